This is an optimization exercise on Yosys and OpenROAD, whose aim is small area, not a production implementation.
The RTL was checked by simulation tests, not by an equivalence proof against the original design.
Runs are listed by start time; runs that overlapped did not see each other's results, and the first one shown may already differ from the original design.
Not every run is shown, and edits may drop behaviour that the tests do not exercise.
Power and IR drop assume default switching activity.

===== flow/run.sh =====
#!/bin/bash
# synth_recipe.tcl (not shown) runs the flow's synth.tcl, then flattens the netlist and writes it again
# the make line also repeats each setting of config.mk as NAME=value (left out here)
make -C /OpenROAD-flow-scripts/flow DESIGN_CONFIG=/design/flow/config.mk WORK_HOME=/design/flow/orfs CLKGATE_MAP_FILE= SYNTH_SCRIPT=/design/flow/synth_recipe.tcl finish

===== flow/config.mk =====
export PLATFORM = sky130hd
export DESIGN_NAME = mlse_eq_top
export DESIGN_NICKNAME = mlse_eq_top
export VERILOG_FILES = /design/flow/design.v
export SDC_FILE = /design/flow/constraint.sdc
export NUM_CORES = 4
export LEC_CHECK = 0
export CAP_MARGIN = 20
export CORE_MARGIN = 2
export CORE_UTILIZATION = 40
export SLEW_MARGIN = 20

===== flow/constraint.sdc =====
create_clock -name core_clock -period 3.3 [get_ports {i_clk}]
set_input_delay 0.6600 -clock core_clock [delete_from_list [all_inputs] [get_ports {i_clk}]]
set_output_delay 0.6600 -clock core_clock [all_outputs]
set_load 0.01 [all_outputs]

===== flow/design.v =====
typedef struct packed {
  logic dpre;
  logic dpst;
  logic dcomp;
  logic dxp;
  logic dxn;
} ari_unit_t;
typedef struct packed {
  logic p1a;
  logic p1b;
  logic p2;
  logic p3o;
  logic p3a;
  logic p3b;
  logic p4p;
  logic p4m;
} flag_unit_t;
`timescale 1ns/1ps
`default_nettype none
module reset_sync #(
    parameter int ActiveLow = 0,
    parameter int SyncRegWidth = 2
) (
    i_rst,
    i_clk,
    o_rst
);
  input wire i_rst;
  input wire i_clk;
  output wire o_rst;
  reg [SyncRegWidth-1:0] sync_reg;
  assign o_rst = sync_reg[0];
  generate
    if (ActiveLow) begin : g_active_hilo
      always @(posedge i_clk or negedge i_rst) begin
        if (~i_rst) sync_reg <= {SyncRegWidth{1'b0}};
        else sync_reg <= {1'b1, sync_reg[SyncRegWidth-1:1]};
      end
    end
    else begin
      always @(posedge i_clk or posedge i_rst) begin
        if (i_rst) sync_reg <= {SyncRegWidth{1'b1}};
        else sync_reg <= {1'b0, sync_reg[SyncRegWidth-1:1]};
      end
    end
  endgenerate
endmodule
`default_nettype wire
`timescale 1ns/1ps
`default_nettype none
module dsp_be_mlse_alu_unit (
    input var logic [2:0][5:0] i_dat_unit_d0m1m2,
    input var logic [7:0] i_cfg_eq_hm1_unit,
    input var logic [7:0] i_cfg_eq_hp1_unit,
    input var logic [7:0] i_cfg_eq_hx_unit,
    output ari_unit_t o_ari_unit
);
  logic signed [5:0] sdat_d0_fxp6p0;
  logic signed [5:0] sdat_dm1_fxp6p0;
  logic signed [5:0] sdat_dm2_fxp6p0;
  logic signed [7:0] scfg_hm1_fxp6p2;
  logic signed [7:0] scfg_hp1_fxp6p2;
  logic signed [7:0] scfg_hx_fxp6p2;
  logic signed [7:0] sdat_d0_fxp6p2;
  logic signed [7:0] sdat_dm1_fxp6p2;
  logic signed [7:0] sdat_dm2_fxp6p2;
  logic signed [7:0] scfg_hm1plus_fxp6p2;
  logic signed [7:0] scfg_hp1plus_fxp6p2;
  logic signed [7:0] scfg_hxplus_fxp6p2;
  logic signed [7:0] scfg_hm1minus_fxp6p2;
  logic signed [7:0] scfg_hp1minus_fxp6p2;
  logic signed [7:0] scfg_hxminus_fxp6p2;
  ari_unit_t ari;
  logic [5:0] dat_d0;
  logic [5:0] dat_dm1;
  logic [5:0] dat_dm2;
  assign {dat_d0, dat_dm1, dat_dm2} = i_dat_unit_d0m1m2;
  assign sdat_d0_fxp6p0 = $signed(dat_d0);
  assign sdat_dm1_fxp6p0 = $signed(dat_dm1);
  assign sdat_dm2_fxp6p0 = $signed(dat_dm2);
  assign scfg_hm1_fxp6p2 = $signed(i_cfg_eq_hm1_unit);
  assign scfg_hp1_fxp6p2 = $signed(i_cfg_eq_hp1_unit);
  assign scfg_hx_fxp6p2 = $signed(i_cfg_eq_hx_unit);
  assign sdat_d0_fxp6p2 = $signed({sdat_d0_fxp6p0, 2'b00});
  assign sdat_dm1_fxp6p2 = $signed({sdat_dm1_fxp6p0, 2'b00});
  assign sdat_dm2_fxp6p2 = $signed({sdat_dm2_fxp6p0, 2'b00});
  assign scfg_hm1plus_fxp6p2 = scfg_hm1_fxp6p2;
  assign scfg_hp1plus_fxp6p2 = scfg_hp1_fxp6p2;
  assign scfg_hxplus_fxp6p2 = scfg_hx_fxp6p2;
  assign scfg_hm1minus_fxp6p2 = -scfg_hm1_fxp6p2;
  assign scfg_hp1minus_fxp6p2 = -scfg_hp1_fxp6p2;
  assign scfg_hxminus_fxp6p2 = -scfg_hx_fxp6p2;
  assign ari.dcomp = sdat_dm1_fxp6p2 > 0 ? 1'b1 : 1'b0;
  assign ari.dxp = sdat_dm1_fxp6p2 > scfg_hxplus_fxp6p2 ? 1'b1 : 1'b0;
  assign ari.dxn = sdat_dm1_fxp6p2 > scfg_hxminus_fxp6p2 ? 1'b1 : 1'b0;
  always_comb begin
    if (sdat_dm1_fxp6p2 > scfg_hp1plus_fxp6p2) begin
      ari.dpst = 1'b1;
    end
    else if (sdat_dm1_fxp6p2 < scfg_hp1minus_fxp6p2) begin
      ari.dpst = 1'b0;
    end
    else begin
      if (sdat_dm2_fxp6p2 > sdat_dm1_fxp6p2) begin
        ari.dpst = 1'b0;
      end
      else begin
        ari.dpst = 1'b1;
      end
    end
  end
  always_comb begin
    if (sdat_dm1_fxp6p2 > scfg_hm1plus_fxp6p2) begin
      ari.dpre = 1'b1;
    end
    else if (sdat_dm1_fxp6p2 < scfg_hm1minus_fxp6p2) begin
      ari.dpre = 1'b0;
    end
    else begin
      if (sdat_dm1_fxp6p2 > sdat_d0_fxp6p2) begin
        ari.dpre = 1'b1;
      end
      else begin
        ari.dpre = 1'b0;
      end
    end
  end
  assign o_ari_unit = ari;
endmodule
`default_nettype wire
`timescale 1ns/1ps
`default_nettype none
module dsp_be_mlse_alu #(
    parameter int PRLL_RANK = 64,
    parameter int PRE_PIPELINE_DEPTH = 3,
    parameter int PST_PIPELINE_DEPTH = 1
) (
    input var logic i_clk,
    input var logic [PRLL_RANK-1:0] i_rst,
    input var logic [PRLL_RANK-1:0] i_en,
    input var logic i_cfg_eq_in_inv,
    input var logic [PRLL_RANK-1:0][5:0] i_dat_be,
    input var logic [8*PRLL_RANK-1:0] i_cfg_eq_hm1,   
    input var logic [8*PRLL_RANK-1:0] i_cfg_eq_hp1,   
    input var logic [8*PRLL_RANK-1:0] i_cfg_eq_hx,    
    output logic [PRLL_RANK-1:0][4:0] o_ari
);
  logic [PRLL_RANK-1:0] rst_sync;
  logic [PRLL_RANK-1:0][5:0] dat_be;
  logic [PRLL_RANK-1:0][7:0] cfg_eq_hm1_unit;
  logic [PRLL_RANK-1:0][7:0] cfg_eq_hp1_unit;
  logic [PRLL_RANK-1:0][7:0] cfg_eq_hx_unit;
  logic [PRE_PIPELINE_DEPTH+1-1:0][PRLL_RANK-1:0][5:0] dat_pipe_pre;
  logic [PRE_PIPELINE_DEPTH+1-1:0][PRLL_RANK-1:0][5:0] dat_pipe_pre_dly;
  logic [PRLL_RANK-1:0][5:0] dat;
  logic [PRLL_RANK-1:0][5:0] dat_dly;
  logic [PRLL_RANK-1:0][2:0][5:0] dat_d0m1m2;
  logic [PRLL_RANK-1:0][4:0] ari;
  logic [PST_PIPELINE_DEPTH+1-1:0][PRLL_RANK-1:0][4:0] ari_pipe_pst;
  generate
    for (genvar k = 0; k < PRLL_RANK; k = k + 1) begin : g_rst_sync
      reset_sync #(
          .ActiveLow(0),
          .SyncRegWidth(2)
      ) reset_sync_alu (
          .i_rst(i_rst[k]),     
          .i_clk(i_clk),
          .o_rst(rst_sync[k])
      );
    end
  endgenerate
  generate
    for (genvar k = 0; k < PRLL_RANK; k = k + 1) begin : g_unpack_dat_be
      assign dat_be[k] = i_cfg_eq_in_inv ? ~i_dat_be[k] : i_dat_be[k];
    end
  endgenerate
  generate
    for (genvar k = 0; k < PRLL_RANK; k = k + 1) begin : g_unpack_cfg_eq
      assign cfg_eq_hm1_unit[k] = i_cfg_eq_hm1[8*k+:8];
      assign cfg_eq_hp1_unit[k] = i_cfg_eq_hp1[8*k+:8];
      assign cfg_eq_hx_unit[k]  = i_cfg_eq_hx[8*k+:8];
    end
  endgenerate
  assign dat_pipe_pre[0] = dat_be;
  generate
    for (genvar k = 0; k < PRLL_RANK; k = k + 1) begin : g_dat_pipe_pre_in_en
      always_ff @(posedge i_clk or posedge rst_sync[k]) begin
        if (rst_sync[k]) begin
          dat_pipe_pre_dly[0][k] <= '0;
        end
        else if (i_en[k]) begin
          dat_pipe_pre_dly[0][k] <= dat_be[k];
        end
      end
    end   
  endgenerate
  generate
    for (genvar k = 0; k < PRLL_RANK; k = k + 1) begin : g_dat_pipe_pre_en
      for (genvar i = 1; i < PRE_PIPELINE_DEPTH + 1; i = i + 1) begin : g_dat_pipe_pre
        always_ff @(posedge i_clk or posedge rst_sync[k]) begin
          if (rst_sync[k]) begin
            dat_pipe_pre[i][k] <= '0;
            dat_pipe_pre_dly[i][k] <= '0;
          end
          else if (i_en[k]) begin
            dat_pipe_pre[i][k] <= dat_pipe_pre[i-1][k];
            if (k == PRLL_RANK - 1 || k == PRLL_RANK - 2) begin
              dat_pipe_pre_dly[i][k] <= dat_pipe_pre_dly[i-1][k];
            end
            else begin
              dat_pipe_pre_dly[i][k] <= '0;
            end
          end
        end
      end   
    end   
  endgenerate
  assign dat = dat_pipe_pre[PRE_PIPELINE_DEPTH];
  assign dat_dly = dat_pipe_pre_dly[PRE_PIPELINE_DEPTH];
  generate
    for (genvar k = 0; k < PRLL_RANK; k = k + 1) begin : g_ari_unit
      if (k == 0) begin : g_assym_k_0
        assign dat_d0m1m2[k] = {dat[k], dat_dly[PRLL_RANK-1], dat_dly[PRLL_RANK-2]};
      end
      else if (k == 1) begin : g_assym_k_1
        assign dat_d0m1m2[k] = {dat[k], dat[k-1], dat_dly[PRLL_RANK-1]};
      end
      else begin : g_assym_k_2_63
        assign dat_d0m1m2[k] = {dat[k], dat[k-1], dat[k-2]};
      end
      dsp_be_mlse_alu_unit dsp_be_mlse_alu_unit (
          .i_dat_unit_d0m1m2(dat_d0m1m2[k]),
          .i_cfg_eq_hm1_unit(cfg_eq_hm1_unit[k]),
          .i_cfg_eq_hp1_unit(cfg_eq_hp1_unit[k]),
          .i_cfg_eq_hx_unit(cfg_eq_hx_unit[k]),
          .o_ari_unit(ari[k])
      );
    end   
  endgenerate
  assign ari_pipe_pst[0] = ari;
  generate
    for (genvar k = 0; k < PRLL_RANK; k = k + 1) begin : g_ari_pipe_pst_en
      for (genvar i = 1; i < PST_PIPELINE_DEPTH + 1; i = i + 1) begin : g_ari_pipe_pst
        always_ff @(posedge i_clk or posedge rst_sync[k]) begin
          if (rst_sync[k]) begin
            ari_pipe_pst[i][k] <= '0;
          end
          else if (i_en[k]) begin
            ari_pipe_pst[i][k] <= ari_pipe_pst[i-1][k];
          end
        end
      end   
    end   
  endgenerate
  assign o_ari = ari_pipe_pst[PST_PIPELINE_DEPTH];
endmodule
`default_nettype wire
`timescale 1ns/1ps
`default_nettype none
module dsp_be_patt_filt_unit (
    input var logic [2:0][4:0] i_ari_unit_d0m1m2,
    input var logic i_cfg_eq_p1a_en,
    input var logic i_cfg_eq_p1b_en,
    input var logic i_cfg_eq_p2_en,
    input var logic i_cfg_eq_p3o_en,
    input var logic i_cfg_eq_p3a_en,
    input var logic i_cfg_eq_p3b_en,
    input var logic i_cfg_eq_p4p_en,
    input var logic i_cfg_eq_p4m_en,
    output flag_unit_t o_flag_unit_d0
);
  ari_unit_t  ari_unit_d0;
  ari_unit_t  ari_unit_dm1;
  ari_unit_t  ari_unit_dm2;
  flag_unit_t flag_unit_d0;
  assign {ari_unit_d0, ari_unit_dm1, ari_unit_dm2} = i_ari_unit_d0m1m2;
  always_comb begin
    if ((ari_unit_dm2.dpre == ari_unit_dm1.dpre) &&
        (ari_unit_dm1.dpre == ari_unit_d0.dpre) &&
        (ari_unit_dm1.dpre != ari_unit_dm1.dpst)) begin
      flag_unit_d0.p1a = 1'b1;
    end
    else begin
      flag_unit_d0.p1a = 1'b0;
    end
  end
  always_comb begin
    if ((ari_unit_dm2.dpst == ari_unit_dm1.dpst) &&
            (ari_unit_dm1.dpst == ari_unit_d0.dpst) &&
            (ari_unit_dm1.dpre != ari_unit_dm1.dpst)) begin
      flag_unit_d0.p1b = 1'b1;
    end
    else begin
      flag_unit_d0.p1b = 1'b0;
    end
  end
  always_comb begin
    if ((ari_unit_dm2.dpre != ari_unit_dm2.dpst) && (ari_unit_d0.dpre != ari_unit_d0.dpst)) begin
      flag_unit_d0.p2 = 1'b1;
    end
    else begin
      flag_unit_d0.p2 = 1'b0;
    end
  end
  always_comb begin
    if (ari_unit_dm1.dpre != ari_unit_dm1.dpst) begin
      flag_unit_d0.p3o = 1'b1;
    end
    else begin
      flag_unit_d0.p3o = 1'b0;
    end
  end
  always_comb begin
    if ((ari_unit_dm1.dpre  != ari_unit_dm1.dpst    )   &&
          (ari_unit_dm2.dpre  == ari_unit_dm2.dpst    )   &&
          (ari_unit_d0.dpre    == ari_unit_d0.dpst  )   &&
          (ari_unit_dm1.dcomp == ari_unit_dm1.dpst    )   &&
          (ari_unit_d0.dxn == 1'b1     )   &&
          (ari_unit_d0.dxp == 1'b0     )   ) begin
      flag_unit_d0.p3a = 1'b1;
    end
    else begin
      flag_unit_d0.p3a = 1'b0;
    end
  end
  always_comb begin
    if (    (ari_unit_dm2.dpre  == ari_unit_dm2.dpst    )   &&
              (ari_unit_dm1.dpre  == ari_unit_dm1.dpst    )   &&
              (ari_unit_d0.dpre    == ari_unit_d0.dpst  )   &&
              (ari_unit_dm2.dpre  == ari_unit_d0.dpre  )   &&
              (ari_unit_dm1.dpre  == ari_unit_d0.dpre  )   &&
              (ari_unit_dm1.dpre  == 1'b1     )   &&
              (ari_unit_dm1.dxp   == 1'b0     )   )
          begin
      flag_unit_d0.p4m = 1'b1;
    end
    else begin
      flag_unit_d0.p4m = 1'b0;
    end
  end
  always_comb begin
    if (    (ari_unit_dm1.dpre  != ari_unit_dm1.dpst    )   &&
              (ari_unit_dm2.dpre  == ari_unit_dm2.dpst    )   &&
              (ari_unit_d0.dpre    == ari_unit_d0.dpst  )   &&
              (ari_unit_dm1.dcomp == ari_unit_dm1.dpre    )   &&
              (ari_unit_dm2.dxn   == 1'b1     )   &&
              (ari_unit_dm2.dxp   == 1'b0     )   )
          begin
      flag_unit_d0.p3b = 1'b1;
    end
    else begin
      flag_unit_d0.p3b = 1'b0;
    end
  end
  always_comb begin
    if (    (ari_unit_dm2.dpre  == ari_unit_dm2.dpst    )   &&
              (ari_unit_dm1.dpre  == ari_unit_dm1.dpst    )   &&
              (ari_unit_d0.dpre    == ari_unit_d0.dpst  )   &&
              (ari_unit_dm2.dpre  == ari_unit_d0.dpre  )   &&
              (ari_unit_dm1.dpre  == ari_unit_d0.dpre  )   &&
              (ari_unit_dm1.dpre  == 1'b0     )   &&
              (ari_unit_dm1.dxn   == 1'b1     )   )
          begin
      flag_unit_d0.p4p = 1'b1;
    end
    else begin
      flag_unit_d0.p4p = 1'b0;
    end
  end
  assign o_flag_unit_d0.p1a = flag_unit_d0.p1a & i_cfg_eq_p1a_en;
  assign o_flag_unit_d0.p1b = flag_unit_d0.p1b & i_cfg_eq_p1b_en;
  assign o_flag_unit_d0.p2  = flag_unit_d0.p2 & i_cfg_eq_p2_en;
  assign o_flag_unit_d0.p3o = flag_unit_d0.p3o & i_cfg_eq_p3o_en;
  assign o_flag_unit_d0.p3a = flag_unit_d0.p3a & i_cfg_eq_p3a_en;
  assign o_flag_unit_d0.p3b = flag_unit_d0.p3b & i_cfg_eq_p3b_en;
  assign o_flag_unit_d0.p4p = flag_unit_d0.p4p & i_cfg_eq_p4p_en;
  assign o_flag_unit_d0.p4m = flag_unit_d0.p4m & i_cfg_eq_p4m_en;
endmodule
`default_nettype wire
`timescale 1ns/1ps
`default_nettype none
module dsp_be_patt_filt #(
    parameter int PRLL_RANK = 64,
    parameter int PRE_PIPELINE_DEPTH = 3,
    parameter int PST_PIPELINE_DEPTH = 2
) (
    input var logic i_clk,
    input var logic [PRLL_RANK-1:0] i_rst,
    input var logic [PRLL_RANK-1:0] i_en,
    input var logic i_cfg_eq_p1a_en,
    input var logic i_cfg_eq_p1b_en,
    input var logic i_cfg_eq_p2_en,
    input var logic i_cfg_eq_p3o_en,
    input var logic i_cfg_eq_p3a_en,
    input var logic i_cfg_eq_p3b_en,
    input var logic i_cfg_eq_p4p_en,
    input var logic i_cfg_eq_p4m_en,
    input var logic [PRLL_RANK-1:0][4:0] i_ari,
    output logic [PRLL_RANK-1:0][4:0] o_ari,
    output logic [PRLL_RANK-1:0][7:0] o_flag
);
  logic [PRLL_RANK-1:0] rst_sync;
  logic [PRE_PIPELINE_DEPTH+1-1:0][PRLL_RANK-1:0][4:0] ari_pipe_pre;
  logic [PRE_PIPELINE_DEPTH+1-1:0][PRLL_RANK-1:0][4:0] ari_pipe_pre_dly;
  logic [PRLL_RANK-1:0][4:0] ari;
  logic [PRLL_RANK-1:0][4:0] ari_dly;
  logic [PRLL_RANK-1:0][2:0][4:0] ari_d0m1m2;
  logic [PRLL_RANK-1:0][7:0] flag_d0;
  logic [PST_PIPELINE_DEPTH+1-1:0][PRLL_RANK-1:0][7:0] flag_pipe_pst;
  logic [PST_PIPELINE_DEPTH+1-1:0][PRLL_RANK-1:0][4:0] ari_pipe_pst;
  generate
    for (genvar k = 0; k < PRLL_RANK; k = k + 1) begin : g_rst_sync
      reset_sync #(
          .ActiveLow(0),
          .SyncRegWidth(2)
      ) reset_sync_alu (
          .i_rst(i_rst[k]),     
          .i_clk(i_clk),
          .o_rst(rst_sync[k])
      );
    end
  endgenerate
  assign ari_pipe_pre[0] = i_ari;
  generate
    for (genvar k = 0; k < PRLL_RANK; k = k + 1) begin : g_ari_pipe_pre_in_en
      always_ff @(posedge i_clk or posedge rst_sync[k]) begin
        if (rst_sync[k]) begin
          ari_pipe_pre_dly[0][k] <= '0;
        end
        else if (i_en[k]) begin
          ari_pipe_pre_dly[0][k] <= i_ari[k];
        end
      end
    end   
  endgenerate
  generate
    for (genvar k = 0; k < PRLL_RANK; k = k + 1) begin : g_ari_pipe_pre_en
      for (genvar i = 1; i < PRE_PIPELINE_DEPTH + 1; i = i + 1) begin : g_ari_pipe_pre
        always_ff @(posedge i_clk or posedge rst_sync[k]) begin
          if (rst_sync[k]) begin
            ari_pipe_pre[i][k] <= '0;
            ari_pipe_pre_dly[i][k] <= '0;
          end
          else if (i_en[k]) begin
            ari_pipe_pre[i][k] <= ari_pipe_pre[i-1][k];
            if (k == PRLL_RANK - 1 || k == PRLL_RANK - 2) begin
              ari_pipe_pre_dly[i][k] <= ari_pipe_pre_dly[i-1][k];
            end
            else begin
              ari_pipe_pre_dly[i][k] <= '0;
            end
          end
        end
      end   
    end   
  endgenerate
  assign ari = ari_pipe_pre[PRE_PIPELINE_DEPTH];
  assign ari_dly = ari_pipe_pre_dly[PRE_PIPELINE_DEPTH];
  generate
    for (genvar k = 0; k < PRLL_RANK; k = k + 1) begin : g_patt_filt_unit
      if (k == 0) begin : g_assym_k_0
        assign ari_d0m1m2[k] = {ari[0], ari_dly[PRLL_RANK-1], ari_dly[PRLL_RANK-2]};
      end
      else if (k == 1) begin : g_assym_k_1
        assign ari_d0m1m2[k] = {ari[1], ari[0], ari_dly[PRLL_RANK-1]};
      end
      else begin : g_assym_k_2_63
        assign ari_d0m1m2[k] = {ari[k], ari[k-1], ari[k-2]};
      end
      dsp_be_patt_filt_unit dsp_be_patt_filt_unit (
          .i_ari_unit_d0m1m2(ari_d0m1m2[k]),
          .i_cfg_eq_p1a_en(i_cfg_eq_p1a_en),
          .i_cfg_eq_p1b_en(i_cfg_eq_p1b_en),
          .i_cfg_eq_p2_en (i_cfg_eq_p2_en),
          .i_cfg_eq_p3o_en(i_cfg_eq_p3o_en),
          .i_cfg_eq_p3a_en(i_cfg_eq_p3a_en),
          .i_cfg_eq_p3b_en(i_cfg_eq_p3b_en),
          .i_cfg_eq_p4p_en(i_cfg_eq_p4p_en),
          .i_cfg_eq_p4m_en(i_cfg_eq_p4m_en),
          .o_flag_unit_d0(flag_d0[k])
      );
    end
  endgenerate
  assign ari_pipe_pst[0] = ari;
  generate
    for (genvar k = 0; k < PRLL_RANK; k = k + 1) begin : g_ari_pipe_pst_en
      for (genvar i = 1; i < PST_PIPELINE_DEPTH + 1; i = i + 1) begin : g_ari_pipe_pst
        always_ff @(posedge i_clk or posedge rst_sync[k]) begin
          if (rst_sync[k]) begin
            ari_pipe_pst[i][k] <= '0;
          end
          else if (i_en[k]) begin
            ari_pipe_pst[i][k] <= ari_pipe_pst[i-1][k];
          end
        end
      end   
    end   
  endgenerate
  assign o_ari = ari_pipe_pst[PST_PIPELINE_DEPTH];
  assign flag_pipe_pst[0] = flag_d0;
  generate
    for (genvar k = 0; k < PRLL_RANK; k = k + 1) begin : g_flag_pipe_pst_en
      for (genvar i = 1; i < PST_PIPELINE_DEPTH + 1; i = i + 1) begin : g_flag_pipe_pst
        always_ff @(posedge i_clk or posedge rst_sync[k]) begin
          if (rst_sync[k]) begin
            flag_pipe_pst[i][k] <= '0;
          end
          else if (i_en[k]) begin
            flag_pipe_pst[i][k] <= flag_pipe_pst[i-1][k];
          end
        end
      end   
    end   
  endgenerate
  assign o_flag = flag_pipe_pst[PST_PIPELINE_DEPTH];
endmodule
`default_nettype wire
`timescale 1ns/1ps
`default_nettype none
module dsp_be_mlse_dec_unit (
    input var logic [2:0][7:0] i_flag_unit_d0m1m2,
    input var ari_unit_t i_ari_unit_dm2,
    output logic o_drx_unit_d0
);
  flag_unit_t flag_unit_d0;
  flag_unit_t flag_unit_dm1;
  flag_unit_t flag_unit_dm2;
  ari_unit_t  ari_unit_dm2;
  assign {flag_unit_d0, flag_unit_dm1, flag_unit_dm2} = i_flag_unit_d0m1m2;
  assign ari_unit_dm2 = i_ari_unit_dm2;
  always_comb begin
    if (flag_unit_d0.p3b == 1'b1) o_drx_unit_d0 = ~ari_unit_dm2.dpre;
    else if (flag_unit_d0.p2 == 1'b1) o_drx_unit_d0 = ari_unit_dm2.dpst;
    else if (flag_unit_dm1.p1a == 1'b1) o_drx_unit_d0 = ari_unit_dm2.dpst;
    else if (flag_unit_dm1.p1b == 1'b1) o_drx_unit_d0 = ari_unit_dm2.dpre;
    else if (flag_unit_dm1.p3o == 1'b1) o_drx_unit_d0 = ari_unit_dm2.dcomp;
    else if (flag_unit_dm1.p2 == 1'b1) o_drx_unit_d0 = ~ari_unit_dm2.dpre;
    else if (flag_unit_dm1.p4m == 1'b1) o_drx_unit_d0 = 1'b0;
    else if (flag_unit_dm1.p4p == 1'b1) o_drx_unit_d0 = 1'b1;
    else if (flag_unit_dm2.p3a == 1'b1) o_drx_unit_d0 = ~ari_unit_dm2.dpst;
    else if (flag_unit_dm2.p2 == 1'b1) o_drx_unit_d0 = ari_unit_dm2.dpre;
    else o_drx_unit_d0 = ari_unit_dm2.dpst;
  end
endmodule
`default_nettype wire
`timescale 1ns/1ps
`default_nettype none
module dsp_be_mlse_dec #(
    parameter int PRLL_RANK = 64,
    parameter int PRE_PIPELINE_DEPTH = 3,
    parameter int PST_PIPELINE_DEPTH = 1
) (
    input var logic i_clk,
    input var logic [PRLL_RANK-1:0] i_rst,
    input var logic [PRLL_RANK-1:0] i_en,
    input var logic i_cfg_eq_out_inv,
    input var logic i_cfg_eq_out_endian,
    input var logic [PRLL_RANK-1:0][4:0] i_ari,
    input var logic [PRLL_RANK-1:0][7:0] i_flag,
    output logic [PRLL_RANK-1:0] o_drx
);
  logic [PRLL_RANK-1:0] rst_sync;
  logic [PRE_PIPELINE_DEPTH+1-1:0][PRLL_RANK-1:0][4:0] ari_pipe_pre;
  logic [PRE_PIPELINE_DEPTH+1-1:0][PRLL_RANK-1:0][4:0] ari_pipe_pre_dly;
  logic [PRLL_RANK-1:0][4:0] ari;
  logic [PRLL_RANK-1:0][4:0] ari_dly;
  logic [PRE_PIPELINE_DEPTH+1-1:0][PRLL_RANK-1:0][7:0] flag_pipe_pre;
  logic [PRE_PIPELINE_DEPTH+1-1:0][PRLL_RANK-1:0][7:0] flag_pipe_pre_dly;
  logic [PRLL_RANK-1:0][7:0] flag;
  logic [PRLL_RANK-1:0][7:0] flag_dly;
  logic [PRLL_RANK-1:0][2:0][7:0] flag_d0m1m2;
  logic [PRLL_RANK-1:0][4:0] ari_dm2;
  logic [PRLL_RANK-1:0] drx_d0;
  logic [PST_PIPELINE_DEPTH+1-1:0][PRLL_RANK-1:0] drx_pipe_pst;
  logic [PRLL_RANK-1:0] drx_pipe_last;
  logic [PRLL_RANK-1:0] drx_chicken;
  generate
    for (genvar k = 0; k < PRLL_RANK; k = k + 1) begin : g_rst_sync
      reset_sync #(
          .ActiveLow(0),
          .SyncRegWidth(2)
      ) reset_sync_alu (
          .i_rst(i_rst[k]),     
          .i_clk(i_clk),
          .o_rst(rst_sync[k])
      );
    end
  endgenerate
  assign ari_pipe_pre[0] = i_ari;
  generate
    for (genvar k = 0; k < PRLL_RANK; k = k + 1) begin : g_ari_pipe_pre_in_en
      always_ff @(posedge i_clk or posedge rst_sync[k]) begin
        if (rst_sync[k]) begin
          ari_pipe_pre_dly[0][k] <= '0;
        end
        else if (i_en[k]) begin
          ari_pipe_pre_dly[0][k] <= i_ari[k];
        end
      end
    end   
  endgenerate
  generate
    for (genvar k = 0; k < PRLL_RANK; k = k + 1) begin : g_ari_pipe_pre_en
      for (genvar i = 1; i < PRE_PIPELINE_DEPTH + 1; i = i + 1) begin : g_ari_pipe_pre
        always_ff @(posedge i_clk or posedge rst_sync[k]) begin
          if (rst_sync[k]) begin
            ari_pipe_pre[i][k] <= '0;
            ari_pipe_pre_dly[i][k] <= '0;
          end
          else if (i_en[k]) begin
            ari_pipe_pre[i][k] <= ari_pipe_pre[i-1][k];
            if (k == PRLL_RANK - 1 || k == PRLL_RANK - 2) begin
              ari_pipe_pre_dly[i][k] <= ari_pipe_pre_dly[i-1][k];
            end
            else begin
              ari_pipe_pre_dly[i][k] <= '0;
            end
          end
        end
      end   
    end   
  endgenerate
  assign ari = ari_pipe_pre[PRE_PIPELINE_DEPTH];
  assign ari_dly = ari_pipe_pre_dly[PRE_PIPELINE_DEPTH];
  assign flag_pipe_pre[0] = i_flag;
  generate
    for (genvar k = 0; k < PRLL_RANK; k = k + 1) begin : g_flag_pipe_pre_in_en
      always_ff @(posedge i_clk or posedge rst_sync[k]) begin
        if (rst_sync[k]) begin
          flag_pipe_pre_dly[0][k] <= '0;
        end
        else if (i_en[k]) begin
          flag_pipe_pre_dly[0][k] <= i_flag[k];
        end
      end
    end   
  endgenerate
  generate
    for (genvar k = 0; k < PRLL_RANK; k = k + 1) begin : g_flag_pipe_pre_en
      for (genvar i = 1; i < PRE_PIPELINE_DEPTH + 1; i = i + 1) begin : g_flag_pipe_pre
        always_ff @(posedge i_clk or posedge rst_sync[k]) begin
          if (rst_sync[k]) begin
            flag_pipe_pre[i][k] <= '0;
            flag_pipe_pre_dly[i][k] <= '0;
          end
          else if (i_en[k]) begin
            flag_pipe_pre[i][k] <= flag_pipe_pre[i-1][k];
            if (k == PRLL_RANK - 1 || k == PRLL_RANK - 2) begin
              flag_pipe_pre_dly[i][k] <= flag_pipe_pre_dly[i-1][k];
            end
            else begin
              flag_pipe_pre_dly[i][k] <= '0;
            end
          end
        end
      end   
    end   
  endgenerate
  assign flag = flag_pipe_pre[PRE_PIPELINE_DEPTH];
  assign flag_dly = flag_pipe_pre_dly[PRE_PIPELINE_DEPTH];
  generate
    for (genvar k = 0; k < PRLL_RANK; k = k + 1) begin : g_dec_unit
      if (k == 0) begin : g_assym_k_0
        assign flag_d0m1m2[k] = {flag[k], flag_dly[PRLL_RANK-1], flag_dly[PRLL_RANK-2]};
        assign ari_dm2[k] = ari_dly[PRLL_RANK-2];
      end
      else if (k == 1) begin : g_assym_k_1
        assign flag_d0m1m2[k] = {flag[k], flag[k-1], flag_dly[PRLL_RANK-1]};
        assign ari_dm2[k] = ari_dly[PRLL_RANK-1];
      end
      else begin : g_assym_k_2_63
        assign flag_d0m1m2[k] = {flag[k], flag[k-1], flag[k-2]};
        assign ari_dm2[k] = ari[k-2];
      end
      dsp_be_mlse_dec_unit dsp_be_mlse_dec_unit (
          .i_flag_unit_d0m1m2(flag_d0m1m2[k]),
          .i_ari_unit_dm2(ari_dm2[k]),
          .o_drx_unit_d0(drx_d0[k])
      );
    end
  endgenerate
  assign drx_pipe_pst[0] = drx_d0;
  generate
    for (genvar k = 0; k < PRLL_RANK; k = k + 1) begin : g_drx_pipe_pst_en
      for (genvar i = 1; i < PST_PIPELINE_DEPTH + 1; i = i + 1) begin : g_drx_pipe_pst
        always_ff @(posedge i_clk or posedge rst_sync[k]) begin
          if (rst_sync[k]) begin
            drx_pipe_pst[i][k] <= '0;
          end
          else if (i_en[k]) begin
            drx_pipe_pst[i][k] <= drx_pipe_pst[i-1][k];
          end
        end
      end   
    end   
  endgenerate
  assign drx_pipe_last = drx_pipe_pst[PST_PIPELINE_DEPTH];
  assign drx_chicken   = i_cfg_eq_out_inv ? ~drx_pipe_last : drx_pipe_last;
  logic [PRLL_RANK-1:0] drx_chicken_rev;
  generate
    for (genvar k = 0; k < PRLL_RANK; k = k + 1) begin : g_drx_rev
      assign drx_chicken_rev[k] = drx_chicken[PRLL_RANK-1-k];
    end
  endgenerate
  always_comb begin
    if (i_cfg_eq_out_endian) begin
      o_drx = drx_chicken_rev;   
    end
    else begin
      o_drx = drx_chicken;   
    end
  end
endmodule
`default_nettype wire
`timescale 1ns/1ps
`default_nettype none
module dsp_be_eq #(
    parameter int PRLL_RANK = 64,
    parameter int ALU_PRE_PP_DEPTH = 3,
    parameter int ALU_PST_PP_DEPTH = 1,
    parameter int FILT_PRE_PP_DEPTH = 3,
    parameter int FILT_PST_PP_DEPTH = 2,
    parameter int DEC_PRE_PP_DEPTH = 3,
    parameter int DEC_PST_PP_DEPTH = 1
) (
    input var logic i_clk,
    input var logic [PRLL_RANK-1:0] i_rst_alu,
    input var logic [PRLL_RANK-1:0] i_rst_filt,
    input var logic [PRLL_RANK-1:0] i_rst_dec,
    input var logic [PRLL_RANK-1:0] i_en_alu,
    input var logic [PRLL_RANK-1:0] i_en_filt,
    input var logic [PRLL_RANK-1:0] i_en_dec,
    input var logic i_cfg_eq_in_inv,
    input var logic i_cfg_eq_out_inv,
    input var logic i_cfg_eq_out_endian,
    input var logic i_cfg_eq_p1a_en,
    input var logic i_cfg_eq_p1b_en,
    input var logic i_cfg_eq_p2_en,
    input var logic i_cfg_eq_p3o_en,
    input var logic i_cfg_eq_p3a_en,
    input var logic i_cfg_eq_p3b_en,
    input var logic i_cfg_eq_p4p_en,
    input var logic i_cfg_eq_p4m_en,
    input var logic [8*PRLL_RANK-1:0] i_cfg_eq_hm1,   
    input var logic [8*PRLL_RANK-1:0] i_cfg_eq_hp1,   
    input var logic [8*PRLL_RANK-1:0] i_cfg_eq_hx,    
    input var logic [PRLL_RANK-1:0][5:0] i_dat_be,   
    output var logic [PRLL_RANK-1:0] o_drx
);
  logic [PRLL_RANK-1:0][4:0] ari;
  logic [PRLL_RANK-1:0][4:0] ari_fwd;
  logic [PRLL_RANK-1:0][7:0] flag;
  dsp_be_mlse_alu #(
      .PRLL_RANK(PRLL_RANK),
      .PRE_PIPELINE_DEPTH(ALU_PRE_PP_DEPTH),
      .PST_PIPELINE_DEPTH(ALU_PST_PP_DEPTH)
  ) dsp_be_mlse_alu (
      .i_clk(i_clk),
      .i_rst(i_rst_alu),
      .i_en (i_en_alu),
      .i_cfg_eq_in_inv(i_cfg_eq_in_inv),
      .i_cfg_eq_hm1(i_cfg_eq_hm1),
      .i_cfg_eq_hp1(i_cfg_eq_hp1),
      .i_cfg_eq_hx(i_cfg_eq_hx),
      .i_dat_be(i_dat_be),
      .o_ari(ari)
  );
  dsp_be_patt_filt #(
      .PRLL_RANK(PRLL_RANK),
      .PRE_PIPELINE_DEPTH(FILT_PRE_PP_DEPTH),
      .PST_PIPELINE_DEPTH(FILT_PST_PP_DEPTH)
  ) dsp_be_patt_filt (
      .i_clk(i_clk),
      .i_rst(i_rst_filt),
      .i_en (i_en_filt),
      .i_cfg_eq_p1a_en(i_cfg_eq_p1a_en),
      .i_cfg_eq_p1b_en(i_cfg_eq_p1b_en),
      .i_cfg_eq_p2_en (i_cfg_eq_p2_en),
      .i_cfg_eq_p3o_en(i_cfg_eq_p3o_en),
      .i_cfg_eq_p3a_en(i_cfg_eq_p3a_en),
      .i_cfg_eq_p3b_en(i_cfg_eq_p3b_en),
      .i_cfg_eq_p4p_en(i_cfg_eq_p4p_en),
      .i_cfg_eq_p4m_en(i_cfg_eq_p4m_en),
      .i_ari (ari),
      .o_ari (ari_fwd),
      .o_flag(flag)
  );
  dsp_be_mlse_dec #(
      .PRLL_RANK(PRLL_RANK),
      .PRE_PIPELINE_DEPTH(DEC_PRE_PP_DEPTH),
      .PST_PIPELINE_DEPTH(DEC_PST_PP_DEPTH)
  ) dsp_be_mlse_dec (
      .i_clk(i_clk),
      .i_rst(i_rst_dec),
      .i_en (i_en_dec),
      .i_cfg_eq_out_inv(i_cfg_eq_out_inv),
      .i_cfg_eq_out_endian(i_cfg_eq_out_endian),
      .i_ari (ari_fwd),
      .i_flag(flag),
      .o_drx (o_drx)
  );
endmodule
`default_nettype wire
`timescale 1ns/1ps
`default_nettype none
module mlse_eq_top (
    input wire i_clk,
    input wire i_rst,
    input wire i_en,
    input wire i_cfg_eq_in_inv,
    input wire i_cfg_eq_out_inv,
    input wire i_cfg_eq_out_endian,
    input wire i_cfg_eq_p1a_en,
    input wire i_cfg_eq_p1b_en,
    input wire i_cfg_eq_p2_en,
    input wire i_cfg_eq_p3o_en,
    input wire i_cfg_eq_p3a_en,
    input wire i_cfg_eq_p3b_en,
    input wire i_cfg_eq_p4p_en,
    input wire i_cfg_eq_p4m_en,
    input wire [511:0] i_cfg_eq_hm1,   
    input wire [511:0] i_cfg_eq_hp1,   
    input wire [511:0] i_cfg_eq_hx,    
    input wire [383:0] i_dat_be,   
    output wire [63:0] o_drx
);
  localparam int N = 64;
  localparam int DEPTH = 13;
  logic [N-1:0][5:0] x;
  for (genvar k = 0; k < N; k++) begin : g_x
    assign x[k] = i_cfg_eq_in_inv ? ~i_dat_be[6*k+:6] : i_dat_be[6*k+:6];
  end
  logic [5:0] x63_q;      
  logic       c63_q;      
  logic [4:0] a63_q;      
  logic [3:0] a62_q;      
  logic [6:0] f63_q;      
  logic [1:0] f62_q;      
  logic [N-1:0] c;        
  logic [N-1:0] dpre, dpst, dcomp, dxp, dxn;
  for (genvar k = 0; k < N; k++) begin : g_alu
    logic signed [5:0] vm1, v0;
    logic signed [7:0] s, hm, hp, hx;
    logic cm1;
    assign v0 = x[k];
    if (k == 0) begin : g_k0
      assign vm1 = x63_q;
      assign cm1 = c63_q;
    end else begin : g_kn
      assign vm1 = x[k-1];
      assign cm1 = c[k-1];
    end
    assign c[k] = vm1 > v0;
    assign s  = {vm1, 2'b00};
    assign hm = i_cfg_eq_hm1[8*k+:8];
    assign hp = i_cfg_eq_hp1[8*k+:8];
    assign hx = i_cfg_eq_hx[8*k+:8];
    assign dcomp[k] = s > 0;
    assign dxp[k] = s > hx;
    assign dxn[k] = s > -hx;
    assign dpst[k] = (s > hp) ? 1'b1 : (s < -hp) ? 1'b0 : !cm1;
    assign dpre[k] = (s > hm) ? 1'b1 : (s < -hm) ? 1'b0 : c[k];
  end
  logic [N-1:0] m;
  assign m = dpre ^ dpst;
  logic [N-1:0] p1a, p1b, p2, p3o, p3a, p3b, p4p, p4m;
  for (genvar k = 0; k < N; k++) begin : g_flag
    logic pre0, pre1, pre2, pst0, pst1, pst2, m0, m1, m2;
    logic comp1, xp0, xn0, xp1, xn1, xw2;
    assign pre0 = dpre[k];
    assign pst0 = dpst[k];
    assign m0 = m[k];
    assign xp0 = dxp[k];
    assign xn0 = dxn[k];
    if (k == 0) begin : g_k0
      assign {pre1, pst1, comp1, xp1, xn1} = a63_q;
      assign pre2 = a62_q[3];
      assign pst2 = a62_q[2];
      assign xw2 = a62_q[0];
    end else if (k == 1) begin : g_k1
      assign pre1 = dpre[0];
      assign pst1 = dpst[0];
      assign comp1 = dcomp[0];
      assign xp1 = dxp[0];
      assign xn1 = dxn[0];
      assign pre2 = a63_q[4];
      assign pst2 = a63_q[3];
      assign xw2 = a63_q[0] & ~a63_q[1];
    end else begin : g_kn
      assign pre1 = dpre[k-1];
      assign pst1 = dpst[k-1];
      assign comp1 = dcomp[k-1];
      assign xp1 = dxp[k-1];
      assign xn1 = dxn[k-1];
      assign pre2 = dpre[k-2];
      assign pst2 = dpst[k-2];
      assign xw2 = dxn[k-2] & ~dxp[k-2];
    end
    assign m1 = pre1 ^ pst1;
    assign m2 = pre2 ^ pst2;
    assign p1a[k] = i_cfg_eq_p1a_en & (pre2 == pre1) & (pre1 == pre0) & m1;
    assign p1b[k] = i_cfg_eq_p1b_en & (pst2 == pst1) & (pst1 == pst0) & m1;
    assign p2[k]  = i_cfg_eq_p2_en & m2 & m0;
    assign p3o[k] = i_cfg_eq_p3o_en & m1;
    assign p3a[k] = i_cfg_eq_p3a_en & m1 & !m2 & !m0 & (comp1 == pst1) & xn0 & !xp0;
    assign p3b[k] = i_cfg_eq_p3b_en & m1 & !m2 & !m0 & (comp1 == pre1) & xw2;
    assign p4m[k] = i_cfg_eq_p4m_en & !m2 & !m1 & !m0 & (pre2 == pre0) & (pre1 == pre0) & pre1 & !xp1;
    assign p4p[k] = i_cfg_eq_p4p_en & !m2 & !m1 & !m0 & (pre2 == pre0) & (pre1 == pre0) & !pre1 & xn1;
  end
  logic [N-1:0] dec;
  for (genvar k = 0; k < N; k++) begin : g_dec
    logic f1_p1a, f1_p1b, f1_p3o, f1_p2, f1_p4m, f1_p4p, f2_p3a, f2_p2;
    logic a_pre, a_pst, a_comp;
    if (k == 0) begin : g_k0
      assign {f1_p1a, f1_p1b, f1_p2, f1_p3o, f2_p3a, f1_p4p, f1_p4m} = {f63_q[6:3], f62_q[1], f63_q[1:0]};
      assign f2_p2 = f62_q[0];
      assign {a_pre, a_pst, a_comp} = a62_q[3:1];
    end else if (k == 1) begin : g_k1
      assign f1_p1a = p1a[0];
      assign f1_p1b = p1b[0];
      assign f1_p2  = p2[0];
      assign f1_p3o = p3o[0];
      assign f1_p4p = p4p[0];
      assign f1_p4m = p4m[0];
      assign f2_p3a = f63_q[2];
      assign f2_p2  = f63_q[4];
      assign {a_pre, a_pst, a_comp} = a63_q[4:2];
    end else begin : g_kn
      assign f1_p1a = p1a[k-1];
      assign f1_p1b = p1b[k-1];
      assign f1_p2  = p2[k-1];
      assign f1_p3o = p3o[k-1];
      assign f1_p4p = p4p[k-1];
      assign f1_p4m = p4m[k-1];
      assign f2_p3a = p3a[k-2];
      assign f2_p2  = p2[k-2];
      assign a_pre  = dpre[k-2];
      assign a_pst  = dpst[k-2];
      assign a_comp = dcomp[k-2];
    end
    assign dec[k] = p3b[k] ? !a_pre :
                    p2[k]  ? a_pst :
                    f1_p1a ? a_pst :
                    f1_p1b ? a_pre :
                    f1_p3o ? a_comp :
                    f1_p2  ? !a_pre :
                    f1_p4m ? 1'b0 :
                    f1_p4p ? 1'b1 :
                    f2_p3a ? !a_pst :
                    f2_p2  ? a_pre : a_pst;
  end
  logic [DEPTH-1:0][N-1:0] dq;
  always_ff @(posedge i_clk) begin
    if (i_en) begin
      x63_q <= x[63];
      c63_q <= c[63];
      a63_q <= {dpre[63], dpst[63], dcomp[63], dxp[63], dxn[63]};
      a62_q <= {dpre[62], dpst[62], dcomp[62], dxn[62] & ~dxp[62]};
      f63_q <= {p1a[63], p1b[63], p2[63], p3o[63], p3a[63], p4p[63], p4m[63]};
      f62_q <= {p3a[62], p2[62]};
      dq <= {dq[DEPTH-2:0], dec};
    end
  end
  logic [N-1:0] drx, drx_rev;
  assign drx = dq[DEPTH-1] ^ {N{i_cfg_eq_out_inv}};
  for (genvar k = 0; k < N; k++) begin : g_rev
    assign drx_rev[k] = drx[N-1-k];
  end
  assign o_drx = i_cfg_eq_out_endian ? drx_rev : drx;
  logic unused_rst;
  assign unused_rst = i_rst;
endmodule
`default_nettype wire

==> metrics.md, run 1 <==
| Metric | Value |
|---|---|
| Die X | `571 um` |
| Syn Nets | `20000` |
| Final nets | `26400` |
| Unrepaired setup endpoints after global routing | `yes` |
| Crit path largest cell delay | `0.54 ns` |
| Final Total Pwr | `0.0796 W` |
| Post-synth top area cell | `ha_1` |
| H-tree levels | `3` |
| Synth warnings | `1` |
| Core ar. | `320000 sq um` |
| Most frequent cell after synthesis | `ha_1` |
| CTS Root Cell | `clkbuf_16` |
| Vias in the first global route | `139000` |
| DPL Wire Length | `579000 um` |
| Synth cell types | `111` |
| Overflow left after global routing | `0` |
| Layout cells sized above 1 | `29.5%` |
| First-pass GRT wire length | `937000 um` |
| Max Buffers Root-to-Sink | `3` |
| Hold Vio Cnt, Final | `0` |
| Crit-path cells | `buf_16 -> buf_6 -> buf_12 -> xnor2_1 -> inv_1 -> buf_4 -> ha_1 -> a2111o_1 -> a41oi_2 -> a21oi_2 -> a221o_1 -> buf_6 -> nor3_4 -> nand3_2 -> o31ai_2 -> a32oi_1 -> or4_1 -> a31oi_1 -> o31ai_1` |
| Hold Slack | `0.378 ns` |
| Worst path required time | `3.74 ns` |
| Tot GR Track Use | `39.4%` |
| Worst path slowest cell | `or4_1` |
| GPL Wtd Cong | `1.06` |
| Count of input and output buffers | `1996` |
| Top Family by Delay on Critical Path | `compound AO/OA/AOI/OAI gates` |
| Post-Syn Instances | `15400` |
| Fin Setup TNS | `-51.25 ns` |
| DRC errors left | `0` |
| Final setup margin | `-0.952 ns` |
| Minimum clock period after layout | `4.25 ns` |
| Simple-gate area share of the yosys netlist | `17.8%` |
| CTS tree | `done` |
| Final setup viols | `73` |
| Max Clk Rate | `235 MHz` |
| Synth Area per Inst | `8.35 sq um` |
| CTS Buf Count | `93` |
| Top cell type's share of synthesized area | `26.2%` |
| Post-synthesis xor/xnor area fraction | `8.85%` |
| Die height | `571 um` |
| CTS Hold Buffers Added | `0` |
| Fillers | `27600` |
| Worst Path Buf+Inv | `6` |
| P&R area growth vs syn | `61.4%` |
| Async S/R FF share, synth | `0%` |
| P_leak | `96.9 nW` |
| Largest net degree at the start of global routing | `83` |
| Post-synth top cells | `ha_1 (2688), inv_1 (1774), xnor2_1 (980)` |
| Area of the mapped netlist | `128000 sq um` |
| Final WL | `677000 um` |
| Slew Viols, Final | `0` |
| Pre-CTS WS | `-2.44 ns` |
| Post-synth EDFFs | `857` |
| Post-synthesis mux area share | `1.35%` |
| Clock latency at the later pin of the worst-skew pair | `0.71 ns` |
| Top FF cell, synth | `edfxtp_1` |
| CTS clock-pin slew for the worst setup and hold paths | `0.07 ns` |
| Cell Pwr Density | `384 nW/um^2` |
| Largest family of logic cells by synthesized area | `adder cells` |
| DR pass1 iterations | `6` |
| Post-synthesis sequential area ratio | `20.0%` |
| Clock Skews | `0.0542 ns` |
| Worst-path fanout max | `9` |
| Layout Check Fails | `setup timing` |
| Crit. End Element | `register` |
| Clock sinks | `857` |
| Critical path startpoint category | `input port` |
| Max cap viols | `0` |
| Initial antenna violation count | `446` |
| Synth Area in Compound Gates | `19.5%` |
| Synth top area cells | `ha_1 (26%), edfxtp_1 (20%), xnor2_1 (6.7%)` |
| Starting Density | `40.1%` |
| Worst vdd ir | `0.506 mV` |
| Final ANT Viol Nets | `0` |
| Crit path kind | `in -> reg` |
| Hold crit path type | `reg -> reg` |
| Drt initial violations | `12000` |
| Status | `failed layout checks` |
| Number of vias per cell | `5.58` |
| Slew @ Worst Pin | `0.839 ns` |
| DR WL/cell | `25.6 um` |
| I/O pins | `1998` |
| Vias after detailed routing | `148000` |
| Row cnt | `208` |
| Worst rel slew slack | `43.6%` |
| Most used cell along the critical path | `buf_6` |
| Layout Utilization | `64.7%` |
| Adder-Cell Fraction of Synth Area | `26.2%` |
| Critical path arrival | `4.69 ns` |
| Die ar. | `325000 sq um` |
| Yosys reg bits | `857` |
| Fin crit share | `129%` |
## flip-flops by register name, indices dropped and copies added, names as in the netlist
register / flops
c63_q: 1
a62_q: 4
a63_q: 5
x63_q: 6
f63_q: 7
dq: 832
f62_q: 2
## metrics by stage
| stage | area, sq um | instances |
|---|---|---|
| finish | 207000 | 26500 |
| detailed placement | 190000 | 25500 |
| global placement | 190000 | 25500 |
| floorplan | 132000 | 15400 |
| CTS | 201000 | 25900 |
| global route | 207000 | 26300 |
## where the power goes
part	switching, W	total, W	internal (W)
Sequential	0.000685	0.0146	0.0139
Combinational	0.0275	0.0539	0.0264
Clock	0.00484	0.0112	0.00633
Total	0.0330	0.0796	0.0466
## area by class of cell
type                            instances  area, sq um  share of cell area, %
Timing Repair Buffer                 6651        58900                   28.4
Multi-Input combinational cell      12400       107000                   51.4
Clock buffer                           98         2350                   1.13
Sequential cell                       857        25700                   12.4
Clock inverter                         74          911                  0.440
Inverter                             1777         6690                   3.23
Antenna cell                          362          906                  0.437
Tap cell                             4200         5260                   2.54
## cells by family after synthesis
family	count (synthesis)
and+or+nand+nor	4551
AOI/OAI and AO/OA	3729
muxes	169
buffers and inverters	2094
xor gates and xnor gates	1295
adders and majority gates	2688
DFF	857
## path summary, 6_finish.rpt
kind | from | slack (ns) | depth (start not counted) | endpoint
setup / recovery | i_cfg_eq_in_inv | -0.95 | 19 | dq[40]$_DFFE_PP_
hold / removal | dq[16]$_DFFE_PP_ | 0.38 | 0 | dq[80]$_DFFE_PP_
hold reg to reg | dq[16]$_DFFE_PP_ | 0.38 | 0 | dq[80]$_DFFE_PP_
setup reg to reg | x63_q[5]$_DFFE_PP_ | -0.20 | 12 | dq[4]$_DFFE_PP_
## timing repair
action	CTS	global route
pin swaps	410	346
gates cloned	9	6
setup endpoints to repair	77	75
resized for setup	1098	844
setup buffers	202	177
hold endpoints to repair	0	0
## routing by layer
layer	GRT usage, %	up-vias	wire length (um)
met5	1.50	-	859
met4	27.0	132	51000
met1	47.6	69700	264000
met2	60.4	6085	294000
li1	-	70000	-
met3	11.3	1581	66500
## placed cells by master (no fill, tap or decap), types with 76 or more instances in the layout
master	n
buf_12	211
o22ai_1	97
nor2_1	815
nor2b_1	184
clkdlybuf4s50_1	1908
o21ai_1	117
xor2_4	125
xor2_2	107
mux2i_1	135
a211oi_1	145
inv_2	76
nor4_1	158
xor2_1	81
a21o_1	573
buf_4	4241
a21oi_1	604
inv_1	1693
nor3_1	376
and3_1	130
clkbuf_16	98
o31ai_1	132
xnor2_1	865
buf_6	174
nand3_1	656
ha_1	2604
o21ai_0	729
ha_4	81
nand2_1	903
nand4_1	259
nand2b_1	292
o211ai_1	89
a21oi_2	76
diode_2	362
a31oi_1	168
nor3_2	82
edfxtp_1	857
## worst reg2reg max path: stages, from the launching register on
cell and delay, ns:
edfxtp_1 0.57, ha_4 0.36, nor3b_1 0.17, o211a_1 0.20, nor2_1 0.07, a221o_1 0.37, a211oi_4 0.37, mux2_2 0.24
and4_1 0.22, nor3_2 0.05, o31ai_2 0.23, a221oi_2 0.11, o31ai_2 0.31
==> run 2, diff against run 1 <==
--- a/flow/design.v
+++ b/flow/design.v
@@ -825,22 +825,20 @@
     output wire [63:0] o_drx
 );
   localparam int N = 64;
-  localparam int DEPTH = 13;
+  localparam int DEPTH = 12;
   logic [N-1:0][5:0] x;
   for (genvar k = 0; k < N; k++) begin : g_x
     assign x[k] = i_cfg_eq_in_inv ? ~i_dat_be[6*k+:6] : i_dat_be[6*k+:6];
   end
   logic [5:0] x63_q;      
   logic       c63_q;      
-  logic [4:0] a63_q;      
-  logic [3:0] a62_q;      
-  logic [6:0] f63_q;      
-  logic [1:0] f62_q;      
+  logic [3:0][4:0] at_q;  
+  logic [N-1:0] qpre, qpst, qcomp, qxp, qxn;
   logic [N-1:0] c;        
   logic [N-1:0] dpre, dpst, dcomp, dxp, dxn;
   for (genvar k = 0; k < N; k++) begin : g_alu
-    logic signed [5:0] vm1, v0;
-    logic signed [7:0] s, hm, hp, hx;
+    logic [5:0] vm1, v0;
+    logic [7:0] hm, hp, hx;
     logic cm1;
     assign v0 = x[k];
     if (k == 0) begin : g_k0
@@ -850,114 +848,73 @@
       assign vm1 = x[k-1];
       assign cm1 = c[k-1];
     end
-    assign c[k] = vm1 > v0;
-    assign s  = {vm1, 2'b00};
     assign hm = i_cfg_eq_hm1[8*k+:8];
     assign hp = i_cfg_eq_hp1[8*k+:8];
     assign hx = i_cfg_eq_hx[8*k+:8];
-    assign dcomp[k] = s > 0;
-    assign dxp[k] = s > hx;
-    assign dxn[k] = s > -hx;
-    assign dpst[k] = (s > hp) ? 1'b1 : (s < -hp) ? 1'b0 : !cm1;
-    assign dpre[k] = (s > hm) ? 1'b1 : (s < -hm) ? 1'b0 : c[k];
-  end
-  logic [N-1:0] m;
-  assign m = dpre ^ dpst;
-  logic [N-1:0] p1a, p1b, p2, p3o, p3a, p3b, p4p, p4m;
-  for (genvar k = 0; k < N; k++) begin : g_flag
-    logic pre0, pre1, pre2, pst0, pst1, pst2, m0, m1, m2;
-    logic comp1, xp0, xn0, xp1, xn1, xw2;
-    assign pre0 = dpre[k];
-    assign pst0 = dpst[k];
-    assign m0 = m[k];
-    assign xp0 = dxp[k];
-    assign xn0 = dxn[k];
-    if (k == 0) begin : g_k0
-      assign {pre1, pst1, comp1, xp1, xn1} = a63_q;
-      assign pre2 = a62_q[3];
-      assign pst2 = a62_q[2];
-      assign xw2 = a62_q[0];
-    end else if (k == 1) begin : g_k1
-      assign pre1 = dpre[0];
-      assign pst1 = dpst[0];
-      assign comp1 = dcomp[0];
-      assign xp1 = dxp[0];
-      assign xn1 = dxn[0];
-      assign pre2 = a63_q[4];
-      assign pst2 = a63_q[3];
-      assign xw2 = a63_q[0] & ~a63_q[1];
-    end else begin : g_kn
-      assign pre1 = dpre[k-1];
-      assign pst1 = dpst[k-1];
-      assign comp1 = dcomp[k-1];
-      assign xp1 = dxp[k-1];
-      assign xn1 = dxn[k-1];
-      assign pre2 = dpre[k-2];
-      assign pst2 = dpst[k-2];
-      assign xw2 = dxn[k-2] & ~dxp[k-2];
-    end
-    assign m1 = pre1 ^ pst1;
-    assign m2 = pre2 ^ pst2;
-    assign p1a[k] = i_cfg_eq_p1a_en & (pre2 == pre1) & (pre1 == pre0) & m1;
-    assign p1b[k] = i_cfg_eq_p1b_en & (pst2 == pst1) & (pst1 == pst0) & m1;
-    assign p2[k]  = i_cfg_eq_p2_en & m2 & m0;
-    assign p3o[k] = i_cfg_eq_p3o_en & m1;
-    assign p3a[k] = i_cfg_eq_p3a_en & m1 & !m2 & !m0 & (comp1 == pst1) & xn0 & !xp0;
-    assign p3b[k] = i_cfg_eq_p3b_en & m1 & !m2 & !m0 & (comp1 == pre1) & xw2;
-    assign p4m[k] = i_cfg_eq_p4m_en & !m2 & !m1 & !m0 & (pre2 == pre0) & (pre1 == pre0) & pre1 & !xp1;
-    assign p4p[k] = i_cfg_eq_p4p_en & !m2 & !m1 & !m0 & (pre2 == pre0) & (pre1 == pre0) & !pre1 & xn1;
-  end
+    gts #(6) u_c (.a(vm1), .b(v0), .g0(1'b0), .gt(c[k]));
+    logic [5:0] nv;
+    logic [6:0] u;
+    logic em, ep, ex, hi_m, lo_m, hi_p, lo_p, lo_m0, lo_p0, dxn0;
+    assign nv = ~vm1;
+    assign u = {nv[5], nv} + 7'd1;
+    assign em = hm == 8'h80;
+    assign ep = hp == 8'h80;
+    assign ex = hx == 8'h80;
+    gts #(6) u_him (.a(vm1), .b(hm[7:2]), .g0(1'b0), .gt(hi_m));
+    gts #(6) u_lom (.a(nv), .b(hm[7:2]), .g0(1'b1), .gt(lo_m0));
+    gts #(6) u_hip (.a(vm1), .b(hp[7:2]), .g0(1'b0), .gt(hi_p));
+    gts #(6) u_lop (.a(nv), .b(hp[7:2]), .g0(1'b1), .gt(lo_p0));
+    gts #(6) u_xp (.a(vm1), .b(hx[7:2]), .g0(1'b0), .gt(dxp[k]));
+    gts #(7) u_xn (.a({hx[7], hx[7:2]}), .b(u), .g0(hx[1:0] != 2'b00), .gt(dxn0));
+    assign lo_m = lo_m0 & ~em;
+    assign lo_p = lo_p0 & ~ep;
+    assign dcomp[k] = !vm1[5] && (vm1 != 6'd0);
+    assign dxn[k] = dxn0 | (ex & (vm1 != 6'h20));
+    assign dpst[k] = hi_p ? 1'b1 : lo_p ? 1'b0 : !cm1;
+    assign dpre[k] = hi_m ? 1'b1 : lo_m ? 1'b0 : c[k];
+  end
+  logic [N+3:0] ep, es, ec, exp_, exn;
+  assign ep = {qpre, at_q[3][4], at_q[2][4], at_q[1][4], at_q[0][4]};
+  assign es = {qpst, at_q[3][3], at_q[2][3], at_q[1][3], at_q[0][3]};
+  assign ec = {qcomp, at_q[3][2], at_q[2][2], at_q[1][2], at_q[0][2]};
+  assign exp_ = {qxp, at_q[3][1], at_q[2][1], at_q[1][1], at_q[0][1]};
+  assign exn = {qxn, at_q[3][0], at_q[2][0], at_q[1][0], at_q[0][0]};
+  logic [N+3:0] em;
+  assign em = ep ^ es;
   logic [N-1:0] dec;
   for (genvar k = 0; k < N; k++) begin : g_dec
-    logic f1_p1a, f1_p1b, f1_p3o, f1_p2, f1_p4m, f1_p4p, f2_p3a, f2_p2;
-    logic a_pre, a_pst, a_comp;
-    if (k == 0) begin : g_k0
-      assign {f1_p1a, f1_p1b, f1_p2, f1_p3o, f2_p3a, f1_p4p, f1_p4m} = {f63_q[6:3], f62_q[1], f63_q[1:0]};
-      assign f2_p2 = f62_q[0];
-      assign {a_pre, a_pst, a_comp} = a62_q[3:1];
-    end else if (k == 1) begin : g_k1
-      assign f1_p1a = p1a[0];
-      assign f1_p1b = p1b[0];
-      assign f1_p2  = p2[0];
-      assign f1_p3o = p3o[0];
-      assign f1_p4p = p4p[0];
-      assign f1_p4m = p4m[0];
-      assign f2_p3a = f63_q[2];
-      assign f2_p2  = f63_q[4];
-      assign {a_pre, a_pst, a_comp} = a63_q[4:2];
-    end else begin : g_kn
-      assign f1_p1a = p1a[k-1];
-      assign f1_p1b = p1b[k-1];
-      assign f1_p2  = p2[k-1];
-      assign f1_p3o = p3o[k-1];
-      assign f1_p4p = p4p[k-1];
-      assign f1_p4m = p4m[k-1];
-      assign f2_p3a = p3a[k-2];
-      assign f2_p2  = p2[k-2];
-      assign a_pre  = dpre[k-2];
-      assign a_pst  = dpst[k-2];
-      assign a_comp = dcomp[k-2];
-    end
-    assign dec[k] = p3b[k] ? !a_pre :
-                    p2[k]  ? a_pst :
-                    f1_p1a ? a_pst :
-                    f1_p1b ? a_pre :
-                    f1_p3o ? a_comp :
-                    f1_p2  ? !a_pre :
-                    f1_p4m ? 1'b0 :
-                    f1_p4p ? 1'b1 :
-                    f2_p3a ? !a_pst :
-                    f2_p2  ? a_pre : a_pst;
+    localparam int J = k + 4;
+    logic m0, m1, m2, m3, m4, p1, p2, p3, s1, s2, s3, c1, c2, c3, xp2, xn2;
+    logic t0, r1, r2, r3, r4, r5, r8, d0, d1;
+    assign {m0, m1, m2, m3, m4} = {em[J], em[J-1], em[J-2], em[J-3], em[J-4]};
+    assign {p1, p2, p3} = {ep[J-1], ep[J-2], ep[J-3]};
+    assign {s1, s2, s3} = {es[J-1], es[J-2], es[J-3]};
+    assign {c1, c2, c3} = {ec[J-1], ec[J-2], ec[J-3]};
+    assign xp2 = exp_[J-2];
+    assign xn2 = exn[J-2];
+    assign t0 = (i_cfg_eq_p3b_en & m1 & !m0 & (c1 == p1) & xn2 & !xp2)             
+              | (i_cfg_eq_p2_en & m3 & m1)                                         
+              | (!m3 & !m1 & (p3 == p2) & (p1 == p2) &
+                 (p2 ? (i_cfg_eq_p4m_en & !xp2) : (i_cfg_eq_p4p_en & xn2)))         
+              | (i_cfg_eq_p3a_en & m3 & !m4 & (c3 == s3) & xn2 & !xp2);            
+    assign d0 = s2 ^ t0;
+    assign r1 = i_cfg_eq_p2_en & m0;                                               
+    assign r2 = i_cfg_eq_p1a_en & (p3 == p2) & (p2 == p1);                         
+    assign r3 = i_cfg_eq_p1b_en & (s3 == s2) & (s2 == s1);                         
+    assign r4 = i_cfg_eq_p3o_en;                                                   
+    assign r5 = i_cfg_eq_p2_en & m3 & m1;                                          
+    assign r8 = i_cfg_eq_p2_en & m4;                                               
+    assign d1 = (r1 | r2) ? s2 : r3 ? !s2 : r4 ? c2 : r5 ? s2 : r8 ? !s2 : s2;
+    assign dec[k] = m2 ? d1 : d0;
   end
   logic [DEPTH-1:0][N-1:0] dq;
   always_ff @(posedge i_clk) begin
     if (i_en) begin
       x63_q <= x[63];
       c63_q <= c[63];
-      a63_q <= {dpre[63], dpst[63], dcomp[63], dxp[63], dxn[63]};
-      a62_q <= {dpre[62], dpst[62], dcomp[62], dxn[62] & ~dxp[62]};
-      f63_q <= {p1a[63], p1b[63], p2[63], p3o[63], p3a[63], p4p[63], p4m[63]};
-      f62_q <= {p3a[62], p2[62]};
+      for (int i = 0; i < 4; i++)
+        at_q[i] <= {qpre[N-4+i], qpst[N-4+i], qcomp[N-4+i], qxp[N-4+i], qxn[N-4+i]};
+      {qpre, qpst, qcomp, qxp, qxn} <= {dpre, dpst, dcomp, dxp, dxn};
       dq <= {dq[DEPTH-2:0], dec};
     end
   end
@@ -970,4 +927,20 @@
   logic unused_rst;
   assign unused_rst = i_rst;
 endmodule
+module gts #(
+    parameter int W = 6
+) (
+    input  wire [W-1:0] a,
+    input  wire [W-1:0] b,
+    input  wire         g0,
+    output wire         gt
+);
+  wire [W:0] g;
+  assign g[0] = g0;
+  for (genvar i = 0; i < W - 1; i++) begin : g_bit
+    assign g[i+1] = (a[i] ^ b[i]) ? a[i] : g[i];
+  end
+  assign g[W] = (a[W-1] ^ b[W-1]) ? b[W-1] : g[W-1];
+  assign gt = g[W];
+endmodule
 `default_nettype wire
--- a/flow/config.mk
+++ b/flow/config.mk
@@ -5,6 +5,7 @@
 export SDC_FILE = /design/flow/constraint.sdc
 export NUM_CORES = 4
 export LEC_CHECK = 0
+export ABC_AREA = 1
 export CAP_MARGIN = 20
 export CORE_MARGIN = 2
 export CORE_UTILIZATION = 40
==> run 2 against run 1 <==
  * The run now fails in 3_2_place_iop
  * Area after synthesis decreased by 19%
  * Synthesized cell count increased by 6.8%
==> metrics.md, run 2 <==
| Metric | Value |
|---|---|
| Top cell type's share of synthesized area | `32.1% (+5.9 points)` |
| Row cnt | `187 (-10%)` |
| Area of the mapped netlist | `104000 sq um (-19%)` |
| Starting Density | `40.1% (about the same)` |
| Async S/R FF share, synth | `0% (unchanged)` |
| Synth warnings | `1 (unchanged)` |
| Post-synthesis sequential area ratio | `32.1% (+12 points)` |
| Post-Syn Instances | `16400 (+6.8%)` |
| Status | `stopped before the end` |
| Most frequent cell after synthesis | `nand2_1` |
| Die X | `514 um (-9.9%)` |
| Yosys reg bits | `1110 (+30%)` |
| Exit stage | `3_2_place_iop` |
| Die height | `514 um (-9.9%)` |
| Top FF cell, synth | `edfxtp_1` |
| First Err | `[ERROR PPL-0024] Number of IO pins (1998) exceeds maximum number of available positions (1862). Increase the die perimeter from 2055.08um to 2717.28um.` |
| Post-synth top cells | `nand2_1 (6606), inv_1 (2195), nand3_1 (1358)` |
| Post-synth top area cell | `edfxtp_1` |
| Synth top area cells | `edfxtp_1 (32%), nand2_1 (24%), inv_1 (7.9%)` |
| Synth Area per Inst | `6.33 sq um (-24%)` |
| Synth cell types | `56 (-50%)` |
| Syn Nets | `18500 (-7.6%)` |
| Post-synth EDFFs | `1110 (+30%)` |
## run 2: cell count changes after synthesis, moves of 182 or more
cell      delta
nand3_1    +647
nand2_1   +5657
nand2b_1   -296
nor2b_1    -199
a21o_1     -572
ha_1      -2560
edfxtp_1   +253
nor3_1     -421
a211oi_1   -182
inv_1      +421
xnor2_1    -850
a31oi_1    -204
o22ai_1    +288
a21oi_1    -231
## run 2: kinds of logic after synthesis
family,synth area share [%]
buffers and inverters,10.1
xor gates and xnor gates,4.59
and+or+nand+nor,39.9
muxes,0.0325
adders and majority gates,1.54
AOI/OAI and AO/OA,11.8
DFF,32.1
==> run 3, diff against run 2 <==
--- a/flow/config.mk
+++ b/flow/config.mk
@@ -7,6 +7,6 @@
 export LEC_CHECK = 0
 export ABC_AREA = 1
 export CAP_MARGIN = 20
-export CORE_MARGIN = 2
-export CORE_UTILIZATION = 40
+export CORE_AREA = 10 10 690 690
+export DIE_AREA = 0 0 700 700
 export SLEW_MARGIN = 20
==> run 3 against run 2 <==
  * The run now finishes clean
  * Area after synthesis unchanged
  * Synthesized cell count unchanged
==> metrics.md, run 3 <==
| Metric | Value |
|---|---|
| Max reg flops | `768` |
| Metal3 WL | `71900 um` |
| Starting Density | `22.6% (-18 points)` |
| Syn Nets | `18500 (unchanged)` |
| Synth top area cells | `edfxtp_1 (32%), nand2_1 (24%), inv_1 (7.9%)` |
| Number of vias per cell | `4.86` |
| Worst path slowest cell | `clkdlybuf4s50_1` |
| Die X | `700 um (+36%)` |
| Max Clk Rate | `334 MHz` |
| Fin Setup TNS | `0 ns` |
| Worst-path fanout max | `2` |
| DR pass1 iterations | `8` |
| Commonest non-fill, non-tap cell in the layout | `nand2_1` |
| Count of input and output buffers | `1996` |
| Slew @ Worst Pin | `0.986 ns` |
| Worst path required time | `2.64 ns` |
| DPL Wire Length | `575000 um` |
| Post-Syn Instances | `16400 (unchanged)` |
| Pre-CTS WS | `0.0279 ns` |
| Met2 wire length | `290000 um` |
| Final nets | `21200` |
| Initial antenna violation count | `534` |
| Unrepaired setup endpoints after global routing | `no` |
| Most frequent cells in the layout | `nand2_1 (6606), inv_1 (2193), clkdlybuf4s50_1 (1965)` |
| Critical path startpoint category | `register` |
| Die height | `700 um (+36%)` |
| Core ar. | `460000 sq um` |
| Drt initial violations | `13000` |
| Crit-path cells | `xor2_1 -> nor2_1 -> a21oi_1 -> clkdlybuf4s50_1` |
| Crit. End Element | `primary output` |
| Synth Area per Inst | `6.33 sq um (unchanged)` |
| Tot GR Track Use | `25.5%` |
| Minimum clock period after layout | `2.99 ns` |
| Final WL | `661000 um` |
| Final ANT Viol Nets | `0` |
| Max Buffers Root-to-Sink | `4` |
| Final setup viols | `0` |
| CTS Hold Buffers Added | `0` |
| CTS clock-pin slew for the worst setup and hold paths | `0.06 ns` |
| P&R area growth vs syn | `37.2%` |
| Routed met1 length | `266000 um` |
| DRC errors left | `0` |
| Slew Viols, Final | `0` |
| Hold Vio Cnt, Final | `0` |
| Status | `finished clean` |
| CTS tree | `done` |
| Cell Pwr Density | `386 nW/um^2` |
| Crit path largest cell delay | `0.58 ns` |
| Worst vdd ir | `0.393 mV` |
| Multi-input gate area | `60200 sq um` |
| Die ar. | `490000 sq um` |
| Vias in the first global route | `112000` |
| Max Used Layer | `met5` |
| Hold crit path type | `in -> reg` |
| Clock Skews | `0.0974 ns` |
| Vias after detailed routing | `125000` |
| DR WL/cell | `25.8 um` |
| Clock sinks | `1110` |
| Synth warnings | `1 (unchanged)` |
| Async S/R FF share, synth | `0% (unchanged)` |
| Row cnt | `249 (+33%)` |
| Critical path arrival | `2.33 ns` |
| Most flop-heavy register | `dq` |
| Overflow left after global routing | `0` |
| P_leak | `67.6 nW` |
| Layout cells sized above 1 | `8.64%` |
| Post-synth EDFFs | `1110 (unchanged)` |
| Most frequent cell after synthesis | `nand2_1` |
| Area of the mapped netlist | `104000 sq um (unchanged)` |
| Seq. cell area | `33300 sq um` |
| CTS Buf Count | `137` |
| Worst rel slew slack | `33.8%` |
| Final setup margin | `0.306 ns` |
| Post-cts sizing count | `0` |
| Largest net degree at the start of global routing | `112` |
| Post-synth top area cell | `edfxtp_1` |
| Max cap viols | `0` |
| Yosys reg bits | `1110 (unchanged)` |
| Fin crit share | `90.7%` |
| Top FF cell, synth | `edfxtp_1` |
| First-pass GRT wire length | `889000 um` |
| CTS Root Cell | `clkbuf_16` |
| Top cell type's share of synthesized area | `32.1% (unchanged)` |
| Post-synth top cells | `nand2_1 (6606), inv_1 (2195), nand3_1 (1358)` |
| Fillers | `50400` |
| GPL Wtd Cong | `1.02` |
| I/O pins | `1998` |
| Synth cell types | `56 (unchanged)` |
| H-tree levels | `4` |
| Hold Slack | `0.220 ns` |
| Setup bufs post-CTS | `0` |
| Clock latency at the later pin of the worst-skew pair | `0.86 ns` |
| Post-synthesis sequential area ratio | `32.1% (unchanged)` |
| Crit path kind | `reg -> out` |
## run 3: cell counts after synthesis
No cell type changed its count.
## run 3: layer usage
layer | track usage (%) | vias to the layer above
met2 | 39.7 | 5701
li1 | - | 59400
met1 | 31.5 | 57900
met5 | 0 | -
met4 | 11.3 | 302
met3 | 9.12 | 1360
## run 3: where the power goes
| group | switching [W] | internal (W) | total (W) |
|---|---|---|---|
| clock network | 0.00665 | 0.00874 | 0.0154 |
| logic | 0.0127 | 0.00811 | 0.0208 |
| registers | 0.00132 | 0.0174 | 0.0187 |
## run 3: kinds of logic after synthesis
kind of cell / share of synthesized area (%)
AND/OR/NAND/NOR: 39.9
multiplexers: 0.0325
AO/OA/AOI/OAI: 11.8
flip-flops: 32.1
XOR/XNOR: 4.59
buffers and inverters: 10.1
adder cells (fa/ha/maj): 1.54
## run 3: worst max-delay path: cells and delay by family (launching register included)
kind	cells	cell delay, ns
and+or+nand+nor	1	0.06
DFF	1	0.48
xor gates and xnor gates	1	0.22
AOI/OAI and AO/OA	1	0.13
buffers and inverters	1	0.58
## run 3: final cells by class
| cell class | count | share of cell area [%] |
|---|---|---|
| Clock inverter | 88 | 0.633 |
| Tap cell | 6149 | 5.40 |
| Sequential cell | 1110 | 23.4 |
| Timing Repair Buffer | 2877 | 19.3 |
| Multi-Input combinational cell | 12700 | 42.2 |
| Inverter | 2333 | 6.17 |
| Antenna cell | 233 | 0.409 |
| Clock buffer | 152 | 2.47 |
## run 3: worst paths after layout
check	start	endpoint	slack, ns	cells after the start
worst max register to register	qpst[12]$_SDFFCE_PP1P_	dq[13]$_DFFE_PP_	0.57	12
worst max-delay path	dq[765]$_DFFE_PP_	o_drx[61]	0.31	4
worst min register to register	dq[511]$_DFFE_PP_	dq[575]$_DFFE_PP_	0.35	0
worst min-delay path	i_en	dq[723]$_DFFE_PP_	0.22	1
## run 3: metrics by stage
stage / std cells / power, W / util [%] / cell area, sq um
6_report: 25600 / 0.0550 / 31.0 / 143000
3_3_place_gp: 25200 / 0.0393 / 29.9 / 138000
2_1_floorplan: 16400 / 0.0294 / - / 104000
5_1_grt: 25500 / 0.0582 / 30.9 / 142000
4_1_cts: 25400 / 0.0553 / 30.8 / 142000
3_5_place_dp: 25200 / 0.0395 / 29.9 / 138000
==> run 4, diff against run 3 <==
==> flow/flow/run.sh (new file) <==
#!/bin/bash
# Layout flow: the standard synthesis, then its combinational logic mapped
# again by ABC with an area-oriented script (registers, their names and cell
# types are kept), then the standard flow from floorplan to finish.
set -euo pipefail
W=$PWD
R=$W/orfs/results/$FLOW_PLATFORM/mlse_eq_top/base
F=$W/flow

bash standard.sh synth > $W/log_1_standard_synth.log 2>&1
cp $R/1_2_yosys.v $W/std_1_2_yosys.v

LIB=$FLOW_HOME/platforms/$FLOW_PLATFORM/lib/sky130_fd_sc_hd__tt_025C_1v80.lib
DU=""
for c in $(sed -n '/DONT_USE_CELLS += /,/^#/p' $FLOW_HOME/platforms/$FLOW_PLATFORM/config.mk | grep -o 'sky130_fd_sc_hd__[a-z0-9_]*'); do
  DU="$DU -dont_use $c"
done
FFS=$(grep -o 'sky130_fd_sc_hd__[a-z0-9_]*' $W/std_1_2_yosys.v | sort -u | grep -E 'df|dl' | tr '\n' ' ')
BB=""
for c in $FFS; do BB="$BB blackbox $c;"; done

yosys -l $W/log_2_reopt.log -p "read_verilog $W/std_1_2_yosys.v; read_liberty -ignore_miss_func $LIB; $BB hierarchy -top $FLOW_TOP; flatten; hierarchy -top $FLOW_TOP; opt_clean; abc -script $F/area.abc -liberty $LIB $DU; opt_clean -purge; read_liberty -lib -ignore_redef $LIB; setundef -zero; hilomap -singleton -hicell sky130_fd_sc_hd__conb_1 HI -locell sky130_fd_sc_hd__conb_1 LO; insbuf -buf sky130_fd_sc_hd__buf_4 A X; opt_clean -purge; tee -o $W/reopt_stat.txt stat -liberty $LIB; check -assert -mapped; write_verilog -noattr -nohex -nodec $W/reopt.v" > /dev/null 2>&1

cp $W/reopt.v $R/1_2_yosys.v
touch $R/1_2_yosys.v
bash standard.sh > $W/log_3_standard_finish.log 2>&1
==> flow/flow/area.abc (new file) <==
strash
balance -l
resub -K 6 -l
rewrite -l
resub -K 6 -N 2 -l
refactor -l
resub -K 8 -l
balance -l
resub -K 8 -N 2 -l
rewrite -l
resub -K 10 -l
rewrite -z -l
resub -K 10 -N 2 -l
balance -l
resub -K 12 -l
refactor -z -l
resub -K 12 -N 2 -l
rewrite -z -l
balance -l
balance -l
resub -K 6 -l
rewrite -l
resub -K 6 -N 2 -l
refactor -l
resub -K 8 -l
balance -l
resub -K 8 -N 2 -l
rewrite -l
resub -K 10 -l
rewrite -z -l
resub -K 10 -N 2 -l
balance -l
resub -K 12 -l
refactor -z -l
resub -K 12 -N 2 -l
rewrite -z -l
balance -l
dch -f
amap
topo
==> flow/standard.sh (new file) <==
#!/bin/bash
# synth_recipe.tcl (not shown) runs the flow's synth.tcl, then flattens the netlist and writes it again
# the make line also repeats each setting of config.mk as NAME=value (left out here)
make -C /OpenROAD-flow-scripts/flow DESIGN_CONFIG=/design/flow/config.mk WORK_HOME=/design/flow/orfs CLKGATE_MAP_FILE= SYNTH_SCRIPT=/design/flow/synth_recipe.tcl "${@:-finish}"
removed: flow/run.sh
==> run 4 against run 3 <==
  * Sequential power about the same
  * Final area decreased by 6.4%
  * Synthesized cell count decreased by 32%
  * Sequential share of layout area increased by 1.6 points
==> metrics.md, run 4 <==
| Metric | Value |
|---|---|
| Number of vias per cell | `5.14 (+5.7%)` |
| Final WL | `638000 um (-3.6%)` |
| Layout cells sized above 1 | `14.1% (+5.4 points)` |
| Status | `finished clean` |
| Initial antenna violation count | `365 (-32%)` |
| Worst-path fanout max | `6 (+4)` |
| Row cnt | `249 (unchanged)` |
| CTS Root Cell | `clkbuf_16` |
| Die height | `700 um (unchanged)` |
| DR pass1 iterations | `10 (+2)` |
| DR WL/cell | `29.6 um (+15%)` |
| Final ANT Viol Nets | `0 (unchanged)` |
| Die ar. | `490000 sq um (unchanged)` |
| Hold Vio Cnt, Final | `0 (unchanged)` |
| Clock Skews | `0.0868 ns (-0.0106 ns)` |
| Vias in the first global route | `103000 (-8.3%)` |
| GPL Wtd Cong | `1.03 (+0.74%)` |
| Crit path kind | `reg -> reg` |
| P&R area growth vs syn | `55.9%` |
| Area of the mapped netlist | `85600 sq um (-18%)` |
| DRC errors left | `0 (unchanged)` |
| Crit path largest cell delay | `1.07 ns (+0.49 ns)` |
| Slew Viols, Final | `0 (unchanged)` |
| First-pass GRT wire length | `854000 um (-3.9%)` |
| Final setup viols | `0 (unchanged)` |
| Die X | `700 um (unchanged)` |
| Critical path arrival | `3.73 ns (+1.40 ns)` |
| Final setup margin | `0.0641 ns (-0.242 ns)` |
| Starting Density | `18.6% (-4.0 points)` |
| Most frequent cells in the layout | `clkdlybuf4s50_1 (1962), nor2_1 (1938), buf_4 (1804)` |
| Crit-path cells | `clkinv_1 -> nand2_1 -> nand2_1 -> clkinv_1 -> o41ai_2 -> a221oi_1 -> clkinv_1 -> o221ai_1` |
| Synth Area per Inst | `7.68 sq um (+21%)` |
| Max Clk Rate | `309 MHz (-7.5%)` |
| Drt initial violations | `13100 (+0.81%)` |
| Minimum clock period after layout | `3.24 ns (+0.242 ns)` |
| Clock latency at the later pin of the worst-skew pair | `0.88 ns (+0.02 ns)` |
| Most flop-heavy register | `dq` |
| P_leak | `46.6 nW (-31%)` |
| Worst rel slew slack | `24.2% (-9.6 points)` |
| Layout Utilization | `29.0% (-2.0 points)` |
| Slew @ Worst Pin | `1.13 ns (+0.139 ns)` |
| Crit. End Element | `register` |
| Largest net degree at the start of global routing | `110 (-1.8%)` |
| Unrepaired setup endpoints after global routing | `no` |
| Post-Syn Instances | `11100 (-32%)` |
| Hold crit path type | `in -> reg` |
| CTS tree | `done` |
| CTS clock-pin slew for the worst setup and hold paths | `0.06 ns (about the same)` |
| Vias after detailed routing | `111000 (-11%)` |
| Count of input and output buffers | `1996 (unchanged)` |
| Synth warnings | `1 (unchanged)` |
| Worst vdd ir | `0.316 mV (-20%)` |
| Max reg flops | `768 (unchanged)` |
| Commonest non-fill, non-tap cell in the layout | `clkdlybuf4s50_1` |
| Max Buffers Root-to-Sink | `4 (unchanged)` |
| Fin crit share | `98.1% (+7.3 points)` |
| Clock sinks | `1110 (unchanged)` |
| Worst path slowest cell | `o41ai_2` |
| Syn Nets | `13100 (-29%)` |
| H-tree levels | `4 (unchanged)` |
| Tot GR Track Use | `24.6% (-0.90 points)` |
| I/O pins | `1998 (unchanged)` |
| DPL Wire Length | `555000 um (-3.4%)` |
| Worst path required time | `3.79 ns (+1.15 ns)` |
| Max cap viols | `0 (unchanged)` |
| Worst Path Buf+Inv | `3 (+2)` |
| Core ar. | `460000 sq um (unchanged)` |
| Cell Pwr Density | `410 nW/um^2 (+6.3%)` |
| Pre-CTS WS | `-0.971 ns (-0.999 ns)` |
| Critical path startpoint category | `register` |
| Most used cell along the critical path | `clkinv_1` |
| Overflow left after global routing | `0 (unchanged)` |
| Top Family by Delay on Critical Path | `compound AO/OA/AOI/OAI gates` |
| Final nets | `17100 (-19%)` |
| CTS Buf Count | `143 (+4.4%)` |
-- run 4: changes by cell type in the layout (fill, tap and decap cells not counted), sizes merged, moves of 272 or more --
cell / delta
buf: +979
o22ai: +272
o221ai: +380
xor2: -360
nor2: +1009
nand2: -5652
nand3: -1332
a21oi: +559
clkinv: +1650
a31oi: +297
inv: -2325
-- run 4: where the power goes --
| group | leakage, nW | internal [W] | total, W | switching [W] |
|---|---|---|---|---|
| Combinational | 33.5 | 0.00849 | 0.0201 | 0.0116 |
| Clock | 2.25 | 0.00917 | 0.0160 | 0.00685 |
| Sequential | 10.9 | 0.0174 | 0.0186 | 0.00123 |
-- run 4: layout make-up --
| type | instances | area, sq um |
|---|---|---|
| clock buffers | 157 | 3630 |
| fillers | 49800 | 327000 |
| inverters | 1655 | 6250 |
| multi-input cells | 8381 | 46200 |
| clock inverters | 97 | 1050 |
| repair buffers | 3853 | 34900 |
| diodes | 165 | 413 |
| well taps | 6149 | 7690 |
| flip-flops and latches | 1110 | 33300 |
-- run 4: path summary, 6_finish.rpt --
path                           from  slack [ns]           endpoint  cells after the start
max          qpst[51]$_SDFFCE_PP1P_        0.06   dq[55]$_DFFE_PP_                      8
min                            i_en        0.25  dq[645]$_DFFE_PP_                      1
max reg2reg  qpst[51]$_SDFFCE_PP1P_        0.06   dq[55]$_DFFE_PP_                      8
min reg2reg       dq[252]$_DFFE_PP_        0.34  dq[316]$_DFFE_PP_                      0
-- run 4: timing repair --
action / CTS / global route
cloned: 0 / 0
setup buffers: 2 / 2
endpoints found under the setup margin: 2 / 7
gates resized for setup: 1 / 7
pin swaps: 0 / 0
endpoints found under the hold margin: 0 / 0
hold buffers: 0 / 0
-- run 4: through the flow --
step / std cells / area [sq um] / hold WS [ns] / setup TNS (ns) / total power (W)
2_1_floorplan: 11100 / 85700 / 0.400 / -1.70 / 0.0267
3_3_place_gp: 21100 / 128000 / 0.400 / -41.56 / 0.0385
3_5_place_dp: 21100 / 128000 / 0.405 / -43.77 / 0.0386
4_1_cts: 21400 / 133000 / 0.205 / 0 / 0.0551
5_1_grt: 21500 / 133000 / 0.224 / 0 / 0.0575
6_report: 21600 / 134000 / 0.251 / 0 / 0.0547
-- run 4: worst register-to-register path: stages, from the launching register on --
cell and delay [ns]:
edfxtp_1 0.57, clkinv_1 0.20, nand2_1 0.08, nand2_1 0.20
clkinv_1 0.32, o41ai_2 1.07, a221oi_1 0.25, clkinv_1 0.10
o221ai_1 0.15
-- run 4: metal layers --
layer	global-route usage [%]	up-vias	wire (um)
li1	-	51500	-
met1	33.0	52600	278000
met2	37.7	5479	275000
met3	6.68	1159	58900
met4	8.69	158	25200
met5	0.135	-	1080
==> run 5, diff against run 4 <==
--- a/flow/design.v
+++ b/flow/design.v
@@ -832,15 +832,12 @@
   end
   logic [5:0] x63_q;      
   logic       c63_q;      
-  logic [3:0][4:0] at_q;  
-  logic [N-1:0] qpre, qpst, qcomp, qxp, qxn;
   logic [N-1:0] c;        
-  logic [N-1:0] dpre, dpst, dcomp, dxp, dxn;
+  logic [N-1:0] am, as, ay, az;
   for (genvar k = 0; k < N; k++) begin : g_alu
-    logic [5:0] vm1, v0;
+    logic [5:0] vm1, qx;
     logic [7:0] hm, hp, hx;
-    logic cm1;
-    assign v0 = x[k];
+    logic cm1, ep, hi_m, lo_m, hi_p, lo_p, dpre, dpst, dcomp, dxp, dxn;
     if (k == 0) begin : g_k0
       assign vm1 = x63_q;
       assign cm1 = c63_q;
@@ -851,70 +848,55 @@
     assign hm = i_cfg_eq_hm1[8*k+:8];
     assign hp = i_cfg_eq_hp1[8*k+:8];
     assign hx = i_cfg_eq_hx[8*k+:8];
-    gts #(6) u_c (.a(vm1), .b(v0), .g0(1'b0), .gt(c[k]));
-    logic [5:0] nv;
-    logic [6:0] u;
-    logic em, ep, ex, hi_m, lo_m, hi_p, lo_p, lo_m0, lo_p0, dxn0;
-    assign nv = ~vm1;
-    assign u = {nv[5], nv} + 7'd1;
-    assign em = hm == 8'h80;
+    gts #(6) u_c (.a(vm1), .b(x[k]), .g0(1'b0), .gt(c[k]));
+    hilo u_m (.a(vm1), .b(hm[7:2]), .hi(hi_m), .lo(lo_m));
+    hilo u_p (.a(vm1), .b(hp[7:2]), .hi(hi_p), .lo(lo_p));
     assign ep = hp == 8'h80;
-    assign ex = hx == 8'h80;
-    gts #(6) u_him (.a(vm1), .b(hm[7:2]), .g0(1'b0), .gt(hi_m));
-    gts #(6) u_lom (.a(nv), .b(hm[7:2]), .g0(1'b1), .gt(lo_m0));
-    gts #(6) u_hip (.a(vm1), .b(hp[7:2]), .g0(1'b0), .gt(hi_p));
-    gts #(6) u_lop (.a(nv), .b(hp[7:2]), .g0(1'b1), .gt(lo_p0));
-    gts #(6) u_xp (.a(vm1), .b(hx[7:2]), .g0(1'b0), .gt(dxp[k]));
-    gts #(7) u_xn (.a({hx[7], hx[7:2]}), .b(u), .g0(hx[1:0] != 2'b00), .gt(dxn0));
-    assign lo_m = lo_m0 & ~em;
-    assign lo_p = lo_p0 & ~ep;
-    assign dcomp[k] = !vm1[5] && (vm1 != 6'd0);
-    assign dxn[k] = dxn0 | (ex & (vm1 != 6'h20));
-    assign dpst[k] = hi_p ? 1'b1 : lo_p ? 1'b0 : !cm1;
-    assign dpre[k] = hi_m ? 1'b1 : lo_m ? 1'b0 : c[k];
-  end
-  logic [N+3:0] ep, es, ec, exp_, exn;
-  assign ep = {qpre, at_q[3][4], at_q[2][4], at_q[1][4], at_q[0][4]};
-  assign es = {qpst, at_q[3][3], at_q[2][3], at_q[1][3], at_q[0][3]};
-  assign ec = {qcomp, at_q[3][2], at_q[2][2], at_q[1][2], at_q[0][2]};
-  assign exp_ = {qxp, at_q[3][1], at_q[2][1], at_q[1][1], at_q[0][1]};
-  assign exn = {qxn, at_q[3][0], at_q[2][0], at_q[1][0], at_q[0][0]};
-  logic [N+3:0] em;
-  assign em = ep ^ es;
+    assign qx = ~hx[7:2] + {5'd0, hx[1:0] == 2'b00};
+    gts #(6) u_xp (.a(vm1), .b(hx[7:2]), .g0(1'b0), .gt(dxp));
+    gts #(6) u_xn (.a(vm1), .b(qx), .g0(1'b0), .gt(dxn));
+    assign dcomp = !vm1[5] && (vm1 != 6'd0);
+    assign dpst = hi_p ? 1'b1 : (lo_p & ~ep) ? 1'b0 : !cm1;
+    assign dpre = hi_m ? 1'b1 : lo_m ? 1'b0 : c[k];
+    assign am[k] = dpre ^ dpst;
+    assign as[k] = dpst;
+    assign ay[k] = am[k] ? dcomp : (dxn & !dxp);
+    assign az[k] = dpre ? (i_cfg_eq_p4m_en & !dxp) : (i_cfg_eq_p4p_en & dxn);
+  end
+  logic [N-1:0] qm, qs, qy, qz;       
+  logic [3:0] tm, ts, ty, tz;         
+  logic [N+3:0] m, s, p, y, z, m2e, eqp, eqs;
+  assign m = {qm, tm};
+  assign s = {qs, ts};
+  assign y = {qy, ty};
+  assign z = {qz, tz};
+  assign p = s ^ m;
+  assign m2e = m & {(N + 4){i_cfg_eq_p2_en}};
+  assign eqp = {~(p[N+3:1] ^ p[N+2:0]), 1'b0};
+  assign eqs = {~(s[N+3:1] ^ s[N+2:0]), 1'b0};
   logic [N-1:0] dec;
   for (genvar k = 0; k < N; k++) begin : g_dec
     localparam int J = k + 4;
-    logic m0, m1, m2, m3, m4, p1, p2, p3, s1, s2, s3, c1, c2, c3, xp2, xn2;
-    logic t0, r1, r2, r3, r4, r5, r8, d0, d1;
-    assign {m0, m1, m2, m3, m4} = {em[J], em[J-1], em[J-2], em[J-3], em[J-4]};
-    assign {p1, p2, p3} = {ep[J-1], ep[J-2], ep[J-3]};
-    assign {s1, s2, s3} = {es[J-1], es[J-2], es[J-3]};
-    assign {c1, c2, c3} = {ec[J-1], ec[J-2], ec[J-3]};
-    assign xp2 = exp_[J-2];
-    assign xn2 = exn[J-2];
-    assign t0 = (i_cfg_eq_p3b_en & m1 & !m0 & (c1 == p1) & xn2 & !xp2)             
-              | (i_cfg_eq_p2_en & m3 & m1)                                         
-              | (!m3 & !m1 & (p3 == p2) & (p1 == p2) &
-                 (p2 ? (i_cfg_eq_p4m_en & !xp2) : (i_cfg_eq_p4p_en & xn2)))         
-              | (i_cfg_eq_p3a_en & m3 & !m4 & (c3 == s3) & xn2 & !xp2);            
-    assign d0 = s2 ^ t0;
-    assign r1 = i_cfg_eq_p2_en & m0;                                               
-    assign r2 = i_cfg_eq_p1a_en & (p3 == p2) & (p2 == p1);                         
-    assign r3 = i_cfg_eq_p1b_en & (s3 == s2) & (s2 == s1);                         
-    assign r4 = i_cfg_eq_p3o_en;                                                   
-    assign r5 = i_cfg_eq_p2_en & m3 & m1;                                          
-    assign r8 = i_cfg_eq_p2_en & m4;                                               
-    assign d1 = (r1 | r2) ? s2 : r3 ? !s2 : r4 ? c2 : r5 ? s2 : r8 ? !s2 : s2;
-    assign dec[k] = m2 ? d1 : d0;
+    logic t0, d0, d1, r12, r3, r5;
+    assign t0 = (y[J-2] & ((i_cfg_eq_p3b_en & m[J-1] & !m[J] & (y[J-1] == p[J-1])) |   
+                           (i_cfg_eq_p3a_en & m[J-3] & !m[J-4] & (y[J-3] == s[J-3]))))  
+              | (m2e[J-3] & m[J-1])                                                     
+              | (!m[J-3] & !m[J-1] & eqp[J-2] & eqp[J-1] & z[J-2]);                     
+    assign d0 = s[J-2] ^ t0;
+    assign r12 = m2e[J] | (i_cfg_eq_p1a_en & eqp[J-2] & eqp[J-1]);                     
+    assign r3 = i_cfg_eq_p1b_en & eqs[J-2] & eqs[J-1];                                 
+    assign r5 = m2e[J-3] & m[J-1];                                                     
+    assign d1 = r12 ? s[J-2] : r3 ? !s[J-2] : i_cfg_eq_p3o_en ? y[J-2] :
+                r5 ? s[J-2] : m2e[J-4] ? !s[J-2] : s[J-2];
+    assign dec[k] = m[J-2] ? d1 : d0;
   end
   logic [DEPTH-1:0][N-1:0] dq;
   always_ff @(posedge i_clk) begin
     if (i_en) begin
-      x63_q <= x[63];
-      c63_q <= c[63];
-      for (int i = 0; i < 4; i++)
-        at_q[i] <= {qpre[N-4+i], qpst[N-4+i], qcomp[N-4+i], qxp[N-4+i], qxn[N-4+i]};
-      {qpre, qpst, qcomp, qxp, qxn} <= {dpre, dpst, dcomp, dxp, dxn};
+      x63_q <= x[N-1];
+      c63_q <= c[N-1];
+      {qm, qs, qy, qz} <= {am, as, ay, az};
+      {tm, ts, ty, tz} <= {qm[N-1:N-4], qs[N-1:N-4], qy[N-1:N-4], qz[N-1:N-4]};
       dq <= {dq[DEPTH-2:0], dec};
     end
   end
@@ -943,4 +925,26 @@
   assign g[W] = (a[W-1] ^ b[W-1]) ? b[W-1] : g[W-1];
   assign gt = g[W];
 endmodule
+module hilo #(
+    parameter int W = 6
+) (
+    input  wire [W-1:0] a,
+    input  wire [W-1:0] b,
+    output wire         hi,
+    output wire         lo
+);
+  wire [W:0] g, l;
+  wire [W-1:0] e;
+  assign e = a ^ b;
+  assign g[0] = 1'b0;
+  assign l[0] = 1'b1;
+  for (genvar i = 0; i < W - 1; i++) begin : g_bit
+    assign g[i+1] = e[i] ? a[i] : g[i];
+    assign l[i+1] = e[i] ? l[i] : ~a[i];
+  end
+  assign g[W] = e[W-1] ? b[W-1] : g[W-1];
+  assign l[W] = e[W-1] ? l[W-1] : b[W-1];
+  assign hi = g[W];
+  assign lo = l[W];
+endmodule
 `default_nettype wire
--- a/flow/flow/run.sh
+++ b/flow/flow/run.sh
@@ -1,7 +1,9 @@
 #!/bin/bash
 # Layout flow: the standard synthesis, then its combinational logic mapped
 # again by ABC with an area-oriented script (registers, their names and cell
-# types are kept), then the standard flow from floorplan to finish.
+# types are kept), then the standard flow from floorplan to finish, with
+# the smallest buffer on the ports, and the pins of each lane placed so that
+# the 64 lanes lie in a folded ring along the long, low die (flow/pins.tcl).
 set -euo pipefail
 W=$PWD
 R=$W/orfs/results/$FLOW_PLATFORM/mlse_eq_top/base
@@ -23,4 +25,4 @@
 
 cp $W/reopt.v $R/1_2_yosys.v
 touch $R/1_2_yosys.v
-bash standard.sh > $W/log_3_standard_finish.log 2>&1
+bash standard.sh "BUFFER_PORTS_ARGS=-buffer_cell sky130_fd_sc_hd__buf_1" PRE_IO_PLACEMENT_TCL=$F/pins.tcl finish > $W/log_3_standard_finish.log 2>&1
==> flow/flow/pins.tcl (new file) <==
# Pin regions for a long, low die: lane k (0..31) on the top edge and lane
# 63-k below it on the bottom edge, in 32 equal segments from left to right,
# so that the lanes form a folded ring (lane 63 next to lane 0, 31 next to 32).
# Global control and configuration pins go on the left edge.
set die_area [ord::get_die_area]
set die_w [expr {[lindex $die_area 2] - [lindex $die_area 0]}]
set seg [expr {($die_w - 20.0) / 32.0}]
proc lane_pins {k} {
  set names {}
  for {set i 0} {$i < 6} {incr i} { lappend names "i_dat_be\[[expr {6 * $k + $i}]\]" }
  foreach bus {i_cfg_eq_hm1 i_cfg_eq_hp1 i_cfg_eq_hx} {
    for {set i 0} {$i < 8} {incr i} { lappend names "$bus\[[expr {8 * $k + $i}]\]" }
  }
  # o_drx is left to the pin placer
  return $names
}
for {set k 0} {$k < 32} {incr k} {
  set a [expr {10.0 + $k * $seg}]
  set b [expr {10.0 + ($k + 1) * $seg}]
  set_io_pin_constraint -pin_names [lane_pins $k] -region "top:$a-$b"
  set_io_pin_constraint -pin_names [lane_pins [expr {63 - $k}]] -region "bottom:$a-$b"
}
set_io_pin_constraint -pin_names {i_clk i_rst i_en i_cfg_eq_in_inv i_cfg_eq_out_inv i_cfg_eq_out_endian i_cfg_eq_p1a_en i_cfg_eq_p1b_en i_cfg_eq_p2_en i_cfg_eq_p3o_en i_cfg_eq_p3a_en i_cfg_eq_p3b_en i_cfg_eq_p4p_en i_cfg_eq_p4m_en} -region "left:*"
--- a/flow/config.mk
+++ b/flow/config.mk
@@ -7,6 +7,6 @@
 export LEC_CHECK = 0
 export ABC_AREA = 1
 export CAP_MARGIN = 20
-export CORE_AREA = 10 10 690 690
-export DIE_AREA = 0 0 700 700
+export CORE_AREA = 5 5 1245 195
+export DIE_AREA = 0 0 1250 200
 export SLEW_MARGIN = 20
==> run 5 against run 4 <==
  * Critical path depth grew 13
  * Total power shrank 18%
  * Still clean
  * Largest cell class unchanged
  * First-iteration DRC count shrank 22%
  * Highest routed layer unchanged
  * Routed wire length shrank 46%
==> metrics.md, run 5 <==
| Metric | Value |
|---|---|
| Switching Fraction | `37.3% (+1.3 points)` |
| H-tree levels | `3 (-1)` |
| Clock latency at the later pin of the worst-skew pair | `0.80 ns (-0.08 ns)` |
| CTS clock-pin slew for the worst setup and hold paths | `0.09 ns (+0.03 ns)` |
| Row cnt | `69 (-72%)` |
| Hold Path Depth | `3 (+2)` |
| Pre-CTS WS | `-0.679 ns (+0.292 ns)` |
| Drt initial violations | `10100 (-22%)` |
| DPL Wire Length | `281000 um (-49%)` |
| I/O pins | `1998 (unchanged)` |
| Max cap viols | `0 (unchanged)` |
| Final ANT Viol Nets | `0 (unchanged)` |
| Tot GR Track Use | `25.5% (+0.92 points)` |
| Max reg flops | `768 (unchanged)` |
| First-pass GRT wire length | `500000 um (-42%)` |
| Hold Path End | `qs[40]$_DFFE_PP_` |
| Starting Density | `35.2% (+17 points)` |
| Slew @ Worst Pin | `1.11 ns (-0.0152 ns)` |
| Max Clk Rate | `316 MHz (+2.1%)` |
| Fin Setup TNS | `0 ns (unchanged)` |
| Layout cells sized above 1 | `13.4% (-0.69 points)` |
| DR pass1 iterations | `10 (unchanged)` |
| Overflow left after global routing | `0 (unchanged)` |
| DR WL/cell | `20.0 um (-33%)` |
| Crit path kind | `in -> reg` |
| Final std cells w/o fill | `17200 (-20%)` |
| Crit. End Element | `register` |
| Number of vias per cell | `5.69 (+11%)` |
| Initial antenna violation count | `20 (-95%)` |
| R2R cell count | `9 (+1)` |
| Largest net degree at the start of global routing | `134 (+22%)` |
| CTS tree | `done` |
| Switching power total | `0.0168 W (-15%)` |
| Final nets | `15900 (-6.7%)` |
| Most flop-heavy register | `dq` |
| Reg2Reg Capture Point | `dq[11]$_DFFE_PP_` |
| Setup bufs post-CTS | `0 (-2)` |
| Internal | `0.0282 W (-19%)` |
| Slew Viols, Final | `0 (unchanged)` |
| Fin crit share | `96.0% (-2.0 points)` |
| Most frequent cells in the layout | `buf_1 (1838), buf_4 (1604), nor2_1 (1455)` |
| Status | `finished clean` |
| CTS Root Cell | `clkbuf_16` |
| Die ar. | `250000 sq um (-49%)` |
| Hold crit path type | `in -> reg` |
| Worst rel slew slack | `26.0% (+1.8 points)` |
| Max Buffers Root-to-Sink | `4 (unchanged)` |
| Die height | `200 um (-71%)` |
| Vias in the first global route | `85200 (-17%)` |
| Syn Nets | `12300 (-5.6%)` |
| Worst vdd ir | `0.515 mV (+63%)` |
| Hold Vio Cnt, Final | `0 (unchanged)` |
| Worst-path fanout max | `20 (+14)` |
| Synth warnings | `1 (unchanged)` |
| CTS Buf Count | `73 (-49%)` |
| Combinational power share | `38.8% (+2.0 points)` |
| Clock sinks | `1043 (-6.0%)` |
| Area of the mapped netlist | `81900 sq um (-4.4%)` |
| Count of input and output buffers | `1868 (-6.4%)` |
| GPL Wtd Cong | `0.952 (-7.7%)` |
| Core ar. | `233000 sq um (-49%)` |
| Commonest non-fill, non-tap cell in the layout | `buf_1` |
| Startpoint of the worst hold path | `i_cfg_eq_hp1[327]` |
| Minimum clock period after layout | `3.17 ns (-0.0675 ns)` |
| Worst path required time | `3.92 ns (+0.13 ns)` |
| Final WL | `344000 um (-46%)` |
| P&R area growth vs syn | `32.8%` |
| Clock share of power | `22.2% (-7.1 points)` |
| Synth Area per Inst | `7.86 sq um (+2.3%)` |
| Critical path arrival | `3.79 ns (+0.06 ns)` |
| DRC errors left | `0 (unchanged)` |
| Placed cell count | `17100 (-19%)` |
| Critical path startpoint category | `input port` |
| Vias after detailed routing | `98200 (-11%)` |
| Power share of the sequential group | `39.0% (+5.0 points)` |
| Slack of the worst reg-to-reg path | `0.28 ns (+0.22 ns)` |
| Unrepaired setup endpoints after global routing | `yes` |
| Final setup margin | `0.132 ns (+0.0675 ns)` |
| P_leak | `37.6 nW (-19%)` |
| Cell Pwr Density | `414 nW/um^2 (+0.99%)` |
| Clock Skews | `0.0899 ns (+0.00309 ns)` |
| Post-Syn Instances | `10400 (-6.6%)` |
| Crit Reg-Reg Startpoint | `qs[8]$_DFFE_PP_` |
| Final setup viols | `0 (unchanged)` |
| Die X | `1250 um (+79%)` |
-- run 5: changes by cell type in the layout (fill, tap and decap cells not counted), sizes merged, moves of 113 or more --
cell and change:
nor2 -486, clkinv -402, o221ai +113, a31oi -175, buf +1607, diode -124, clkdlybuf4s50 -1962, nand3 +187
o21a +130
-- run 5: power by group through the flow --
stage	Clock [W]	Sequential (W)	Combinational, W
2_1_floorplan	0	0.0173	0.00902
3_3_place_gp	0	0.0178	0.0168
3_5_place_dp	0	0.0178	0.0169
4_1_cts	0.0103	0.0175	0.0170
5_1_grt	0.0109	0.0177	0.0191
6_report	0.00998	0.0176	0.0174
-- run 5: area by class of cell --
class                      instances  area (sq um)
sequential                      1043         31300
fill                           23300        124000
tap                             3159          3950
clock buffer                      81          1860
clock inverter                    43           427
antenna                           41           103
multi-input combinational       8069         46000
timing repair buffer            3508         20100
inverter                        1301          4930
-- run 5: metal layers --
layer	share of wire, %	vias to the layer above	global-route usage [%]
li1	-	48400	-
met1	49	45900	40.3
met2	39	3650	34.4
met3	11	292	7.93
met4	0.98	12	2.28
met5	0.12	-	0.161
-- run 5: worst max path at each step --
| stage | slack [ns] | from | endpoint |
|---|---|---|---|
| floorplan | -0.45 | i_cfg_eq_in_inv | qy[57]$_DFFE_PP_ |
| global placement | -0.65 | i_cfg_eq_in_inv | qy[62]$_DFFE_PP_ |
| detailed placement | -0.68 | i_cfg_eq_in_inv | qy[32]$_DFFE_PP_ |
| CTS | 0.16 | i_cfg_eq_in_inv | qy[32]$_DFFE_PP_ |
| global route | -0.07 | i_cfg_eq_in_inv | qy[25]$_DFFE_PP_ |
| finish | 0.13 | i_cfg_eq_in_inv | qy[25]$_DFFE_PP_ |
-- run 5: per-stage QoR --
stage          instance area [sq um]  hold WS (ns)  total power [W]  utilization (%)
6_report                      109000         0.297           0.0450             46.7
3_3_place_gp                  106000         0.400           0.0346             45.6
4_1_cts                       108000         0.211           0.0448             46.6
5_1_grt                       109000         0.259           0.0477             46.7
2_1_floorplan                  82100         0.400           0.0263                -
3_5_place_dp                  106000         0.405           0.0347             45.6
-- run 5: repair_timing --
item	in CTS	in global routing
endpoints found under the setup margin	0	48
hold buffers	0	0
resized for setup	0	62
-- run 5: worst max-delay path: stages --
cell and delay, ns:
clkbuf_4 0.14, buf_12 0.16, clkinv_16 0.11, buf_12 0.21, buf_4 0.20, nor2_1 0.05, a21oi_1 0.16, clkinv_1 0.12
o22ai_1 0.14, o221ai_1 0.13, o221ai_1 0.09, o221ai_1 0.13, o21ai_0 0.09, a21oi_1 0.06, a21oi_1 0.22, buf_4 0.15
nor3_1 0.04, a221o_1 0.32, nor2_1 0.17, a21oi_2 0.07, o32ai_1 0.26
==> run 6, diff against run 5 <==
--- a/flow/flow/run.sh
+++ b/flow/flow/run.sh
@@ -4,6 +4,8 @@
 # types are kept), then the standard flow from floorplan to finish, with
 # the smallest buffer on the ports, and the pins of each lane placed so that
 # the 64 lanes lie in a folded ring along the long, low die (flow/pins.tcl).
+# The timing-driven global placement keeps its buffering only once its overflow
+# is below 0.3, so that it buffers for a placement close to the final one.
 set -euo pipefail
 W=$PWD
 R=$W/orfs/results/$FLOW_PLATFORM/mlse_eq_top/base
@@ -25,4 +27,4 @@
 
 cp $W/reopt.v $R/1_2_yosys.v
 touch $R/1_2_yosys.v
-bash standard.sh "BUFFER_PORTS_ARGS=-buffer_cell sky130_fd_sc_hd__buf_1" PRE_IO_PLACEMENT_TCL=$F/pins.tcl finish > $W/log_3_standard_finish.log 2>&1
+bash standard.sh "BUFFER_PORTS_ARGS=-buffer_cell sky130_fd_sc_hd__buf_1" PRE_IO_PLACEMENT_TCL=$F/pins.tcl GPL_KEEP_OVERFLOW=0.3 finish > $W/log_3_standard_finish.log 2>&1
==> run 6 against run 5 <==
  * The layout now fails its checks (setup timing)
  * First-iteration DRC count up 3.1%
  * Maximum frequency down 4.9%
  * Cell count down 0.13%
  * Via count up 0.42%
  * Setup slack worse by 0.16 ns
  * Sequential share of layout area down 0.11 points
  * Combinational power about the same
  * Clock-buffer cell count down 2
  * Critical endpoint is now qy[40]$_DFFE_PP_
  * Largest power group is now combinational logic
  * Highest routed layer unchanged
==> metrics.md, run 6 <==
| Metric | Value |
|---|---|
| Status | `failed layout checks` |
| Layout Check Fails | `setup timing` |
| Met2 usage | `33.4% (-0.95 points)` |
| Die height | `200 um (unchanged)` |
| Slack of the worst reg-to-reg path | `0.27 ns (about the same)` |
| Unrepaired setup endpoints after global routing | `yes` |
| Crit Reg-Reg Startpoint | `qs[55]$_DFFE_PP_` |
| Max Buffers Root-to-Sink | `4 (unchanged)` |
| Clock latency at the later pin of the worst-skew pair | `0.82 ns (+0.02 ns)` |
| Hold crit path type | `in -> reg` |
| First-pass GRT wire length | `493000 um (-1.2%)` |
| DR WL/cell | `19.9 um (-0.18%)` |
| Hold Vio Cnt, Final | `0 (unchanged)` |
| Max cap viols | `0 (unchanged)` |
| Critical path startpoint category | `input port` |
| P&R area growth vs syn | `33.4%` |
| Gr busiest metal | `met1` |
| Syn Nets | `12300 (unchanged)` |
| Clock sinks | `1043 (unchanged)` |
| Final nets | `15900 (+0.050%)` |
| Count of input and output buffers | `1868 (unchanged)` |
| Crit. End Element | `register` |
| Largest net degree at the start of global routing | `79 (-41%)` |
| CTS Root Cell | `clkbuf_16` |
| P_leak | `37.8 nW (+0.69%)` |
| Final ANT Viol Nets | `0 (unchanged)` |
| Post-Syn Instances | `10400 (unchanged)` |
| Drt initial violations | `10500 (+3.1%)` |
| Row cnt | `69 (unchanged)` |
| Synth warnings | `1 (unchanged)` |
| Most flop-heavy register | `dq` |
| Die X | `1250 um (unchanged)` |
| Final setup margin | `-0.0322 ns (-0.164 ns)` |
| Area of the mapped netlist | `81900 sq um (unchanged)` |
| Core ar. | `233000 sq um (unchanged)` |
| Tot GR Track Use | `25.2% (-0.34 points)` |
| Worst-path fanout max | `24 (+20%)` |
| Fin crit share | `101% (+5.0 points)` |
| CTS Buf Count | `72 (-1.4%)` |
| Hold Path Depth | `3 (unchanged)` |
| R2R cell count | `9 (unchanged)` |
| Layout Utilization | `46.9% (+0.19 points)` |
| Pre-CTS WS | `-0.970 ns (-0.291 ns)` |
| Minimum clock period after layout | `3.33 ns (+0.164 ns)` |
| Most frequent cells in the layout | `buf_1 (1826), buf_4 (1602), nor2_1 (1455)` |
| Vias after detailed routing | `98600 (+0.42%)` |
| Slew @ Worst Pin | `0.818 ns (-0.292 ns)` |
| Reg2Reg Capture Point | `dq[56]$_DFFE_PP_` |
| Final WL | `343000 um (-0.32%)` |
| Die ar. | `250000 sq um (unchanged)` |
| Crit path kind | `in -> reg` |
| CTS Hold Buffers Added | `0 (unchanged)` |
| Final setup viols | `4 (+4)` |
| CTS tree | `done` |
| I/O pins | `1998 (unchanged)` |
| DR pass1 iterations | `10 (unchanged)` |
| H-tree levels | `3 (unchanged)` |
| Max reg flops | `768 (unchanged)` |
| Worst rel slew slack | `45.5% (+19 points)` |
| Overflow left after global routing | `0 (unchanged)` |
| DRC errors left | `0 (unchanged)` |
| CTS clock-pin slew for the worst setup and hold paths | `0.11 ns (+0.02 ns)` |
| Vias in the first global route | `84800 (-0.54%)` |
| Worst path required time | `3.87 ns (-0.05 ns)` |
| Starting Density | `35.2% (unchanged)` |
| Worst vdd ir | `0.338 mV (-34%)` |
| Hold Path End | `qs[18]$_DFFE_PP_` |
| Cell Pwr Density | `417 nW/um^2 (+0.70%)` |
| GPL Wtd Cong | `0.987 (+3.6%)` |
| Startpoint of the worst hold path | `i_cfg_eq_hp1[151]` |
| Critical path arrival | `3.90 ns (+0.11 ns)` |
| DPL Wire Length | `279000 um (-0.80%)` |
| Initial antenna violation count | `18 (-10%)` |
| M1 GR Usage | `39.8% (-0.56 points)` |
| Layout cells sized above 1 | `13.5% (+0.083 points)` |
| Number of vias per cell | `5.73 (+0.55%)` |
| GRT met3 Usage | `8.23% (+0.30 points)` |
| Slew Viols, Final | `0 (unchanged)` |
| Synth Area per Inst | `7.86 sq um (unchanged)` |
| Commonest non-fill, non-tap cell in the layout | `buf_1` |
| Clock Skews | `0.0887 ns (-0.00115 ns)` |
| Max Clk Rate | `300 MHz (-4.9%)` |
[run 6: changes by cell type in the layout (fill, tap and decap cells not counted), sizes merged]
cell	delta
diode	-33
inv	-15
clkinv	+8
bufinv	+7
buf	+6
clkinvlp	+3
clkbuf	+1
[run 6: repair_timing]
action	in CTS	in global routing
resized for setup	1	51
setup endpoints to repair	2	32
buffers inserted	0	2
pin swaps	0	1
cloned	0	2
[run 6: how the worst max path moves through the flow]
stage,startpoint,endpoint,slack (ns),cells after the start
6_report,i_cfg_eq_in_inv,qy[40]$_DFFE_PP_,-0.03,19
5_1_grt,i_cfg_eq_in_inv,qy[29]$_DFFE_PP_,-0.07,21
4_1_cts,i_cfg_eq_in_inv,qy[40]$_DFFE_PP_,0.03,19
3_5_place_dp,i_cfg_eq_in_inv,qy[40]$_DFFE_PP_,-0.97,19
3_3_place_gp,i_cfg_eq_in_inv,qy[40]$_DFFE_PP_,-0.97,19
2_1_floorplan,i_cfg_eq_in_inv,qy[57]$_DFFE_PP_,-0.45,14
[run 6: area by class of cell]
cell class / instances / area, sq um
clock inverter: 46 / 592
antenna: 8 / 20.0
fill: 23200 / 124000
clock buffer: 79 / 1830
sequential: 1043 / 31300
inverter: 1301 / 4930
timing repair buffer: 3517 / 20500
multi-input combinational: 8069 / 46000
tap: 3159 / 3950
[run 6: metrics by stage]
| step | TNS [ns] | cell area, sq um | power [W] | instances | hold slack [ns] |
|---|---|---|---|---|---|
| CTS | 0 | 109000 | 0.0453 | 17200 | 0.222 |
| floorplan | -47.15 | 82100 | 0.0263 | 10400 | 0.400 |
| global route | -0.169 | 109000 | 0.0483 | 17200 | 0.217 |
| finish | -0.0920 | 109000 | 0.0455 | 17200 | 0.306 |
| global placement | -107.56 | 106000 | 0.0346 | 17100 | 0.400 |
| detailed placement | -116.69 | 106000 | 0.0348 | 17100 | 0.405 |
[run 6: routing by layer]
layer	wire, um	part of all wire, %
met1	169000	49
met2	133000	39
met3	37700	11
met4	3670	1.1
met5	146	0.043
[run 6: where the power goes]
| group | total, W | switching, W | internal (W) |
|---|---|---|---|
| Combinational | 0.0177 | 0.0104 | 0.00728 |
| Clock | 0.0104 | 0.00533 | 0.00505 |
| Sequential | 0.0174 | 0.000988 | 0.0164 |
[run 6: worst max-delay path: stages]
cell and delay, ns:
clkbuf_8 0.21, clkinv_16 0.14, buf_4 0.39, a21oi_4 0.13, clkinv_1 0.13, o211ai_1 0.10
o211ai_1 0.10, o21ai_0 0.08, o21ai_0 0.10, o221ai_1 0.07, a21boi_2 0.20, o221a_1 0.18
a21oi_1 0.04, a222oi_1 0.28, clkinv_1 0.14, buf_4 0.16, a21oi_2 0.19, nor2_1 0.06
a32o_1 0.22

-- re-timing with driven ports --
No port has a modelled driver above. Below, the same layouts with a new extraction and two added sets of constraints. Step 1 sets driving cells, clkbuf_16 on the clock port and buf_2 on the other inputs (assumed; they add their load-dependent delay and slew). Step 2 times the ports against the registers' clock, not the clock port: input delays grow and output delays shrink by t, the midpoint of the rising clock arrivals with the driver on. Three values: ideal, step 1, step 2; two values: the first two.
run	shift t [ns]	setup slack, ns	worst slew at a driven data input, ns
run 1	0.782	-0.952 / -1.143 / -1.924	0.53
run 3	0.917	0.306 / 0.204 / -0.105	0.66
run 4	0.943	0.064 / 0.064 / -0.661	0.63
run 5	0.899	0.132 / -0.391 / -0.718	0.93
run 6	0.920	-0.032 / -0.070 / -0.850	0.53
With both steps, setup timing fails in run 3, run 4 and run 5, where it was met with ideal ports. The setup slack of run 1, which loses most, moves by -0.191 ns with the drivers and by -0.972 ns with both steps.
